This design comes from an exercise in tuning for small area on the open sky130 flow, not from production work.
At most, simulation tests tie the RTL to the original design; equivalence was not proved.
The runs stand in the order in which they began. Some may have run side by side, so a run need not build on the results above it, and the first need not be the original design.
Some runs may be left out. An edit can pass the tests and still lose a function that they never use.
Function not checked in runs 1 to 5 and 11: the RTL went through the layout flow alone.
Power figures rest on the tool's default switching activity, not on a simulated workload.

### flow/constraint.sdc
create_clock -name core_clock -period 5.0 [get_ports {clk}]
set_input_delay 1.0000 -clock core_clock [delete_from_list [all_inputs] [get_ports {clk}]]
set_output_delay 1.0000 -clock core_clock [all_outputs]
set_load 0.01 [all_outputs]
### flow/design.v
module pwm (
    input  wire        clk,
    input  wire        reset,        
    input  wire [4:0]  address,      
    input  wire        write,
    input  wire        chipselect,
    input  wire [31:0] writedata,
    output wire [31:0] readdata,
    output wire [7:0]  pwm_out
);
    reg [31:0] div  [7:0];     
    reg [31:0] duty [7:0];     
    reg [31:0] readdata_reg;
    assign readdata = readdata_reg;
    reg [31:0] counter;
    reg [7:0] pwm_out_reg;
    assign pwm_out = ~pwm_out_reg;   
    integer i;
    always @(posedge clk or posedge reset) begin
        if (reset) begin
            for (i = 0; i < 8; i = i + 1) begin
                div[i]  <= 32'd100;
                duty[i] <= 32'd50;
            end
        end
        else if (chipselect && write) begin
            if (address[0] == 1'b0)
                div[address[3:1]]  <= writedata;    
            else
                duty[address[3:1]] <= writedata;
        end
    end
    always @(posedge clk) begin
        if (address[4:1] < 8) begin
            if (address[0] == 1'b0)
                readdata_reg <= div[address[4:1]];
            else
                readdata_reg <= duty[address[4:1]];
        end
        else begin
            readdata_reg <= 32'd0;
        end
    end
    always @(posedge clk or posedge reset) begin
        if (reset) begin
            counter <= 0;
        end
        else if (counter >= div[0]) begin
            counter <= 0;
        end
        else begin
            counter <= counter + 1;
        end
    end
    always @(posedge clk or posedge reset) begin
        if (reset) begin
            pwm_out_reg <= 8'b0;
        end
        else begin
            for (i = 0; i < 8; i = i + 1) begin
                pwm_out_reg[i] <= (counter < duty[i]) ? 1'b1 : 1'b0;
            end
        end
    end
endmodule
### flow/config.mk
export PLATFORM = sky130hd
export DESIGN_NAME = pwm
export DESIGN_NICKNAME = pwm
export VERILOG_FILES = /design/flow/design.v
export SDC_FILE = /design/flow/constraint.sdc
export NUM_CORES = 4
export LEC_CHECK = 0
export CAP_MARGIN = 20
export CORE_MARGIN = 2
export CORE_UTILIZATION = 40
export SLEW_MARGIN = 20
### flow/run.sh
#!/bin/bash
# synth_recipe.tcl (not shown) runs the flow's synth.tcl, then flattens the netlist and writes it again
# the make line also repeats each setting of config.mk as NAME=value (left out here)
make -C /OpenROAD-flow-scripts/flow DESIGN_CONFIG=/design/flow/config.mk WORK_HOME=/design/flow/orfs CLKGATE_MAP_FILE= SYNTH_SCRIPT=/design/flow/synth_recipe.tcl finish
==> summary.md, run 1 <==
| Metric | Value |
|---|---|
| Clock sinks | `584` |
| Layout cell share with drive strength beyond 1 | `0.2039` |
| Mapped Area | `32300 µm²` |
| DR pass1 iterations | `5` |
| Synth unique cells | `between 60 and 70` |
| H-tree depth | `3` |
| Hold Path Class | `flop to flop` |
| # diodes | `0` |
| Final hold violations | `0` |
| Final max-slew violation count | `0` |
| Routability congestion estimate | `0.8688` |
| Global route total overflow | `0` |
| Total power | `14110 µW` |
| All-Layer GR Usage | `0.2380` |
| Req. time, crit path | `5.53 ns` |
| Max FO, Critical Path | `12` |
| Power share of the sequential group | `0.440` |
| Rows | `around 100` |
| Sw frac | `0.2861` |
| Setup TNS | `0 ns` |
| Postcts setup bufs | `0` |
| Syn avg cell area | `10.75 µm²` |
| Achievable Freq | `around 280 MHz` |
| Fillers | `~7500` |
| Startpoint types | `flop` |
| Detail Route Antenna Nets | `0` |
| Status | `complete, no violations` |
| Detailed Route WL | `96.66 mm` |
| Endpoints failing setup | `0` |
| Sequential-to-total area share from yosys stat | `0.4494` |
| Internal power | `10070 µW` |
| Largest net degree at the start of global routing | `roughly 130` |
| Initial Util | `0.4023` |
| # IOs | `81` |
| Combinational share of power | `0.194` |
| Via total after detailed routing | `~23000` |
| First-pass GRT wire length | `149.5 mm` |
| PortBufs | `80` |
| Slew @ Worst Pin | `1.150 ns` |
| Placed wire-length estimate | `66.04 mm` |
| Final nets | `3367` |
| Count of flip-flops with a built-in enable after synthesis | `0` |
| Starting DRT DRC Count | `roughly 1800` |
| CP Capture Type | `flop` |
| Hold_buf cts | `0` |
| Pwr Density | `385.6 nW/µm²` |
| Leak | `0.01736 µW` |
| Reg clk slew, reported paths | `0.06 ns` |
| Crit Path Category | `flop to flop` |
| Full die area | `83030 µm²` |
| Clock Power Share | `0.366` |
| Num CTS Buffers | `between 60 and 70` |
| Fin crit share | `0.7088` |
| Worst IR Drop VDD | `231.0 µV` |
| Switching pwr | `4036 µW` |
| Vias in the first global route | `23950` |
| Main flop type after synthesis | `dfrtp_1` |
| CTS Root Cell | `clkbuf_16` |
| Register area | `14510 µm²` |
| Max-cap viol count | `0` |
| Max Root-Sink Buffers | `3` |
| Arrival @ worst endpoint | `4.08 ns` |
| RSZ-0062 raised after global routing | `no` |
| Slew HR | `0.2288` |
| Antenna violations before repair | `2` |
| CTS resizes | `0` |
| Clk_skew | `0.02949 ns` |
| Area Overhead vs Synth | `13.30%` |
| FF+latch count, synth | `584` |
| Synth Warn # | `3` |
| CTS tree | `built` |
| Post-DR vias/cell | `around 5.6` |
| Die Wd | `288.1 µm` |
| Crit path time final | `3.544 ns` |
| Core box area | `80290 µm²` |
| Die Ht | `about 290 µm` |
| Multi-input gate area | `15920 µm²` |
| Worst skew pair latency | `0.62 ns` |
| Synth Instances | `3004` |
| Routed len/inst | `approximately 23 µm` |
| Synth async-reset ratio | `0.9452` |
| DR DRC count | `0` |
## per-stage QoR
step                      hold slack (ns)  setup slack [ns]    util  area (µm²)  std cells
final                              0.4888             1.456  0.4558       36590       4160
after CTS                          0.4894             1.463  0.4557       36590       4160
after global routing               0.5089             1.298  0.4558       36590       4160
after global placement             0.4688             1.204  0.4271       34290       4035
after floorplan                    0.4574            -3.473       -       32300       3004
after detailed placement           0.4763             1.167  0.4271       34290       4035
## per-layer routing
metal | wire (µm) | up-vias | track usage
met4 | 3263 | 2 | 0.07863
li1 | - | 10750 | -
met2 | 44310 | 642 | 0.3788
met5 | 9 | - | 0
met1 | 43180 | 11800 | 0.3293
met3 | 5889 | 166 | 0.04194
## kinds of logic after synthesis
| group | share of synthesized area |
|---|---|
| AND/OR/NAND/NOR | 0.07872 |
| adder cells (fa/ha/maj) | 0.1089 |
| XOR/XNOR | 0.008136 |
| buffers and inverters | 0.06055 |
| multiplexers | 0.1674 |
| flip-flops | 0.4494 |
| AO/OA/AOI/OAI | 0.1269 |
## cell usage in the layout, fill, tap and decap left out, types with 18 or more instances in the layout
| master | synthesis | final |
|---|---|---|
| xor2_1 | 19 | 19 |
| mux2_2 | 266 | 266 |
| dfrtp_1 | 504 | 504 |
| clkdlybuf4s50_1 | 0 | 75 |
| mux2_4 | 30 | 30 |
| dfstp_2 | 48 | 48 |
| a21o_1 | 69 | 69 |
| clkbuf_16 | 0 | 69 |
| dfxtp_1 | 32 | 32 |
| o21ai_0 | 287 | 287 |
| inv_1 | 296 | 294 |
| clkbuf_1 | 95 | 18 |
| nand3_1 | 41 | 40 |
| a221oi_1 | 45 | 45 |
| ha_1 | 281 | 281 |
| nand2_1 | 292 | 291 |
| mux4_2 | 73 | 73 |
| buf_4 | 9 | 60 |
| a21oi_1 | 136 | 136 |
| nor2_1 | 104 | 97 |
| nand4_1 | 65 | 65 |
| a211oi_1 | 23 | 22 |
## power by group through the flow
| stage | Combinational, µW | Clock (µW) | Sequential (µW) |
|---|---|---|---|
| final | 2730 | 5160 | 6220 |
| after global routing | 3070 | 5460 | 6330 |
| after CTS | 2750 | 5260 | 6210 |
| after detailed placement | 2730 | 0 | 6290 |
| after global placement | 2680 | 0 | 6270 |
| after floorplan | 1990 | 0 | 6120 |
## synth_stat cells (30+ instances only)
library cell	n	area [µm²]
mux2_4	30	450.4
mux4_2	73	1644
dfstp_2	48	1261
dfxtp_1	32	640.6
a221oi_1	45	394.1
o21ai_0	287	1436
dfrtp_1	504	12610
a21o_1	69	518.0
buf_2	64	320.3
nand2_1	292	1096
nand4_1	65	406.6
inv_1	296	1111
ha_1	281	3516
nor2_1	104	390.4
mux2_2	266	2995
clkbuf_1	95	356.6
a21oi_1	136	680.7
nand3_1	41	205.2
## worst max-delay path, cell delays in order, from the launching register on
cell      delay, ns
dfrtp_1        0.72
ha_1           0.37
a41o_1         0.22
a221oi_1       0.30
o31ai_1        0.19
a211oi_1       0.94
o31ai_1        0.45
a21oi_1        0.28
## worst paths after layout
check	start	end	slack, ns	cells after the start
worst max register to register	counter[6]	pwm_out_reg[5]	1.46	7
max in group asynchronous	reset	counter[11]	3.03	3
worst max-delay path	counter[6]	pwm_out_reg[5]	1.46	7
min in group asynchronous	reset	duty[4][31]	0.84	2
worst min-delay path	div[2][22]	div[2][22]	0.49	1
worst min register to register	div[2][22]	div[2][22]	0.49	1
## area by class of cell
cell class / count / area share
Clock inverter: 21 / 0.007249
Clock buffer: 104 / 0.05543
Sequential cell: 584 / 0.3966
Inverter: 298 / 0.03074
Timing Repair Buffer: 149 / 0.03877
Multi-Input combinational cell: 1944 / 0.4349
Tap cell: 1060 / 0.03624
==> inputs of run 2 (changes only) <==
==> flow/design.v (replaced) <==
module pwm (
    input  wire        clk,
    input  wire        reset,        
    input  wire [4:0]  address,      
    input  wire        write,
    input  wire        chipselect,
    input  wire [31:0] writedata,
    output wire [31:0] readdata,
    output wire [7:0]  pwm_out
);
    reg [31:0] regs [15:0];
    reg [15:0] wrtn;
    wire we = chipselect & write;
    integer i;
    function automatic lt32(input [31:0] a, input [31:0] b);
        integer k;
        reg r;
        begin
            r = 1'b0;
            for (k = 0; k < 32; k = k + 1)
                r = (~a[k] & b[k]) | ((~a[k] | b[k]) & r);
            lt32 = r;
        end
    endfunction
    always @(posedge clk) begin
        for (i = 0; i < 16; i = i + 1)
            if (we && address[3:0] == i)
                regs[i] <= writedata;
    end
    always @(posedge clk or posedge reset) begin
        if (reset)
            wrtn <= 16'd0;
        else
            for (i = 0; i < 16; i = i + 1)
                if (we && address[3:0] == i)
                    wrtn[i] <= 1'b1;
    end
    reg [31:0] readdata_reg;
    assign readdata = readdata_reg;
    wire [31:0] raw_rd  = regs[address[3:0]];
    wire        flag_rd = wrtn[address[3:0]];
    wire [31:0] rst_rd  = address[0] ? 32'd50 : 32'd100;
    always @(posedge clk)
        readdata_reg <= address[4] ? 32'd0 : (flag_rd ? raw_rd : rst_rd);
    reg [31:0] counter;
    wire wrap = wrtn[0] ? ~lt32(counter, regs[0]) : (counter >= 32'd100);
    always @(posedge clk or posedge reset) begin
        if (reset)
            counter <= 32'd0;
        else if (wrap)
            counter <= 32'd0;
        else
            counter <= counter + 32'd1;
    end
    reg [7:0] pwm_out_reg;
    assign pwm_out = ~pwm_out_reg;
    wire lt_rst = counter < 32'd50;
    always @(posedge clk or posedge reset) begin
        if (reset)
            pwm_out_reg <= 8'b0;
        else
            for (i = 0; i < 8; i = i + 1)
                pwm_out_reg[i] <= wrtn[2*i+1] ? lt32(counter, regs[2*i+1]) : lt_rst;
    end
endmodule
==> summary.md, run 2 <==
| Metric | Value |
|---|---|
| Die Ht | `259.4 µm` |
| Routability congestion estimate | `about 0.96` |
| Crit Path Category | `flop to flop` |
| Slew HR | `0.1999` |
| DR DRC count | `0` |
| FF+latch count, synth | `600` |
| Req. time, crit path | `5.56 ns` |
| Core box area | `64460 µm²` |
| Hold_buf cts | `0` |
| Layout cell share with drive strength beyond 1 | `0.1172` |
| Synth Instances | `2010` |
| Crit path time final | `between 4 and 5 ns` |
| Commonest cells post-synth | `edfxtp_1 (512), a22oi_1 (175), nor2_1 (147)` |
| Endpoints failing setup | `0` |
| Final max-slew violation count | `0` |
| Largest family of logic cells by synthesized area | `compound AO/OA/AOI/OAI gates` |
| RSZ-0062 raised after global routing | `no` |
| Max incr delay on CP | `around 0.94 ns` |
| Num CTS Buffers | `about 60` |
| Worst Path Buf+Inv | `1` |
| Full die area | `67310 µm²` |
| Post-synthesis mux area share | `0.004314` |
| # IOs | `81` |
| Post-synth top area cell | `edfxtp_1` |
| Initial Util | `0.4049` |
| Global route total overflow | `0` |
| First-pass GRT wire length | `134.4 mm` |
| Critical-path cell list | `inv_2 -> o221ai_1 -> a2bb2oi_1 -> a221oi_1 -> maj3_1 -> o2bb2ai_1 -> a2111oi_0 -> a2111oi_0 -> nor2_1 -> o2111ai_1 -> a21oi_1 -> o32ai_1 -> nand2_1` |
| # diodes | `0` |
| Routed len/inst | `about 31 µm` |
| Main flop type after synthesis | `edfxtp_1` |
| Total power | `about 11000 µW` |
| PortBufs | `80` |
| Worst skew pair latency | `0.64 ns` |
| Status | `complete, no violations` |
| Max FFs per register | `slightly above 500` |
| CP top delay family | `compound AO/OA/AOI/OAI gates` |
| Detailed Route WL | `approximately 93 mm` |
| Most frequent CP cell | `a2111oi_0` |
| Antenna violations before repair | `1` |
| Fin util | `0.4704` |
| Rows | `93` |
| DR pass1 iterations | `6` |
| Fin crit share | `0.8508` |
| Share of the synthesized area in the top cell type | `0.5890` |
| CTS Root Cell | `clkbuf_16` |
| Max Root-Sink Buffers | `3` |
| Placed wire-length estimate | `a little over 60 mm` |
| All-Layer GR Usage | `0.2748` |
| Achievable Freq | `235.1 MHz` |
| H-tree depth | `2` |
| Max FO, Critical Path | `11` |
| Startpoint types | `flop` |
| Slew @ Worst Pin | `roughly 1.2 ns` |
| Die Wd | `roughly 260 µm` |
| DP Worst Slack | `between 0.8 and 0.9 ns` |
| CP Capture Type | `flop` |
| Starting DRT DRC Count | `around 2700` |
| Commonest non-fill, non-tap cell in the layout | `edfxtp_1` |
| Final worst slack | `0.7459 ns` |
| Final hold violations | `0` |
| CTS resizes | `0` |
| Post-DR vias/cell | `6.471` |
| Synth Warn # | `2` |
| Synth unique cells | `71` |
| Largest net degree at the start of global routing | `57` |
| Synth Area in Simple Gates | `0.08734` |
| CTS tree | `built` |
| Synth async-reset ratio | `0.09333` |
| Syn avg cell area | `about 13 µm²` |
| Mapped Area | `~26000 µm²` |
| Reg clk slew, reported paths | `0.06 ns` |
| Worst IR Drop VDD | `282.0 µV` |
| Pwr Density | `371.4 nW/µm²` |
| Count leader, synth | `edfxtp_1` |
| Area contributors post-synth | `edfxtp_1 (59%), dfrtp_1 (5.4%), a22oi_1 (5.0%)` |
| Synth Area in Compound Gates | `0.1735` |
| Hold Path Class | `flop to flop` |
| Area Overhead vs Synth | `16.17%` |
| Sequential-to-total area share from yosys stat | `0.6673` |
| Most frequent cells in the layout | `edfxtp_1 (512), a22oi_1 (175), nor2_1 (137), a21oi_1 (98), inv_1 (81)` |
| Leak | `between 0.009 and 0.01 µW` |
| Clk_skew | `0.02019 ns` |
| Clock sinks | `600` |
| Area share of fa/ha/maj cells after synthesis | `0.02512` |
| Via total after detailed routing | `19450` |
| Max-cap viol count | `0` |
| Postcts setup bufs | `0` |
| XOR/XNOR Fraction of Synth Area | `0.01007` |
| Arrival @ worst endpoint | `4.82 ns` |
| Final nets | `about 2100` |
| Vias in the first global route | `about 19000` |
| Slowest CP cell | `a2111oi_0` |
| Detail Route Antenna Nets | `0` |
| Count of flip-flops with a built-in enable after synthesis | `just over 500` |
run 2: cell types whose count changed after synthesis, moves of 55 or more:
cell      change
inv_1       -214
edfxtp_1    +512
dfrtp_1     -448
mux4_2       -68
ha_1        -279
a21o_1       -57
o21ai_0     -249
o22ai_1      +55
a22oi_1     +175
mux2_2      -266
nand2_1     -222
run 2: where the power goes:
part	total [µW]	internal, µW	switching [µW]
Clock	4640	2680	1960
Combinational	902	359	542
Sequential	5720	5570	147
Total	11300	8610	2650
run 2: logic make-up after synthesis:
logic type,count (synthesis)
xor gates and xnor gates,30
AOI/OAI and AO/OA,631
DFF,600
buffers and inverters,217
muxes,5
and+or+nand+nor,464
adders and majority gates,63
run 2: layer usage:
| metal | global-route usage | wire (µm) | up-vias |
|---|---|---|---|
| li1 | - | - | 8123 |
| met1 | 0.3737 | 36680 | 9864 |
| met2 | 0.4476 | 44100 | 1243 |
| met3 | 0.03740 | 8100 | 220 |
| met4 | 0.1071 | 3820 | 2 |
| met5 | 0 | 18 | - |
run 2: area by class of cell:
type,count,area (µm²)
Multi-Input combinational cell,1193,8082
Inverter,101,379.1
Timing Repair Buffer,142,1366
Clock inverter,35,360.3
Clock buffer,80,1648
Tap cell,855,1070
Sequential cell,600,17420
Fill cell,5744,34140
run 2: through the flow:
stage / setup TNS [ns] / std cells / cell area (µm²) / hold WS, ns
after floorplan: -5.425 / 2010 / 26130 / 0.4337
after global placement: 0 / 2891 / 28310 / 0.4508
after detailed placement: 0 / 2891 / 28310 / 0.4470
after CTS: 0 / 3006 / 30320 / 0.4622
after global routing: 0 / 3006 / 30320 / 0.4926
final: 0 / 3006 / 30320 / 0.4651
run 2: worst paths after layout:
check | end | start | slack (ns) | cells after the start
worst min register to register | wrtn[10] | wrtn[10] | 0.47 | 1
max in group asynchronous | counter[8] | reset | 3.47 | 3
worst min-delay path | wrtn[10] | wrtn[10] | 0.47 | 1
worst max-delay path | pwm_out_reg[2] | counter[2] | 0.75 | 13
min in group asynchronous | pwm_out_reg[5] | reset | 0.92 | 3
worst max register to register | pwm_out_reg[2] | counter[2] | 0.75 | 13
==> inputs of run 3 (changes only) <==
--- a/flow/design.v
+++ b/flow/design.v
@@ -1 +1,33 @@
+module pwm_lt2 (
+    input  wire [1:0] na,
+    input  wire [1:0] b,
+    input  wire       ci,
+    output wire       co
+);
+    wire c1 = (na[0] & b[0]) | ((na[0] | b[0]) & ci);
+    assign co = (na[1] & b[1]) | ((na[1] | b[1]) & c1);
+endmodule
+module pwm_lt32 (
+    input  wire [31:0] na,
+    input  wire [31:0] b,
+    output wire        lt
+);
+    wire [16:0] c;
+    assign c[0] = 1'b0;
+    genvar k;
+    generate
+        for (k = 0; k < 16; k = k + 1) begin : g
+            pwm_lt2 s (.na(na[2*k+1:2*k]), .b(b[2*k+1:2*k]), .ci(c[k]), .co(c[k+1]));
+        end
+    endgenerate
+    assign lt = c[16];
+endmodule
+module pwm_rdbit (
+    input  wire [15:0] q,
+    input  wire [15:0] sel,
+    input  wire        k,
+    output wire        y
+);
+    assign y = |(q & sel) | k;
+endmodule
 module pwm (
@@ -14,12 +46,2 @@
     integer i;
-    function automatic lt32(input [31:0] a, input [31:0] b);
-        integer k;
-        reg r;
-        begin
-            r = 1'b0;
-            for (k = 0; k < 32; k = k + 1)
-                r = (~a[k] & b[k]) | ((~a[k] | b[k]) & r);
-            lt32 = r;
-        end
-    endfunction
     always @(posedge clk) begin
@@ -39,9 +61,29 @@
     assign readdata = readdata_reg;
-    wire [31:0] raw_rd  = regs[address[3:0]];
-    wire        flag_rd = wrtn[address[3:0]];
-    wire [31:0] rst_rd  = address[0] ? 32'd50 : 32'd100;
+    reg [15:0] sel;
+    always @* begin
+        for (i = 0; i < 16; i = i + 1)
+            sel[i] = ~address[4] && address[3:0] == i && wrtn[i];
+    end
+    wire flag_rd = wrtn[address[3:0]];
+    wire k_div   = ~address[4] & ~address[0] & ~flag_rd;    
+    wire k_duty  = ~address[4] &  address[0] & ~flag_rd;    
+    wire [31:0] kbits = {25'd0, k_div, k_div | k_duty, k_duty, 1'b0, k_div, k_duty, 1'b0};
+    wire [31:0] rd_next;
+    genvar b;
+    generate
+        for (b = 0; b < 32; b = b + 1) begin : rb
+            wire [15:0] col;
+            for (genvar r = 0; r < 16; r = r + 1) begin : rc
+                assign col[r] = regs[r][b];
+            end
+            pwm_rdbit m (.q(col), .sel(sel), .k(kbits[b]), .y(rd_next[b]));
+        end
+    endgenerate
     always @(posedge clk)
-        readdata_reg <= address[4] ? 32'd0 : (flag_rd ? raw_rd : rst_rd);
+        readdata_reg <= rd_next;
     reg [31:0] counter;
-    wire wrap = wrtn[0] ? ~lt32(counter, regs[0]) : (counter >= 32'd100);
+    wire [31:0] ncounter = ~counter;
+    wire lt_div0;
+    pwm_lt32 cmp_div (.na(ncounter), .b(regs[0]), .lt(lt_div0));
+    wire wrap = wrtn[0] ? ~lt_div0 : (counter >= 32'd100);
     always @(posedge clk or posedge reset) begin
@@ -57,2 +99,8 @@
     wire lt_rst = counter < 32'd50;
+    wire [7:0] lt_duty;
+    generate
+        for (b = 0; b < 8; b = b + 1) begin : pc
+            pwm_lt32 cmp (.na(ncounter), .b(regs[2*b+1]), .lt(lt_duty[b]));
+        end
+    endgenerate
     always @(posedge clk or posedge reset) begin
@@ -62,3 +110,3 @@
             for (i = 0; i < 8; i = i + 1)
-                pwm_out_reg[i] <= wrtn[2*i+1] ? lt32(counter, regs[2*i+1]) : lt_rst;
+                pwm_out_reg[i] <= wrtn[2*i+1] ? lt_duty[i] : lt_rst;
     end
--- a/flow/config.mk
+++ b/flow/config.mk
@@ -11 +11,3 @@
 export SLEW_MARGIN = 20
+export SYNTH_HIERARCHICAL = 1
+export SYNTH_MINIMUM_KEEP_SIZE = 0
==> summary.md, run 3 <==
| Metric | Value |
|---|---|
| Core box area | `slightly above 60000 µm²` |
| Post-DR vias/cell | `~6` |
| Most frequent cells in the layout | `edfxtp_1 (512), a21oi_1 (166), nand2_1 (161), o22ai_1 (141), a22oi_1 (130)` |
| Syn avg cell area | `approximately 14 µm²` |
| Slowest CP cell | `dfrtp_1` |
| FF+latch count, synth | `600` |
| Arrival @ worst endpoint | `5.35 ns` |
| Critical path origin | `counter[1]` |
| Hold Path Class | `flop to flop` |
| Clk_skew | `roughly 0.032 ns` |
| CTS Root Cell | `clkbuf_16` |
| Max-cap viol count | `0` |
| Hold_buf cts | `0` |
| Worst IR Drop VDD | `280.4 µV` |
| Vias in the first global route | `16970` |
| Req. time, crit path | `5.50 ns` |
| RSZ-0062 raised after global routing | `yes` |
| # IOs | `81` |
| Synth Warn # | `9` |
| Commonest non-fill, non-tap cell in the layout | `edfxtp_1` |
| Max incr delay on CP | `0.39 ns` |
| Most frequent CP cell | `a21oi_1` |
| Post-route cell area | `a little under 30000 µm²` |
| Total power | `11410 µW` |
| Starting DRT DRC Count | `1883` |
| Fillers | `5235` |
| CTS tree | `built` |
| Full die area | `63460 µm²` |
| Endpoints failing setup | `0` |
| Antenna violations before repair | `0` |
| All-Layer GR Usage | `0.2159` |
| Count of flip-flops with a built-in enable after synthesis | `512` |
| Slew HR | `0.3226` |
| Die Ht | `~250 µm` |
| Crit Path Category | `flop to flop` |
| Fin crit share | `0.9690` |
| Max FO, Critical Path | `6` |
| Detailed Route WL | `69.57 mm` |
| Placed wire-length estimate | `between 40 and 50 mm` |
| Pwr Density | `383.4 nW/µm²` |
| Area Overhead vs Synth | `21.09%` |
| Via total after detailed routing | `17230` |
| Max FFs per register | `512` |
| Startpoint types | `flop` |
| Commonest cells post-synth | `edfxtp_1 (512), a21oi_1 (178), nand2_1 (161)` |
| Final nets | `2073` |
| Slew @ Worst Pin | `just over 1 ns` |
| Largest net degree at the start of global routing | `36` |
| Crit path time final | `4.845 ns` |
| Sequential-to-total area share from yosys stat | `0.7084` |
| RR Endpoint | `pwm_out_reg[4]` |
| Main flop type after synthesis | `edfxtp_1` |
| Achievable Freq | `206.4 MHz` |
| Hold Worst Slack | `approximately 0.5 ns` |
| Post-DP Area | `27210 µm²` |
| Clock sinks | `600` |
| Worst flop-to-flop path startpoint | `counter[1]` |
| H-tree depth | `3` |
| Synth async-reset ratio | `0.09333` |
| Final max-slew violation count | `0` |
| Initial Util | `0.4058` |
| Reg2reg path depth | `37` |
| Routed len/inst | `approximately 24 µm` |
| R2r setup slk | `0.16 ns` |
| Worst skew pair latency | `0.60 ns` |
| CP Capture Point | `pwm_out_reg[4]` |
| Detail Route Antenna Nets | `0` |
| Final worst slack | `0.1551 ns` |
| Reg clk slew, reported paths | `approximately 0.060 ns` |
| DR pass1 iterations | `9` |
| DR DRC count | `0` |
| Synth Instances | `1780` |
| Fin util | `0.4914` |
| Count leader, synth | `edfxtp_1` |
| Rows | `90` |
| Leak | `0.009778 µW` |
| Die Wd | `about 250 µm` |
| Mapped Area | `24590 µm²` |
| CP Capture Type | `flop` |
| DP Worst Slack | `-0.1656 ns` |
| Max Root-Sink Buffers | `3` |
| PortBufs | `80` |
| Area contributors post-synth | `edfxtp_1 (63%), dfrtp_1 (5.7%), a22oi_1 (4.0%)` |
| Share of the synthesized area in the top cell type | `0.6253` |
| Global route total overflow | `0` |
| First-pass GRT wire length | `103.5 mm` |
| Layout cell share with drive strength beyond 1 | `0.1523` |
| Routability congestion estimate | `0.8477` |
| Status | `complete, no violations` |
| Final hold violations | `0` |
| Post-synth top area cell | `edfxtp_1` |
| Num CTS Buffers | `66` |
| Synth unique cells | `39` |
[run 3: cell types whose count changed after synthesis, sizes merged, moves of 29 or more]
cell,before,now
a21oi,99,178
a22oi,175,131
and4,2,33
buf,32,3
clkbuf,84,8
inv,100,42
maj3,61,0
nand2,70,162
nand2b,52,3
nor2,147,53
nor2b,32,3
o21ai,51,154
o22ai,71,144
[run 3: cell type report]
type	count	area, µm²	share of cell area
Antenna cell	1	2.502	0.00008405
Clock buffer	93	1899	0.06379
Sequential cell	600	17420	0.5850
Timing Repair Buffer	167	1672	0.05615
Clock inverter	27	197.7	0.006640
Inverter	42	157.7	0.005295
Tap cell	782	978.4	0.03286
Multi-Input combinational cell	1153	7448	0.2502
[run 3: cells by family (layout without fill, tap and decap cells)]
kind of cell,after synthesis,count (layout),share of synthesized area
DFF,600,600,0.7084
buffers and inverters,53,329,0.008295
AOI/OAI and AO/OA,705,705,0.1888
and+or+nand+nor,378,378,0.07832
other,10,37,0.001527
xor gates and xnor gates,28,28,0.009975
muxes,4,4,0.003664
adders and majority gates,2,2,0.001018
[run 3: worst min path at each step]
stage / start / endpoint / slack (ns) / depth (start not counted)
floorplan: wrtn[10] / wrtn[10] / 0.45 / 1
global placement: wrtn[4] / wrtn[4] / 0.49 / 1
finish: wrtn[6] / wrtn[6] / 0.50 / 1
CTS: wrtn[6] / wrtn[6] / 0.49 / 1
detailed placement: wrtn[6] / wrtn[6] / 0.48 / 1
global route: wrtn[6] / wrtn[6] / 0.53 / 1
[run 3: per-stage QoR]
step / cells / TNS, ns
6_report: 2865 / 0
5_1_grt: 2864 / -10.24
4_1_cts: 2850 / 0
3_5_place_dp: 2729 / -4.024
3_3_place_gp: 2729 / -3.854
2_1_floorplan: 1806 / 0
[run 3: where the power goes]
| part | internal (µW) | switching (µW) |
|---|---|---|
| sequential | 5570 | 92.2 |
| combinational | 461 | 560 |
| clock | 2800 | 1930 |
[run 3: critical path, delay by kind of cell (launching register included)]
kind                   cells  cell delay (ns)
AO/OA/AOI/OAI             33             3.96
buffers and inverters      3             0.33
AND/OR/NAND/NOR            1             0.07
flip-flops                 1             0.39
[run 3: timing repair]
item | 4_1_cts | 5_1_grt
gates cloned | 0 | 6
resized for setup | 7 | 88
buffers inserted | 1 | 8
pin swaps | 6 | 131
setup endpoints to repair | 33 | 40
[run 3: modules after synthesis, one instance, submodules excluded]
| module | cells | flops+latches | copies in the design |
|---|---|---|---|
| pwm_rdbit | 10 | 0 | 32 |
| pwm | 875 | 600 | 1 |
| pwm_lt2 | 4 | 0 | 144 |
| pwm_lt32 | 1 | 0 | 9 |
[run 3: routing by layer]
metal | vias to the layer above | GRT usage | part of all wire
met5 | - | 0 | 0
met2 | 622 | 0.3603 | 0.49
met3 | 123 | 0.03931 | 0.068
met1 | 8687 | 0.2856 | 0.42
met4 | 0 | 0.07134 | 0.027
li1 | 7801 | - | -
==> inputs of run 4 (changes only) <==
==> flow/design.v (replaced) <==
module pwm (
    input  wire        clk,
    input  wire        reset,        
    input  wire [4:0]  address,      
    input  wire        write,
    input  wire        chipselect,
    input  wire [31:0] writedata,
    output wire [31:0] readdata,
    output wire [7:0]  pwm_out
);
    reg [31:0] regs [15:0];
    reg [15:0] wrtn;
    wire we = chipselect & write;
    integer i;
    function automatic lt32(input [31:0] a, input [31:0] b);
        integer k;
        reg r;
        begin
            r = 1'b0;
            for (k = 0; k < 32; k = k + 1)
                r = (~a[k] & b[k]) | ((~a[k] | b[k]) & r);
            lt32 = r;
        end
    endfunction
    always @(posedge clk) begin
        for (i = 0; i < 16; i = i + 1)
            if (we && address[3:0] == i)
                regs[i] <= writedata;
    end
    always @(posedge clk or posedge reset) begin
        if (reset)
            wrtn <= 16'd0;
        else
            for (i = 0; i < 16; i = i + 1)
                if (we && address[3:0] == i)
                    wrtn[i] <= 1'b1;
    end
    reg [31:0] readdata_reg;
    assign readdata = readdata_reg;
    wire [31:0] raw_rd  = regs[address[3:0]];
    wire        flag_rd = wrtn[address[3:0]];
    wire [31:0] rst_rd  = address[0] ? 32'd50 : 32'd100;
    always @(posedge clk)
        readdata_reg <= address[4] ? 32'd0 : (flag_rd ? raw_rd : rst_rd);
    reg [31:0] counter;
    wire wrap = wrtn[0] ? ~lt32(counter, regs[0]) : (counter >= 32'd100);
    always @(posedge clk or posedge reset) begin
        if (reset)
            counter <= 32'd0;
        else if (wrap)
            counter <= 32'd0;
        else
            counter <= counter + 32'd1;
    end
    reg [7:0] pwm_out_reg;
    assign pwm_out = ~pwm_out_reg;
    wire lt_rst = counter < 32'd50;
    always @(posedge clk or posedge reset) begin
        if (reset)
            pwm_out_reg <= 8'b0;
        else
            for (i = 0; i < 8; i = i + 1)
                pwm_out_reg[i] <= wrtn[2*i+1] ? lt32(counter, regs[2*i+1]) : lt_rst;
    end
endmodule
--- a/flow/config.mk
+++ b/flow/config.mk
@@ -7,7 +7,6 @@
 export LEC_CHECK = 0
-export CAP_MARGIN = 20
+export CAP_MARGIN = 0
 export CORE_MARGIN = 2
 export CORE_UTILIZATION = 40
-export SLEW_MARGIN = 20
-export SYNTH_HIERARCHICAL = 1
-export SYNTH_MINIMUM_KEEP_SIZE = 0
+export CTS_BUF_LIST = sky130_fd_sc_hd__clkbuf_4
+export SLEW_MARGIN = 0
==> summary.md, run 4 <==
| Metric | Value |
|---|---|
| Clk_skew | `0.06867 ns` |
| Reg clk slew, reported paths | `0.06 ns` |
| Routed len/inst | `29.44 µm` |
| DP Worst Slack | `roughly 0.89 ns` |
| Core box area | `64460 µm²` |
| Hold_sp | `wrtn[10]` |
| First-pass GRT wire length | `136.2 mm` |
| FF+latch count, synth | `600` |
| Reg2reg path depth | `13` |
| Placed wire-length estimate | `60.83 mm` |
| Final hold violations | `0` |
| Syn avg cell area | `12.99 µm²` |
| Fin util | `0.4719` |
| Max Root-Sink Buffers | `3` |
| Worst Path Buf+Inv | `1` |
| Arrival @ worst endpoint | `5.23 ns` |
| DR DRC count | `0` |
| Final worst slack | `approximately 0.7 ns` |
| Slew @ Worst Pin | `between 1 and 1.5 ns` |
| Endpoints failing setup | `0` |
| Startpoint types | `flop` |
| Post-synth top area cell | `edfxtp_1` |
| Max FO, Critical Path | `11` |
| Worst skew pair latency | `1.02 ns` |
| Crit path time final | `about 4.3 ns` |
| Commonest non-fill, non-tap cell in the layout | `edfxtp_1` |
| Commonest cells post-synth | `edfxtp_1 (512), a22oi_1 (175), nor2_1 (147)` |
| H-tree depth | `4` |
| Worst flop-to-flop path startpoint | `counter[2]` |
| Achievable Freq | `approximately 230 MHz` |
| Hold Path Stages | `1` |
| Hold Path Class | `flop to flop` |
| Area contributors post-synth | `edfxtp_1 (59%), dfrtp_1 (5.4%), a22oi_1 (5.0%)` |
| Slowest CP cell | `a2111oi_0` |
| Hold endpoint | `wrtn[10]` |
| Detail Route Antenna Nets | `0` |
| Crit Path Category | `flop to flop` |
| CP top delay family | `compound AO/OA/AOI/OAI gates` |
| Max incr delay on CP | `0.91 ns` |
| Hold_buf cts | `0` |
| Share of the synthesized area in the top cell type | `0.5890` |
| Fin crit share | `0.8567` |
| Postcts setup bufs | `0` |
| Global route total overflow | `0` |
| Count of flip-flops with a built-in enable after synthesis | `512` |
| Worst IR Drop VDD | `192.7 µV` |
| Initial Util | `0.4049` |
| Starting DRT DRC Count | `~2700` |
| Leak | `0.01011 µW` |
| R2r setup slk | `between 0.7 and 0.8 ns` |
| Fillers | `5823` |
| Via total after detailed routing | `20010` |
| Synth unique cells | `71` |
| Die Ht | `259.4 µm` |
| Largest net degree at the start of global routing | `57` |
| Vias in the first global route | `19720` |
| Main flop type after synthesis | `edfxtp_1` |
| Die Wd | `259.4 µm` |
| Max-cap viol count | `0` |
| Most frequent cells in the layout | `edfxtp_1 (512), clkbuf_4 (238), a22oi_1 (175), nor2_1 (137), a21oi_1 (98)` |
| Synth Warn # | `2` |
| All-Layer GR Usage | `0.2799` |
| Req. time, crit path | `5.95 ns` |
| RSZ-0062 raised after global routing | `no` |
| CTS tree | `built` |
| PortBufs | `80` |
| Critical path origin | `counter[2]` |
| Sequential-to-total area share from yosys stat | `0.6673` |
| DR pass1 iterations | `6` |
| Clock sinks | `600` |
| Most frequent CP cell | `a2111oi_0` |
| Num CTS Buffers | `155` |
| Synth Instances | `2010` |
| Area Overhead vs Synth | `16.55%` |
| Post-DR vias/cell | `6.282` |
| Pwr Density | `~360 nW/µm²` |
| Routability congestion estimate | `0.9564` |
| Status | `complete, no violations` |
| CTS resizes | `0` |
| Final nets | `2236` |
| RR Endpoint | `pwm_out_reg[2]` |
| Count leader, synth | `edfxtp_1` |
| Slew HR | `0.2252` |
| Critical-path cell list | `inv_2 -> o221ai_1 -> a2bb2oi_1 -> a221oi_1 -> maj3_1 -> o2bb2ai_1 -> a2111oi_0 -> a2111oi_0 -> nor2_1 -> o2111ai_1 -> a21oi_1 -> o32ai_1 -> nand2_1` |
| Post-DP Area | `28310 µm²` |
| Mapped Area | `approximately 26000 µm²` |
| Setup TNS | `0 ns` |
| Post-route cell area | `30420 µm²` |
| Antenna violations before repair | `2` |
| CTS Root Cell | `clkbuf_4` |
| Max FFs per register | `512` |
| CP Capture Type | `flop` |
| Final max-slew violation count | `0` |
| Layout cell share with drive strength beyond 1 | `0.1800` |
| Synth async-reset ratio | `0.09333` |
| Rows | `93` |
| Detailed Route WL | `93.76 mm` |
| Full die area | `67310 µm²` |
| # IOs | `81` |
## run 4: cells by family (layout without fill, tap and decap cells)
| kind of cell | count (synthesis) | after routing | share of synthesized area |
|---|---|---|---|
| AOI/OAI and AO/OA | 631 | 631 | 0.1735 |
| xor gates and xnor gates | 30 | 30 | 0.01007 |
| adders and majority gates | 63 | 63 | 0.02512 |
| buffers and inverters | 217 | 529 | 0.03236 |
| DFF | 600 | 600 | 0.6673 |
| muxes | 5 | 5 | 0.004314 |
| other | 0 | 8 | 0 |
| and+or+nand+nor | 464 | 464 | 0.08734 |
## run 4: area by class of cell
| class | count | area [µm²] | area share |
|---|---|---|---|
| Inverter | 101 | 379.1 | 0.01246 |
| Multi-Input combinational cell | 1193 | 8082 | 0.2656 |
| Clock inverter | 48 | 301.5 | 0.009912 |
| Timing Repair Buffer | 142 | 1366 | 0.04491 |
| Sequential cell | 600 | 17420 | 0.5725 |
| Clock buffer | 238 | 1787 | 0.05873 |
| Antenna cell | 8 | 20.02 | 0.0006581 |
| Tap cell | 855 | 1070 | 0.03517 |
## run 4: per-layer routing
layer	track usage	vias up	share of wire
met5	0	-	0
met4	0.1250	0	0.039
met3	0.05136	238	0.091
met2	0.4517	1300	0.48
met1	0.3692	10040	0.39
li1	-	8431	-
## run 4: report_power, final
group | switching (µW) | internal (µW)
clock network | 2080 | 2340
registers | 149 | 5570
logic | 543 | 359
## run 4: worst max-delay path by stage
stage / to / cells after the start
finish: pwm_out_reg[2] / 13
global route: pwm_out_reg[2] / 13
CTS: pwm_out_reg[2] / 13
detailed placement: readdata_reg[19] / 10
global placement: readdata_reg[8] / 9
floorplan: regs[1][0] / 4
## run 4: per-stage QoR
step / hold slack [ns] / std cells / power [µW]
after floorplan: 0.4337 / 2010 / 6265
after global placement: 0.4508 / 2891 / 6699
after detailed placement: 0.4470 / 2891 / 6711
after CTS: 0.4604 / 3177 / 11110
after global routing: 0.4832 / 3185 / 11480
final: 0.4691 / 3185 / 11040
==> inputs of run 5 (changes only) <==
==> flow/design.v (replaced) <==
module pwm_lt2 (
    input  wire [1:0] na,
    input  wire [1:0] b,
    input  wire       ci,
    output wire       co
);
    wire c1 = (na[0] & b[0]) | ((na[0] | b[0]) & ci);
    assign co = (na[1] & b[1]) | ((na[1] | b[1]) & c1);
endmodule
module pwm_lt32 (
    input  wire [31:0] na,
    input  wire [31:0] b,
    output wire        lt
);
    wire [16:0] c;
    assign c[0] = 1'b0;
    genvar k;
    generate
        for (k = 0; k < 16; k = k + 1) begin : g
            pwm_lt2 s (.na(na[2*k+1:2*k]), .b(b[2*k+1:2*k]), .ci(c[k]), .co(c[k+1]));
        end
    endgenerate
    assign lt = c[16];
endmodule
module pwm_aoi222 (
    input  wire [2:0] a,
    input  wire [2:0] b,
    output wire       y
);
    assign y = ~|(a & b);
endmodule
module pwm_rdbit (
    input  wire [15:0] q,
    input  wire [15:0] sel,
    input  wire        k,
    output wire        y
);
    wire [4:0] n;
    genvar j;
    generate
        for (j = 0; j < 5; j = j + 1) begin : g
            pwm_aoi222 m (.a(q[3*j+2:3*j]), .b(sel[3*j+2:3*j]), .y(n[j]));
        end
    endgenerate
    assign y = ~(&n & ~(q[15] & sel[15])) | k;
endmodule
module pwm_rdbit0 (
    input  wire [15:0] q,
    input  wire [15:0] sel,
    output wire        y
);
    wire [4:0] n;
    genvar j;
    generate
        for (j = 0; j < 5; j = j + 1) begin : g
            pwm_aoi222 m (.a(q[3*j+2:3*j]), .b(sel[3*j+2:3*j]), .y(n[j]));
        end
    endgenerate
    assign y = ~(&n & ~(q[15] & sel[15]));
endmodule
module pwm (
    input  wire        clk,
    input  wire        reset,        
    input  wire [4:0]  address,      
    input  wire        write,
    input  wire        chipselect,
    input  wire [31:0] writedata,
    output wire [31:0] readdata,
    output wire [7:0]  pwm_out
);
    reg [31:0] regs [15:0];
    reg [15:0] wrtn;
    wire we = chipselect & write;
    integer i;
    always @(posedge clk) begin
        for (i = 0; i < 16; i = i + 1)
            if (we && address[3:0] == i)
                regs[i] <= writedata;
    end
    always @(posedge clk or posedge reset) begin
        if (reset)
            wrtn <= 16'd0;
        else
            for (i = 0; i < 16; i = i + 1)
                if (we && address[3:0] == i)
                    wrtn[i] <= 1'b1;
    end
    reg [31:0] readdata_reg;
    assign readdata = readdata_reg;
    reg [15:0] sel;
    always @* begin
        for (i = 0; i < 16; i = i + 1)
            sel[i] = ~address[4] && address[3:0] == i && wrtn[i];
    end
    wire flag_rd = |sel;
    wire k_div   = ~address[4] & ~address[0] & ~flag_rd;    
    wire k_duty  = ~address[4] &  address[0] & ~flag_rd;    
    wire [31:0] kbits = {25'd0, k_div, k_div | k_duty, k_duty, 1'b0, k_div, k_duty, 1'b0};
    wire [31:0] rd_next;
    genvar b;
    generate
        for (b = 0; b < 32; b = b + 1) begin : rb
            wire [15:0] col;
            for (genvar r = 0; r < 16; r = r + 1) begin : rc
                assign col[r] = regs[r][b];
            end
            if (b == 1 || b == 2 || b == 4 || b == 5 || b == 6) begin : k
                pwm_rdbit m (.q(col), .sel(sel), .k(kbits[b]), .y(rd_next[b]));
            end else begin : n
                pwm_rdbit0 m (.q(col), .sel(sel), .y(rd_next[b]));
            end
        end
    endgenerate
    always @(posedge clk)
        readdata_reg <= rd_next;
    reg  [31:0] ncounter;
    wire [31:0] counter = ~ncounter;
    wire lt_div0;
    pwm_lt32 cmp_div (.na(ncounter), .b(regs[0]), .lt(lt_div0));
    wire wrap = wrtn[0] ? ~lt_div0 : (counter >= 32'd100);
    always @(posedge clk or posedge reset) begin
        if (reset)
            ncounter <= 32'hFFFFFFFF;
        else if (wrap)
            ncounter <= 32'hFFFFFFFF;
        else
            ncounter <= ncounter - 32'd1;
    end
    reg [7:0] pwm_out_reg;
    assign pwm_out = ~pwm_out_reg;
    wire lt_rst = counter < 32'd50;
    wire [7:0] lt_duty;
    generate
        for (b = 0; b < 8; b = b + 1) begin : pc
            pwm_lt32 cmp (.na(ncounter), .b(regs[2*b+1]), .lt(lt_duty[b]));
        end
    endgenerate
    always @(posedge clk or posedge reset) begin
        if (reset)
            pwm_out_reg <= 8'b0;
        else
            for (i = 0; i < 8; i = i + 1)
                pwm_out_reg[i] <= wrtn[2*i+1] ? lt_duty[i] : lt_rst;
    end
endmodule
--- a/flow/config.mk
+++ b/flow/config.mk
@@ -7,6 +7,11 @@
 export LEC_CHECK = 0
-export CAP_MARGIN = 0
+export CAP_MARGIN = 20
 export CORE_MARGIN = 2
 export CORE_UTILIZATION = 40
-export CTS_BUF_LIST = sky130_fd_sc_hd__clkbuf_4
-export SLEW_MARGIN = 0
+export CTS_BUF_LIST = sky130_fd_sc_hd__clkbuf_16
+export CTS_CLUSTER_DIAMETER = 70
+export CTS_CLUSTER_SIZE = 24
+export SETUP_SLACK_MARGIN = 0.1
+export SLEW_MARGIN = 20
+export SYNTH_HIERARCHICAL = 1
+export SYNTH_MINIMUM_KEEP_SIZE = 0
==> summary.md, run 5 <==
| Metric | Value |
|---|---|
| Status | `failed layout checks` |
| Violated checks | `setup timing` |
| Clock sinks | `600` |
| Req. time, crit path | `5.49 ns` |
| Via total after detailed routing | `17020` |
| First-pass GRT wire length | `101.3 mm` |
| Hold_buf cts | `0` |
| Final nets | `1930` |
| Num CTS Buffers | `35` |
| Count leader, synth | `edfxtp_1` |
| Max FO, Critical Path | `7` |
| Final max-slew violation count | `0` |
| Worst skew pair latency | `0.59 ns` |
| Fin crit share | `1.007` |
| Fin util | `0.4734` |
| Global route total overflow | `0` |
| Full die area | `around 62000 µm²` |
| Sequential-to-total area share from yosys stat | `0.7252` |
| Detailed Route WL | `68.36 mm` |
| Arrival @ worst endpoint | `5.53 ns` |
| Rows | `89` |
| Commonest cells post-synth | `edfxtp_1 (512), nand2_1 (206), a222oi_1 (160)` |
| Startpoint types | `flop` |
| # diodes | `0` |
| Crit path time final | `5.037 ns` |
| Share of the synthesized area in the top cell type | `0.6387` |
| M1 wire length | `28.80 mm` |
| Area contributors post-synth | `edfxtp_1 (64%), a222oi_1 (6.7%), o22ai_1 (3.7%)` |
| Synth Warn # | `9` |
| Most frequent cells in the layout | `edfxtp_1 (512), nand2_1 (206), a222oi_1 (160), a21oi_1 (142), o22ai_1 (141)` |
| Met3 wire len | `4.647 mm` |
| CTS tree | `built` |
| Placed wire-length estimate | `43.23 mm` |
| Endpoints failing setup | `1` |
| FF+latch count, synth | `600` |
| Max incr delay on CP | `0.58 ns` |
| Setup TNS | `-0.03699 ns` |
| Final hold violations | `0` |
| Die Ht | `249.3 µm` |
| Post-synth top area cell | `edfxtp_1` |
| Hold Path Stages | `1` |
| Routed len/inst | `between 20 and 30 µm` |
| Synth Instances | `1706` |
| Reg2reg path depth | `36` |
| Antenna violations before repair | `0` |
| Main flop type after synthesis | `edfxtp_1` |
| Core box area | `approximately 60000 µm²` |
| Area Overhead vs Synth | `16.51%` |
| Leak | `0.009004 µW` |
| Clk_skew | `0.02636 ns` |
| Hold Worst Slack | `0.4776 ns` |
| PortBufs | `80` |
| Max-cap viol count | `0` |
| Commonest non-fill, non-tap cell in the layout | `edfxtp_1` |
| Top Metal Used | `met4` |
| Achievable Freq | `198.5 MHz` |
| RSZ-0062 raised after global routing | `yes` |
| Final worst slack | `-0.03699 ns` |
| Layout cell share with drive strength beyond 1 | `0.1338` |
| Detail Route met2 WL | `33.54 mm` |
| Slew @ Worst Pin | `just under 1 ns` |
| Pwr Density | `354.7 nW/µm²` |
| Most frequent CP cell | `a21oi_1` |
| DR pass1 iterations | `10` |
| Max Root-Sink Buffers | `3` |
| DR DRC count | `0` |
| Syn avg cell area | `14.11 µm²` |
| Worst IR Drop VDD | `180.6 µV` |
| Hold Path Class | `flop to flop` |
| CTS Root Cell | `clkbuf_16` |
| Die Wd | `249.3 µm` |
| Detail Route Antenna Nets | `0` |
| Post-DR vias/cell | `between 6 and 7` |
| Total power | `9947 µW` |
| DP Worst Slack | `-0.3190 ns` |
| Slowest CP cell | `dfstp_2` |
| Max FFs per register | `between 500 and 600` |
| Vias in the first global route | `approximately 16000` |
| Reg clk slew, reported paths | `about 0.10 ns` |
| Crit Path Category | `flop to flop` |
| Starting DRT DRC Count | `between 2000 and 2500` |
| Count of flip-flops with a built-in enable after synthesis | `512` |
| # IOs | `81` |
| All-Layer GR Usage | `0.2123` |
| H-tree depth | `2` |
| Largest net degree at the start of global routing | `34` |
| Synth unique cells | `51` |
| Routability congestion estimate | `between 0.8 and 0.9` |
| CP Capture Type | `flop` |
| Mapped Area | `24070 µm²` |
| Synth async-reset ratio | `0.09333` |
| Initial Util | `0.4063` |
| Slew HR | `0.3481` |
-- run 5: cell types whose count changed after synthesis, sizes merged, moves of 38 or more --
cell,previous run,this run
a21oi,99,144
a222oi,14,160
a22oi,175,0
nand2b,52,2
and3,2,40
a221oi,40,0
maj3,61,0
nor2,147,24
nand2,70,206
clkbuf,84,7
inv,100,16
a22o,38,0
o21ai,51,157
o22ai,71,144
-- run 5: worst max-delay path: cells and delay by family (launching register included) --
kind | cells | cell delay, ns
flip-flops | 1 | 0.58
buffers and inverters | 2 | 0.25
AO/OA/AOI/OAI | 33 | 4.03
AND/OR/NAND/NOR | 1 | 0.06
-- run 5: Yosys stat by module, one instance, submodules excluded --
module / cells / times used
pwm: 865 / 1
pwm_aoi222: 1 / 160
pwm_lt2: 4 / 144
pwm_lt32: 1 / 9
pwm_rdbit: 3 / 5
pwm_rdbit0: 3 / 27
-- run 5: per-stage QoR --
stage          area (µm²)  instances
2_1_floorplan       24070       1706
3_3_place_gp        26400       2610
3_5_place_dp        26400       2610
4_1_cts             27910       2684
5_1_grt             28040       2687
6_report            28040       2687
-- run 5: cells by family after synthesis --
logic type / share of synthesized area
AOI/OAI and AO/OA: 0.1743
other: 0.001403
DFF: 0.7252
adders and majority gates: 0.0005197
and+or+nand+nor: 0.08956
buffers and inverters: 0.004886
xor gates and xnor gates: 0.003638
muxes: 0.0004159
-- run 5: timing repair --
action | 4_1_cts | 5_1_grt
pin swaps | 113 | 51
gates resized for setup | 51 | 22
endpoints found under the hold margin | 0 | 0
setup endpoints to repair | 40 | 40
buffers inserted | 8 | 2
cloned | 3 | 1
-- run 5: layout make-up --
type | count | area (µm²)
Tap cell | 773 | 967.2
Timing Repair Buffer | 155 | 1538
Inverter | 16 | 60.06
Sequential cell | 600 | 17460
Clock inverter | 26 | 262.8
Fill cell | 5158 | 31200
Clock buffer | 37 | 925.9
Multi-Input combinational cell | 1080 | 6834
-- run 5: metal layers --
layer  global-route usage  vias up
met5                    0        -
met4              0.05387        0
met3              0.02571       90
met2               0.3618      727
met1               0.2891     8610
li1                     -     7591
-- run 5: power breakdown --
| group | total (µW) | internal, µW | switching [µW] |
|---|---|---|---|
| clock network | 3270 | 1550 | 1720 |
| logic | 981 | 460 | 520 |
| registers | 5690 | 5580 | 112 |
| total | 9950 | 7590 | 2350 |
-- run 5: worst paths after layout --
check | slack [ns] | end | startpoint
max in group asynchronous | 3.26 | pwm_out_reg[6] | reset
min in group asynchronous | 1.28 | ncounter[0] | reset
min reg2reg | 0.48 | wrtn[4] | wrtn[4]
max reg2reg | -0.04 | pwm_out_reg[0] | ncounter[1]
max | -0.04 | pwm_out_reg[0] | ncounter[1]
min | 0.48 | wrtn[4] | wrtn[4]
==> inputs of run 6 (changes only) <==
--- a/flow/design.v
+++ b/flow/design.v
@@ -9,2 +9,16 @@
 endmodule
+module pwm_lt6 (
+    input  wire [5:0] na,
+    input  wire [5:0] b,
+    output wire       co
+);
+    integer k;
+    reg c;
+    always @* begin
+        c = 1'b0;
+        for (k = 0; k < 6; k = k + 1)
+            c = (na[k] & b[k]) | ((na[k] | b[k]) & c);
+    end
+    assign co = c;
+endmodule
 module pwm_lt32 (
@@ -14,11 +28,11 @@
 );
-    wire [16:0] c;
-    assign c[0] = 1'b0;
+    wire [13:0] c;
+    pwm_lt6 s0 (.na(na[5:0]), .b(b[5:0]), .co(c[0]));
     genvar k;
     generate
-        for (k = 0; k < 16; k = k + 1) begin : g
-            pwm_lt2 s (.na(na[2*k+1:2*k]), .b(b[2*k+1:2*k]), .ci(c[k]), .co(c[k+1]));
+        for (k = 0; k < 13; k = k + 1) begin : g
+            pwm_lt2 s (.na(na[2*k+7:2*k+6]), .b(b[2*k+7:2*k+6]), .ci(c[k]), .co(c[k+1]));
         end
     endgenerate
-    assign lt = c[16];
+    assign lt = c[13];
 endmodule
@@ -94,3 +108,3 @@
     end
-    wire flag_rd = |sel;
+    wire flag_rd = wrtn[address[3:0]];
     wire k_div   = ~address[4] & ~address[0] & ~flag_rd;    
@@ -115,4 +129,4 @@
         readdata_reg <= rd_next;
-    reg  [31:0] ncounter;
-    wire [31:0] counter = ~ncounter;
+    reg [31:0] counter;
+    wire [31:0] ncounter = ~counter;
     wire lt_div0;
@@ -122,7 +136,7 @@
         if (reset)
-            ncounter <= 32'hFFFFFFFF;
+            counter <= 32'd0;
         else if (wrap)
-            ncounter <= 32'hFFFFFFFF;
+            counter <= 32'd0;
         else
-            ncounter <= ncounter - 32'd1;
+            counter <= counter + 32'd1;
     end
--- a/flow/config.mk
+++ b/flow/config.mk
@@ -9,3 +9,3 @@
 export CORE_MARGIN = 2
-export CORE_UTILIZATION = 40
+export CORE_UTILIZATION = 55
 export CTS_BUF_LIST = sky130_fd_sc_hd__clkbuf_16
@@ -13,3 +13,3 @@
 export CTS_CLUSTER_SIZE = 24
-export SETUP_SLACK_MARGIN = 0.1
+export SETUP_SLACK_MARGIN = 0.05
 export SLEW_MARGIN = 20
==> summary.md, run 6 <==
| Metric | Value |
|---|---|
| Final hold violations | `0` |
| CP Capture Type | `flop` |
| Met3 GRT Util | `0.04280` |
| Starting DRT DRC Count | `3204` |
| Final cell count without fillers | `2483` |
| Achievable Freq | `208.3 MHz` |
| Power share of the sequential group | `0.579` |
| Register area | `17420 µm²` |
| FF+latch count, synth | `600` |
| PortBufs | `80` |
| Sw frac | `0.2332` |
| Largest net degree at the start of global routing | `34` |
| Detailed Route WL | `between 60 and 70 mm` |
| Area Overhead vs Synth | `15.39%` |
| Vias in the first global route | `15690` |
| Switching pwr | `~2300 µW` |
| Leak | `0.009025 µW` |
| Area contributors post-synth | `edfxtp_1 (64%), a222oi_1 (6.7%), dfrtp_1 (5.8%)` |
| First-pass GRT wire length | `97.39 mm` |
| Pwr Density | `352.4 nW/µm²` |
| Total power | `9778 µW` |
| Hold Path Class | `flop to flop` |
| Synth async-reset ratio | `0.09333` |
| CP top delay family | `compound AO/OA/AOI/OAI gates` |
| Final nets | `1915` |
| Clk_skew | `0.02272 ns` |
| Most frequent cells in the layout | `edfxtp_1 (512), nand2_1 (168), a222oi_1 (160), a21oi_1 (129), o22ai_1 (126)` |
| Routed len/inst | `about 27 µm` |
| GR peak layer | `met2` |
| Commonest non-fill, non-tap cell in the layout | `edfxtp_1` |
| Antenna violations before repair | `0` |
| All-Layer GR Usage | `0.2908` |
| Clock sinks | `600` |
| Core box area | `about 43000 µm²` |
| Placed wire-length estimate | `42.45 mm` |
| Max incr delay on CP | `0.41 ns` |
| Fillers | `3200` |
| Final max-slew violation count | `0` |
| Post-DR vias/cell | `6.861` |
| Req. time, crit path | `5.48 ns` |
| Detail Route Antenna Nets | `0` |
| Internal power | `7498 µW` |
| Global route total overflow | `0` |
| RSZ-0062 raised after global routing | `yes` |
| Syn avg cell area | `14.30 µm²` |
| GRT met2 Usage | `0.4445` |
| Multi-input gate area | `between 6000 and 7000 µm²` |
| Die Wd | `between 200 and 250 µm` |
| Max FFs per register | `between 500 and 600` |
| Layout cell share with drive strength beyond 1 | `0.1196` |
| # IOs | `81` |
| Met1 usage | `0.4363` |
| # diodes | `0` |
| Hold_buf cts | `0` |
| Arrival @ worst endpoint | `between 5 and 6 ns` |
| Num CTS Buffers | `36` |
| Initial Util | `0.5582` |
| DR DRC count | `0` |
| Sequential-to-total area share from yosys stat | `0.7243` |
| Commonest cells post-synth | `edfxtp_1 (512), nand2_1 (168), a222oi_1 (160)` |
| CTS tree | `built` |
| Rows | `76` |
| Routability congestion estimate | `0.8632` |
| Synth unique cells | `40` |
| Full die area | `45410 µm²` |
| Worst skew pair latency | `0.58 ns` |
| Status | `complete, no violations` |
| Reg clk slew, reported paths | `0.09 ns` |
| Clock Power Share | `0.327` |
| Worst Path Buf+Inv | `1` |
| Main flop type after synthesis | `edfxtp_1` |
| Worst IR Drop VDD | `325.8 µV` |
| Die Ht | `between 200 and 250 µm` |
| Slew HR | `0.3501` |
| Share of the synthesized area in the top cell type | `0.6394` |
| Endpoints failing setup | `0` |
| Synth Warn # | `10` |
| Fin crit share | `0.9600` |
| CTS Root Cell | `clkbuf_16` |
| Startpoint types | `flop` |
| H-tree depth | `2` |
| Post-synth top area cell | `edfxtp_1` |
| Via total after detailed routing | `17040` |
| DR pass1 iterations | `10` |
| Max FO, Critical Path | `8` |
| Count of flip-flops with a built-in enable after synthesis | `roughly 510` |
| Most frequent CP cell | `a21oi_1` |
| Slew @ Worst Pin | `0.9749 ns` |
| Slowest CP cell | `dfrtp_1` |
| Max Root-Sink Buffers | `3` |
| Crit Path Category | `flop to flop` |
| Placed insts | `2407` |
| Mapped Area | `24050 µm²` |
| Combinational share of power | `0.094` |
| Synth Instances | `approximately 1700` |
| Max-cap viol count | `0` |
| Count leader, synth | `edfxtp_1` |
| Crit path time final | `4.800 ns` |
[run 6: layout make-up]
cell class,instances,share of cell area
repair inverters,1,0.0002706
inverters,42,0.005862
flip-flops and latches,600,0.6277
well taps,585,0.02638
clock inverters,27,0.009154
clock buffers,37,0.03337
multi-input cells,1032,0.2414
repair buffers,159,0.05587
[run 6: cell families after synthesis]
logic type / share of synthesized area
simple gates: 0.07831
fa+ha+maj: 0.001040
xor+xnor: 0.008741
compound gates: 0.1747
buf+inv: 0.008273
flops: 0.7243
mux: 0.004683
[run 6: modules after synthesis (local to each module, per instance), a selection]
module      cell area [µm²]  flip-flops and latches
pwm_rdbit0            16.27                       0
pwm_lt2               20.02                       0
pwm_lt6               61.31                       0
pwm_rdbit             20.02                       0
pwm_aoi222            10.01                       0
pwm                   19010                     600
[run 6: worst paths after layout]
check,from,to,slack [ns],cells past startpoint
setup reg to reg,counter[2],pwm_out_reg[3],0.20,32
setup / recovery,counter[2],pwm_out_reg[3],0.20,32
max in group asynchronous,reset,counter[16],3.28,3
hold / removal,regs[4][20],readdata_reg[20],0.49,2
hold reg to reg,regs[4][20],readdata_reg[20],0.49,2
min in group asynchronous,reset,wrtn[14],0.84,2
[run 6: worst reg2reg max path: cells and delay by family (launching register included)]
kind	cells	cell delay, ns
AND/OR/NAND/NOR	1	0.06
AO/OA/AOI/OAI	30	4.10
buffers and inverters	1	0.13
flip-flops	1	0.41
[run 6: power by group through the flow]
stage | registers (µW) | logic [µW] | clock network [µW]
global route | 5680 | 982 | 3410
detailed placement | 5760 | 807 | 0
CTS | 5650 | 815 | 3250
finish | 5660 | 922 | 3190
floorplan | 5760 | 385 | 0
global placement | 5760 | 804 | 0
[run 6: timing repair]
action	in CTS	in global routing
setup endpoints to repair	33	40
hold endpoints to repair	0	0
pin swaps	2	80
gates resized for setup	6	45
cloned	0	2
setup buffers	0	10
[run 6: metrics by stage]
stage | setup WS (ns) | utilization | setup TNS, ns | hold WS [ns] | instance area, µm²
finish | 0.2001 | 0.6442 | 0 | 0.4898 | 27750
CTS | 0.03736 | 0.6378 | 0 | 0.4907 | 27470
detailed placement | -0.09325 | 0.6102 | -0.09482 | 0.4636 | 26290
global placement | -0.06707 | 0.6102 | -0.06707 | 0.4655 | 26290
global route | -0.2032 | 0.6442 | -6.305 | 0.5053 | 27750
floorplan | 0.6314 | - | 0 | 0.4471 | 24050
[run 6: per-layer routing]
layer | vias up | part of all wire
met5 | - | 0
met4 | 0 | 0.027
met3 | 106 | 0.095
met2 | 946 | 0.46
met1 | 8493 | 0.42
li1 | 7491 | -
==> inputs of run 7 (changes only) <==
==> flow/flow/run.sh (new file) <==
#!/bin/bash
# Layout flow: the standard layout (standard.sh, all ORFS steps unchanged)
# with two settings added to its config.mk:
#  - port buffers: every input and output port still gets a buffer, but a
#    sky130_fd_sc_hd__buf_1 instead of the default delay cell;
#  - clock tree: the same clustering as config.mk asks for, without the dummy
#    loads CTS otherwise adds for balancing.
# The full make output goes to standard.log in the work folder; ORFS's own
# per-step logs are under orfs/logs/.
set -euo pipefail
cat >> config.mk <<'EOF'
export BUFFER_PORTS_ARGS = -buffer_cell sky130_fd_sc_hd__buf_1
export CTS_ARGS = -sink_clustering_enable -repair_clock_nets -buf_list sky130_fd_sc_hd__clkbuf_16 -sink_clustering_size 24 -sink_clustering_max_diameter 70 -dont_use_dummy_load
EOF
bash standard.sh > standard.log 2>&1
==> flow/standard.sh (new file) <==
#!/bin/bash
# synth_recipe.tcl (not shown) runs the flow's synth.tcl, then flattens the netlist and writes it again
# the make line also repeats each setting of config.mk as NAME=value (left out here)
make -C /OpenROAD-flow-scripts/flow DESIGN_CONFIG=/design/flow/config.mk WORK_HOME=/design/flow/orfs CLKGATE_MAP_FILE= SYNTH_SCRIPT=/design/flow/synth_recipe.tcl "${@:-finish}"
--- a/flow/config.mk
+++ b/flow/config.mk
@@ -17 +17,3 @@
 export SYNTH_MINIMUM_KEEP_SIZE = 0
+export BUFFER_PORTS_ARGS = -buffer_cell sky130_fd_sc_hd__buf_1
+export CTS_ARGS = -sink_clustering_enable -repair_clock_nets -buf_list sky130_fd_sc_hd__clkbuf_16 -sink_clustering_size 24 -sink_clustering_max_diameter 70 -dont_use_dummy_load
removed: flow/run.sh
==> summary.md, run 7 <==
| Metric | Value |
|---|---|
| Arrival @ worst endpoint | `between 5 and 6 ns` |
| Largest net degree at the start of global routing | `57` |
| Max incr delay on CP | `0.43 ns` |
| Die Wd | `213.1 µm` |
| H-tree depth | `2` |
| Sw frac | `0.2262` |
| Worst skew pair latency | `0.58 ns` |
| Max FFs per register | `512` |
| Area Overhead vs Synth | `12.28%` |
| Status | `complete, no violations` |
| Max-cap viol count | `0` |
| First-pass GRT wire length | `between 90 and 100 mm` |
| Placed wire-length estimate | `42.26 mm` |
| Final cell count without fillers | `~2500` |
| Core box area | `43080 µm²` |
| Clk_skew | `~0.043 ns` |
| Fin crit share | `0.9637` |
| Clock Power Share | `0.299` |
| Final nets | `between 1500 and 2000` |
| Startpoint types | `flop` |
| Endpoints failing setup | `0` |
| Share of the synthesized area in the top cell type | `0.6394` |
| Slew @ Worst Pin | `approximately 1 ns` |
| RSZ-0062 raised after global routing | `yes` |
| Crit path time final | `4.819 ns` |
| Slowest CP cell | `dfrtp_2` |
| Final hold violations | `0` |
| Synth Instances | `1682` |
| CTS tree | `built` |
| Slew HR | `0.3258` |
| Hold Path Class | `flop to flop` |
| Main flop type after synthesis | `edfxtp_1` |
| Rows | `76` |
| Count leader, synth | `edfxtp_1` |
| Pwr Density | `~350 nW/µm²` |
| CP top delay family | `compound AO/OA/AOI/OAI gates` |
| Initial Util | `0.5582` |
| Count of flip-flops with a built-in enable after synthesis | `512` |
| Post-DR vias/cell | `6.947` |
| Most frequent cells in the layout | `edfxtp_1 (512), nand2_1 (168), a222oi_1 (160), a21oi_1 (130), o22ai_1 (126)` |
| Sequential-to-total area share from yosys stat | `0.7243` |
| Achievable Freq | `207.5 MHz` |
| Worst IR Drop VDD | `between 200 and 300 µV` |
| Internal power | `7239 µW` |
| DR DRC count | `0` |
| Global route total overflow | `0` |
| Synth unique cells | `40` |
| Syn avg cell area | `14.30 µm²` |
| Detail Route Antenna Nets | `0` |
| Synth Warn # | `10` |
| FF+latch count, synth | `600` |
| Combinational share of power | `0.096` |
| Post-synth top area cell | `edfxtp_1` |
| All-Layer GR Usage | `0.2925` |
| Antenna violations before repair | `0` |
| Commonest non-fill, non-tap cell in the layout | `edfxtp_1` |
| Power share of the sequential group | `0.605` |
| Die Ht | `213.1 µm` |
| Crit Path Category | `flop to flop` |
| Max FO, Critical Path | `10` |
| Switching pwr | `2116 µW` |
| Most frequent CP cell | `a21oi_1` |
| Placed insts | `around 2400` |
| Total power | `9355 µW` |
| PortBufs | `80` |
| DR pass1 iterations | `10` |
| Synth async-reset ratio | `0.09333` |
| Req. time, crit path | `5.43 ns` |
| Fin util | `0.6268` |
| Max Root-Sink Buffers | `3` |
| Starting DRT DRC Count | `2979` |
| Mapped Area | `24050 µm²` |
| Routability congestion estimate | `0.8340` |
| Commonest cells post-synth | `edfxtp_1 (512), nand2_1 (168), a222oi_1 (160)` |
| Leak | `between 0.008 and 0.009 µW` |
| Layout cell share with drive strength beyond 1 | `0.1097` |
| # IOs | `just over 80` |
| # diodes | `0` |
| CP Capture Type | `flop` |
| Num CTS Buffers | `36` |
| Final max-slew violation count | `0` |
| Vias in the first global route | `15380` |
| Worst Path Buf+Inv | `4` |
| Full die area | `45410 µm²` |
| Reg clk slew, reported paths | `0.09 ns` |
| Detailed Route WL | `66.83 mm` |
| CTS Root Cell | `clkbuf_16` |
| Routed len/inst | `27.24 µm` |
| Via total after detailed routing | `approximately 17000` |
| Area contributors post-synth | `edfxtp_1 (64%), a222oi_1 (6.7%), dfrtp_1 (5.8%)` |
| Clock sinks | `600` |
==> run 7: worst paths after layout <==
check | to | slack [ns] | cells past startpoint | startpoint
min in group asynchronous | wrtn[5] | 0.64 | 3 | reset
max | counter[4] | 0.18 | 35 | counter[4]
min reg2reg | readdata_reg[24] | 0.47 | 2 | regs[4][24]
max reg2reg | counter[4] | 0.18 | 35 | counter[4]
max in group asynchronous | counter[4] | 3.79 | 3 | reset
min | readdata_reg[24] | 0.47 | 2 | regs[4][24]
==> run 7: power groups by stage <==
stage | registers (µW) | logic [µW] | clock network (µW)
floorplan | 5760 | 385 | 0
global placement | 5760 | 719 | 0
detailed placement | 5760 | 731 | 0
global route | 5670 | 959 | 3000
finish | 5660 | 897 | 2800
CTS | 5650 | 749 | 2860
==> run 7: cells by family (layout without fill, tap and decap cells) <==
group,count (synthesis),in the layout,synth area share
DFF,600,600,0.7243
adders and majority gates,2,2,0.001040
buffers and inverters,50,236,0.008273
muxes,5,5,0.004683
xor gates and xnor gates,24,24,0.008741
AOI/OAI and AO/OA,617,617,0.1747
and+or+nand+nor,384,384,0.07831
==> run 7: per-module statistics from Yosys (local to each module, per instance), a selection <==
module | cells inside | area, µm² | times used
pwm | 877 | 19010 | 1
pwm_lt6 | 9 | 61.31 | 9
pwm_lt2 | 4 | 20.02 | 117
pwm_rdbit | 3 | 20.02 | 5
pwm_rdbit0 | 3 | 16.27 | 27
pwm_aoi222 | 1 | 10.01 | 160
==> run 7: routing by layer <==
metal  part of all wire  GRT usage  wire (µm)
met1               0.42     0.4374      28060
met2               0.46     0.4477      30440
met3              0.098    0.04236       6582
met4              0.026    0.08874       1744
met5                  0          0          0
==> run 7: timing repair <==
item                       4_1_cts  5_1_grt
cloned                           0        5
setup endpoints to repair       35       40
pin swaps                        2       92
hold buffers                     0        0
resized for setup               14       45
setup buffers                    0        7
==> run 7: layout make-up <==
| class | instances | area [µm²] |
|---|---|---|
| Timing Repair inverter | 1 | 7.507 |
| Sequential cell | 600 | 17420 |
| Tap cell | 585 | 732.0 |
| Fill cell | 3309 | 16080 |
| Inverter | 42 | 162.7 |
| Timing Repair Buffer | 157 | 1064 |
| Multi-Input combinational cell | 1032 | 6715 |
| Clock buffer | 36 | 900.9 |
==> run 7: metrics by stage <==
stage / setup slack (ns) / TNS, ns / hold WS (ns) / area [µm²]
floorplan: 0.6314 / 0 / 0.4471 / 24050
global placement: -0.1657 / -1.711 / 0.4621 / 25660
detailed placement: -0.2256 / -3.438 / 0.4628 / 25710
CTS: 0.06434 / 0 / 0.4700 / 26640
global route: -0.2099 / -4.706 / 0.4971 / 27000
finish: 0.1813 / 0 / 0.4704 / 27000
==> run 7: worst reg2reg max path: cells and delay by family, from the launching register on <==
kind / cells / cell delay (ns)
AOI/OAI and AO/OA: 30 / 3.64
buffers and inverters: 4 / 0.59
DFF: 1 / 0.43
and+or+nand+nor: 1 / 0.05
==> inputs of run 8 (changes only) <==
--- a/flow/config.mk
+++ b/flow/config.mk
@@ -7,5 +7,5 @@
 export LEC_CHECK = 0
-export CAP_MARGIN = 20
+export CAP_MARGIN = 0
 export CORE_MARGIN = 2
-export CORE_UTILIZATION = 55
+export CORE_UTILIZATION = 65
 export CTS_BUF_LIST = sky130_fd_sc_hd__clkbuf_16
@@ -14,3 +14,3 @@
 export SETUP_SLACK_MARGIN = 0.05
-export SLEW_MARGIN = 20
+export SLEW_MARGIN = 0
 export SYNTH_HIERARCHICAL = 1
==> summary.md, run 8 <==
| Metric | Value |
|---|---|
| Status | `complete, no violations` |
| Req. time, crit path | `approximately 5.5 ns` |
| First-pass GRT wire length | `between 90 and 100 mm` |
| Main flop type after synthesis | `edfxtp_1` |
| Synth Instances | `1682` |
| Worst skew pair latency | `0.58 ns` |
| Detail Route Antenna Nets | `0` |
| Via total after detailed routing | `17090` |
| Detailed Route WL | `about 64 mm` |
| Clock sinks | `600` |
| Synth Warn # | `10` |
| Hold Path Stages | `2` |
| Most frequent cells in the layout | `edfxtp_1 (512), nand2_1 (168), a222oi_1 (160), o22ai_1 (126), a21oi_1 (121)` |
| Worst IR Drop VDD | `between 300 and 400 µV` |
| Commonest non-fill, non-tap cell in the layout | `edfxtp_1` |
| Final max-slew violation count | `0` |
| Max FO, Critical Path | `5` |
| Endpoints failing setup | `0` |
| Hold_buf cts | `0` |
| CTS Root Cell | `clkbuf_16` |
| Core box area | `between 30000 and 40000 µm²` |
| Routed len/inst | `27.38 µm` |
| Rows | `70` |
| Synth async-reset ratio | `0.09333` |
| DR pass1 iterations | `10` |
| Worst flop-to-flop path startpoint | `counter[1]` |
| Reg clk slew, reported paths | `0.08 ns` |
| Crit Path Category | `flop to flop` |
| Final hold violations | `0` |
| PortBufs | `80` |
| Die Ht | `196.3 µm` |
| Synth unique cells | `40` |
| Largest net degree at the start of global routing | `57` |
| All-Layer GR Usage | `0.3294` |
| Total power | `9355 µW` |
| Share of the synthesized area in the top cell type | `0.6394` |
| Max-cap viol count | `0` |
| Hold endpoint | `readdata_reg[10]` |
| CP Capture Type | `flop` |
| Post-DR vias/cell | `approximately 7.3` |
| Count of flip-flops with a built-in enable after synthesis | `512` |
| Num CTS Buffers | `36` |
| Final nets | `roughly 1900` |
| Sequential-to-total area share from yosys stat | `0.7243` |
| Slew @ Worst Pin | `around 1.3 ns` |
| Global route total overflow | `0` |
| Die Wd | `196.3 µm` |
| Commonest cells post-synth | `edfxtp_1 (512), nand2_1 (168), a222oi_1 (160)` |
| Count leader, synth | `edfxtp_1` |
| Vias in the first global route | `15600` |
| Leak | `roughly 0.0086 µW` |
| CTS tree | `built` |
| Most frequent CP cell | `a21oi_1` |
| RSZ-0062 raised after global routing | `yes` |
| Pwr Density | `348.7 nW/µm²` |
| Max FFs per register | `512` |
| Routability congestion estimate | `0.8762` |
| Syn avg cell area | `14.30 µm²` |
| Startpoint types | `flop` |
| Placed insts | `~2300` |
| Max Root-Sink Buffers | `3` |
| FF+latch count, synth | `600` |
| Max incr delay on CP | `0.41 ns` |
| Area contributors post-synth | `edfxtp_1 (64%), a222oi_1 (6.7%), dfrtp_1 (5.8%)` |
| Hold Worst Slack | `0.4520 ns` |
| RR Endpoint | `pwm_out_reg[3]` |
| Antenna violations before repair | `1` |
| Final cell count without fillers | `2331` |
| Post-route cell area | `26830 µm²` |
| Mapped Area | `24050 µm²` |
| Post-synth top area cell | `edfxtp_1` |
| Fin crit share | `0.9484` |
| R2r setup slk | `around 0.26 ns` |
| Slew HR | `0.1594` |
| # diodes | `0` |
| Arrival @ worst endpoint | `5.21 ns` |
| Post-DP Area | `25470 µm²` |
| Crit path time final | `between 4 and 5 ns` |
| Area Overhead vs Synth | `11.56%` |
| Layout cell share with drive strength beyond 1 | `0.1159` |
| Clk_skew | `0.04288 ns` |
| H-tree depth | `2` |
| Reg2reg path depth | `33` |
| Starting DRT DRC Count | `around 2800` |
| Initial Util | `0.6584` |
| Full die area | `38550 µm²` |
| Hold Path Class | `flop to flop` |
| DR DRC count | `0` |
| # IOs | `81` |
| Achievable Freq | `210.9 MHz` |
| Hold_sp | `regs[4][10]` |
| Slowest CP cell | `dfrtp_1` |
| Placed wire-length estimate | `~40 mm` |
## run 8: changes by cell type in the layout (fill, tap and decap cells not counted), sizes merged
cell	before	now
clkbuf	39	38
buf	154	150
clkinvlp	1	2
inv	42	41
## run 8: power breakdown
| part | leakage, µW | switching, µW | total, µW | internal [µW] |
|---|---|---|---|---|
| Combinational | 0.00258 | 525 | 917 | 392 |
| Clock | 0.000444 | 1490 | 2780 | 1280 |
| Sequential | 0.00558 | 93.1 | 5660 | 5570 |
## run 8: modules after synthesis, one instance, submodules excluded, a selection
module	flip-flops and latches	cells inside	area, µm²	times used
pwm_rdbit0	0	3	16.27	27
pwm_lt2	0	4	20.02	117
pwm	600	877	19010	1
pwm_rdbit	0	3	20.02	5
pwm_lt6	0	9	61.31	9
pwm_aoi222	0	1	10.01	160
## run 8: stage by stage
| stage | util | TNS, ns | setup WS [ns] |
|---|---|---|---|
| 2_1_floorplan | - | 0 | 0.6314 |
| 3_3_place_gp | 0.6973 | 0 | 0.04386 |
| 3_5_place_dp | 0.6973 | -0.04509 | -0.04509 |
| 4_1_cts | 0.7220 | 0 | 0.04346 |
| 5_1_grt | 0.7345 | -1.573 | -0.07419 |
| 6_report | 0.7345 | 0 | 0.2580 |
## run 8: routing by layer
metal	vias to the layer above	wire length, µm	track usage
li1	7437	-	-
met1	8456	25290	0.4955
met2	1091	28880	0.4951
met3	109	7761	0.05784
met4	0	1894	0.1136
met5	-	0	0
## run 8: kinds of logic after synthesis
logic type,after synthesis,share of synthesized area
adder cells (fa/ha/maj),2,0.001040
XOR/XNOR,24,0.008741
buffers and inverters,50,0.008273
AO/OA/AOI/OAI,617,0.1747
multiplexers,5,0.004683
flip-flops,600,0.7243
AND/OR/NAND/NOR,384,0.07831
## run 8: worst max-delay path by stage
stage / start / endpoint / slack [ns] / cells after the start
final: counter[1] / pwm_out_reg[3] / 0.26 / 33
after global routing: counter[1] / counter[2] / -0.07 / 35
after CTS: counter[4] / pwm_out_reg[7] / 0.04 / 33
after detailed placement: counter[4] / pwm_out_reg[7] / -0.05 / 33
after global placement: counter[4] / counter[2] / 0.04 / 34
after floorplan: counter[4] / counter[2] / 0.63 / 33
## run 8: critical path: cells and delay by family, from the launching register on
kind | cells | cell delay [ns]
flops | 1 | 0.41
buf+inv | 2 | 0.20
compound gates | 30 | 4.00
simple gates | 1 | 0.06
## run 8: area by class of cell
type                       count  area [µm²]
timing repair inverter         1       7.507
inverter                      42       173.9
fill                        2402        9697
clock buffer                  36       900.9
tap                          468       585.6
sequential                   600       17420
multi-input combinational   1032        6795
timing repair buffer         152       944.7
## run 8: what timing repair did
| item | 4_1_cts | 5_1_grt |
|---|---|---|
| gates resized for setup | 4 | 77 |
| setup endpoints to repair | 27 | 40 |
| gates cloned | 0 | 3 |
| setup buffers | 0 | 15 |
| pin swaps | 0 | 112 |
==> inputs of run 9 (changes only) <==
--- a/flow/flow/run.sh
+++ b/flow/flow/run.sh
@@ -12,3 +12,3 @@
 export BUFFER_PORTS_ARGS = -buffer_cell sky130_fd_sc_hd__buf_1
-export CTS_ARGS = -sink_clustering_enable -repair_clock_nets -buf_list sky130_fd_sc_hd__clkbuf_16 -sink_clustering_size 24 -sink_clustering_max_diameter 70 -dont_use_dummy_load
+export CTS_ARGS = -sink_clustering_enable -repair_clock_nets -buf_list sky130_fd_sc_hd__clkbuf_16 -sink_clustering_size 32 -sink_clustering_max_diameter 80 -dont_use_dummy_load
 EOF
--- a/flow/config.mk
+++ b/flow/config.mk
@@ -11,4 +11,4 @@
 export CTS_BUF_LIST = sky130_fd_sc_hd__clkbuf_16
-export CTS_CLUSTER_DIAMETER = 70
-export CTS_CLUSTER_SIZE = 24
+export CTS_CLUSTER_DIAMETER = 80
+export CTS_CLUSTER_SIZE = 32
 export SETUP_SLACK_MARGIN = 0.05
@@ -18,2 +18,2 @@
 export BUFFER_PORTS_ARGS = -buffer_cell sky130_fd_sc_hd__buf_1
-export CTS_ARGS = -sink_clustering_enable -repair_clock_nets -buf_list sky130_fd_sc_hd__clkbuf_16 -sink_clustering_size 24 -sink_clustering_max_diameter 70 -dont_use_dummy_load
+export CTS_ARGS = -sink_clustering_enable -repair_clock_nets -buf_list sky130_fd_sc_hd__clkbuf_16 -sink_clustering_size 32 -sink_clustering_max_diameter 80 -dont_use_dummy_load
==> summary.md, run 9 <==
| Metric | Value |
|---|---|
| Hold_sp | `regs[4][4]` |
| Synth Instances | `roughly 1700` |
| Worst skew pair latency | `0.59 ns` |
| Max incr delay on CP | `about 0.41 ns` |
| Synth async-reset ratio | `0.09333` |
| Clk_skew | `0.04786 ns` |
| Hold endpoint | `readdata_reg[4]` |
| DR pass1 iterations | `10` |
| FF+latch count, synth | `600` |
| Count of flip-flops with a built-in enable after synthesis | `512` |
| Global route total overflow | `0` |
| DP Worst Slack | `-0.04509 ns` |
| Detail Route Antenna Nets | `0` |
| Synth unique cells | `40` |
| Slew HR | `0.1740` |
| Startpoint types | `flop` |
| CP Capture Type | `flop` |
| Synth Warn # | `10` |
| Hold Worst Slack | `0.4681 ns` |
| Max FFs per register | `512` |
| Slew @ Worst Pin | `between 1 and 1.5 ns` |
| Initial Util | `0.6584` |
| Num CTS Buffers | `26` |
| Routed len/inst | `27.27 µm` |
| Fin crit share | `0.9458` |
| Main flop type after synthesis | `edfxtp_1` |
| CTS tree | `built` |
| All-Layer GR Usage | `0.3236` |
| Req. time, crit path | `between 5 and 6 ns` |
| Detailed Route WL | `63.24 mm` |
| Full die area | `between 30000 and 40000 µm²` |
| Syn avg cell area | `~14 µm²` |
| Mapped Area | `24050 µm²` |
| Final nets | `approximately 1900` |
| RSZ-0062 raised after global routing | `yes` |
| # IOs | `81` |
| Core box area | `about 37000 µm²` |
| Final worst slack | `0.2708 ns` |
| Worst flop-to-flop path startpoint | `counter[4]` |
| Final max-slew violation count | `0` |
| Die Ht | `196.3 µm` |
| Worst IR Drop VDD | `around 350 µV` |
| Area contributors post-synth | `edfxtp_1 (64%), a222oi_1 (6.7%), dfrtp_1 (5.8%)` |
| DR DRC count | `0` |
| Leak | `0.008488 µW` |
| Count leader, synth | `edfxtp_1` |
| Routability congestion estimate | `0.8762` |
| Share of the synthesized area in the top cell type | `0.6394` |
| Most frequent cells in the layout | `edfxtp_1 (512), nand2_1 (168), a222oi_1 (160), o22ai_1 (126)` |
| PortBufs | `80` |
| Clock sinks | `600` |
| Endpoints failing setup | `0` |
| Arrival @ worst endpoint | `5.18 ns` |
| Reg clk slew, reported paths | `0.12 ns` |
| Die Wd | `196.3 µm` |
| Max Root-Sink Buffers | `3` |
| Area Overhead vs Synth | `10.44%` |
| Starting DRT DRC Count | `~2800` |
| Vias in the first global route | `15470` |
| Post-synth top area cell | `edfxtp_1` |
| RR Endpoint | `pwm_out_reg[7]` |
| Sequential-to-total area share from yosys stat | `0.7243` |
| Placed wire-length estimate | `~40 mm` |
| Max FO, Critical Path | `8` |
| Setup TNS | `0 ns` |
| R2r setup slk | `0.27 ns` |
| Final hold violations | `0` |
| Pwr Density | `between 300 and 400 nW/µm²` |
| Status | `complete, no violations` |
| Fin util | `0.7272` |
| Hold Path Class | `flop to flop` |
| Max-cap viol count | `0` |
| H-tree depth | `1` |
| Crit Path Category | `flop to flop` |
| Largest net degree at the start of global routing | `57` |
| Most frequent CP cell | `a21oi_1` |
| Commonest non-fill, non-tap cell in the layout | `edfxtp_1` |
| Commonest cells post-synth | `edfxtp_1 (512), nand2_1 (168), a222oi_1 (160)` |
| Antenna violations before repair | `1` |
| Fillers | `2412` |
| Achievable Freq | `211.5 MHz` |
| Rows | `70` |
| Crit path time final | `4.729 ns` |
| Slowest CP cell | `dfrtp_1` |
| Via total after detailed routing | `17030` |
| Layout cell share with drive strength beyond 1 | `0.1097` |
| Reg2reg path depth | `33` |
| Post-DR vias/cell | `roughly 7.3` |
| First-pass GRT wire length | `93.74 mm` |
| Hold Path Stages | `2` |
| CTS Root Cell | `clkbuf_16` |
==> run 9: cell types whose count changed in the layout (fill, tap and decap cells not counted), moves of 2 or more <==
cell,delta
clkbuf_16,-9
nor2_4,-4
buf_4,-3
nor2_1,+2
nor2_2,+2
o21ai_0,-2
o21ai_2,+2
==> run 9: power breakdown <==
group          total, µW  switching [µW]  internal (µW)  leakage, µW
combinational        891             510            381      0.00259
sequential          5660            90.7           5570      0.00558
clock               2330            1390            932     0.000320
==> run 9: worst max path at each step <==
| stage | start | end | depth (start not counted) |
|---|---|---|---|
| 3_3_place_gp | counter[4] | counter[2] | 34 |
| 5_1_grt | counter[2] | counter[26] | 35 |
| 3_5_place_dp | counter[4] | pwm_out_reg[7] | 33 |
| 4_1_cts | counter[4] | pwm_out_reg[7] | 33 |
| 6_report | counter[4] | pwm_out_reg[7] | 33 |
| 2_1_floorplan | counter[4] | counter[2] | 33 |
==> run 9: cell type report <==
| class | instances | area [µm²] | area share |
|---|---|---|---|
| clock buffer | 26 | 650.6 | 0.02450 |
| antenna | 1 | 2.502 | 0.00009422 |
| multi-input combinational | 1032 | 6782 | 0.2553 |
| sequential | 600 | 17420 | 0.6558 |
| timing repair buffer | 150 | 947.2 | 0.03566 |
| tap | 468 | 585.6 | 0.02205 |
| inverter | 42 | 173.9 | 0.006549 |
==> run 9: routing by layer <==
| layer | wire length (µm) | global-route usage | vias to the layer above | part of all wire |
|---|---|---|---|---|
| met1 | 24860 | 0.4974 | 8382 | 0.39 |
| met4 | 1861 | 0.09063 | 0 | 0.029 |
| met3 | 7742 | 0.04432 | 113 | 0.12 |
| met2 | 28770 | 0.4947 | 1130 | 0.45 |
| met5 | 0 | 0 | - | 0 |
| li1 | - | - | 7408 | - |
==> run 9: Yosys stat by module (local to each module, per instance), a selection <==
module / cells inside / cell area (µm²) / copies in the design
pwm_lt2: 4 / 20.02 / 117
pwm: 877 / 19010 / 1
pwm_aoi222: 1 / 10.01 / 160
pwm_lt6: 9 / 61.31 / 9
pwm_rdbit: 3 / 20.02 / 5
pwm_rdbit0: 3 / 16.27 / 27
==> run 9: worst max-delay path, delay by kind of cell (launching register included) <==
family,cells,cell delay (ns)
compound gates,30,3.89
buf+inv,2,0.27
simple gates,1,0.06
flops,1,0.41
==> run 9: kinds of logic after synthesis <==
group	share of synthesized area
AO/OA/AOI/OAI	0.1747
flip-flops	0.7243
AND/OR/NAND/NOR	0.07831
buffers and inverters	0.008273
XOR/XNOR	0.008741
multiplexers	0.004683
adder cells (fa/ha/maj)	0.001040
==> run 9: what timing repair did <==
action	CTS	global route
setup endpoints to repair	9	40
pin swaps	0	120
hold buffers	0	0
cloned	0	3
gates resized for setup	4	75
setup buffers	0	12
==> run 9: through the flow <==
step | instances | area, µm² | total power [µW]
final | 2319 | 26560 | 8875
after global routing | 2319 | 26560 | 9117
after CTS | 2303 | 26120 | 8728
after detailed placement | 2277 | 25470 | 6485
after global placement | 2277 | 25470 | 6468
after floorplan | 1682 | 24050 | 6142
==> inputs of run 10 (changes only) <==
--- a/flow/config.mk
+++ b/flow/config.mk
@@ -13,3 +13,3 @@
 export CTS_CLUSTER_SIZE = 32
-export SETUP_SLACK_MARGIN = 0.05
+export SETUP_SLACK_MARGIN = 0
 export SLEW_MARGIN = 0
==> summary.md, run 10 <==
| Metric | Value |
|---|---|
| Status | `complete, no violations` |
| Routed len/inst | `27.28 µm` |
| Synth unique cells | `40` |
| Area contributors post-synth | `edfxtp_1 (64%), a222oi_1 (6.7%), dfrtp_1 (5.8%)` |
| Final worst slack | `0.1907 ns` |
| Full die area | `between 30000 and 40000 µm²` |
| # IOs | `slightly above 80` |
| Top Metal Used | `met4` |
| Worst flop-to-flop path startpoint | `counter[2]` |
| Layout cell share with drive strength beyond 1 | `0.1035` |
| Clock sinks | `600` |
| Post-DR vias/cell | `7.287` |
| Combinational share of power | `0.102` |
| Hold_buf cts | `0` |
| Antenna violations before repair | `1` |
| Pwr Density | `335.1 nW/µm²` |
| Largest family of logic cells by synthesized area | `compound AO/OA/AOI/OAI gates` |
| Final nets | `1900` |
| Crit Path Category | `flop to flop` |
| Fillers | `2418` |
| Endpoints failing setup | `0` |
| Slew @ Worst Pin | `1.244 ns` |
| Switching pwr | `1993 µW` |
| Detail Route Antenna Nets | `0` |
| Synth Instances | `1682` |
| Placed insts | `2277` |
| H-tree depth | `1` |
| Internal power | `6894 µW` |
| Area share of fa/ha/maj cells after synthesis | `0.001041` |
| CP Capture Type | `flop` |
| Routability congestion estimate | `0.8762` |
| Die Wd | `196.3 µm` |
| Synth async-reset ratio | `0.09333` |
| Syn avg cell area | `14.30 µm²` |
| Main flop type after synthesis | `edfxtp_1` |
| Max incr delay on CP | `0.42 ns` |
| Power share of the sequential group | `0.637` |
| Synth Warn # | `10` |
| Worst skew pair latency | `0.59 ns` |
| CTS tree | `built` |
| Detail Route met2 WL | `28.94 mm` |
| First-pass GRT wire length | `93.74 mm` |
| Register area | `17420 µm²` |
| Initial Util | `0.6584` |
| Synth Area in Simple Gates | `0.07831` |
| Setup TNS | `0 ns` |
| Synth Area in Compound Gates | `0.1747` |
| Final max-slew violation count | `0` |
| Hold_sp | `regs[4][21]` |
| Final cell count without fillers | `2324` |
| Post-synthesis mux area share | `0.004683` |
| Mapped Area | `24050 µm²` |
| Reg clk slew, reported paths | `0.11 ns` |
| Worst Path Buf+Inv | `3` |
| Final hold violations | `0` |
| DP Worst Slack | `-0.04509 ns` |
| Total power | `8886 µW` |
| Global route total overflow | `0` |
| Max FO, Critical Path | `9` |
| Sw frac | `0.2242` |
| Count leader, synth | `edfxtp_1` |
| Starting DRT DRC Count | `2846` |
| Worst IR Drop VDD | `352.4 µV` |
| Post-synth top area cell | `edfxtp_1` |
| DR DRC count | `0` |
| Slowest CP cell | `dfrtp_1` |
| Achievable Freq | `207.9 MHz` |
| Count of flip-flops with a built-in enable after synthesis | `between 500 and 600` |
| Fin crit share | `0.9619` |
| M1 wire length | `25.46 mm` |
| Placed wire-length estimate | `40.13 mm` |
| Via total after detailed routing | `16940` |
| Sequential-to-total area share from yosys stat | `0.7243` |
| Clock Power Share | `0.261` |
| Share of the synthesized area in the top cell type | `0.6394` |
| All-Layer GR Usage | `0.3236` |
| FF+latch count, synth | `600` |
| Largest net degree at the start of global routing | `57` |
| Crit path time final | `4.809 ns` |
| Req. time, crit path | `5.43 ns` |
| Num CTS Buffers | `26` |
| Hold Worst Slack | `~0.47 ns` |
| Met3 wire len | `7.213 mm` |
| Area Overhead vs Synth | `10.29%` |
| XOR/XNOR Fraction of Synth Area | `0.008741` |
| Vias in the first global route | `roughly 15000` |
| Max-cap viol count | `0` |
| Die Ht | `196.3 µm` |
| CTS Root Cell | `clkbuf_16` |
| DR pass1 iterations | `9` |
| Startpoint types | `flop` |
| Rows | `70` |
| Max FFs per register | `about 510` |
| Slew HR | `0.1689` |
| Leak | `0.008516 µW` |
| Commonest cells post-synth | `edfxtp_1 (512), nand2_1 (168), a222oi_1 (160)` |
| Max Root-Sink Buffers | `3` |
| Multi-input gate area | `6700 µm²` |
| PortBufs | `80` |
| RSZ-0062 raised after global routing | `yes` |
| Core box area | `36520 µm²` |
| Arrival @ worst endpoint | `5.24 ns` |
| Commonest non-fill, non-tap cell in the layout | `edfxtp_1` |
| Clk_skew | `about 0.058 ns` |
| Critical path origin | `counter[2]` |
| Detailed Route WL | `about 63 mm` |
| CP top delay family | `compound AO/OA/AOI/OAI gates` |
| Hold Path Class | `flop to flop` |
| Most frequent cells in the layout | `edfxtp_1 (512), nand2_1 (168), a222oi_1 (160), o22ai_1 (126), o21ai_1 (125)` |
run 10: changes by cell type in the layout (fill, tap and decap cells not counted), sizes merged:
cell,before,now
buf,147,152
run 10: path summary, 6_finish.rpt:
check                                    to  slack, ns  cells after the start
min in group asynchronous    pwm_out_reg[1]       0.62                      3
min                        readdata_reg[21]       0.47                      2
max                          pwm_out_reg[5]       0.19                     34
max reg2reg                  pwm_out_reg[5]       0.19                     34
max in group asynchronous        counter[8]       3.83                      3
min reg2reg                readdata_reg[21]       0.47                      2
run 10: per-layer routing:
layer,up-vias,global-route usage
met2,1038,0.4947
li1,7406,-
met1,8384,0.4974
met3,108,0.04432
met4,0,0.09063
met5,-,0
run 10: final cells by class:
| type | instances | share of cell area |
|---|---|---|
| sequential | 600 | 0.6567 |
| tap | 468 | 0.02208 |
| timing repair buffer | 155 | 0.03741 |
| antenna | 1 | 0.00009435 |
| multi-input combinational | 1032 | 0.2526 |
| clock buffer | 26 | 0.02453 |
| inverter | 42 | 0.006558 |
run 10: worst reg2reg max path, delay by kind of cell, from the launching register on:
family | cells | cell delay [ns]
compound gates | 30 | 3.85
simple gates | 1 | 0.07
buf+inv | 3 | 0.37
flops | 1 | 0.42
run 10: repair_timing:
action                     in CTS  in global routing
setup endpoints to repair       2                 40
pin swaps                       0                 93
setup buffers                   0                 17
gates resized for setup         3                 54
cloned                          0                  4
run 10: stage by stage:
step           cell area (µm²)  utilization
2_1_floorplan            24050            -
3_3_place_gp             25470       0.6973
3_5_place_dp             25470       0.6973
4_1_cts                  26120       0.7151
5_1_grt                  26520       0.7262
6_report                 26520       0.7262
run 10: power by group through the flow:
stage          combinational [µW]  clock, µW  sequential [µW]
2_1_floorplan                 385          0             5760
3_3_place_gp                  710          0             5760
3_5_place_dp                  722          0             5760
4_1_cts                       727       2350             5650
5_1_grt                       967       2490             5670
6_report                      905       2320             5660
run 10: per-module statistics from Yosys (local to each module, per instance), a selection:
module / flops+latches / copies in the design
pwm_rdbit: 0 / 5
pwm_aoi222: 0 / 160
pwm_lt6: 0 / 9
pwm: 600 / 1
pwm_rdbit0: 0 / 27
pwm_lt2: 0 / 117
run 10: cells by family (layout without fill, tap and decap cells):
logic type,count (synthesis),in the layout
other,0,1
AOI/OAI and AO/OA,617,617
DFF,600,600
xor gates and xnor gates,24,24
adders and majority gates,2,2
buffers and inverters,50,223
and+or+nand+nor,384,384
muxes,5,5
==> inputs of run 11 (changes only) <==
--- a/flow/design.v
+++ b/flow/design.v
@@ -74,2 +74,19 @@
 endmodule
+module pwm_incbit (
+    input  wire c,
+    input  wire t,
+    input  wire wrap,
+    output wire n
+);
+    assign n = ~wrap & (c ^ t);
+endmodule
+module pwm_cy2 (
+    input  wire [1:0] c,
+    input  wire       t,
+    output wire       t1,
+    output wire       to
+);
+    assign t1 = c[0] & t;
+    assign to = c[1] & c[0] & t;
+endmodule
 module pwm (
@@ -134,2 +151,16 @@
     wire wrap = wrtn[0] ? ~lt_div0 : (counter >= 32'd100);
+    wire [31:0] counter_next;
+    wire [31:0] cin;        
+    assign cin[1] = counter[0];
+    assign cin[2] = counter[1] & counter[0];
+    assign cin[31] = counter[30] & cin[30];
+    assign counter_next[0] = ~wrap & ~counter[0];
+    generate
+        for (b = 1; b < 15; b = b + 1) begin : ic
+            pwm_cy2 cy (.c(counter[2*b+1:2*b]), .t(cin[2*b]), .t1(cin[2*b+1]), .to(cin[2*b+2]));
+        end
+        for (b = 1; b < 32; b = b + 1) begin : ib
+            pwm_incbit m (.c(counter[b]), .t(cin[b]), .wrap(wrap), .n(counter_next[b]));
+        end
+    endgenerate
     always @(posedge clk or posedge reset) begin
@@ -137,6 +168,4 @@
             counter <= 32'd0;
-        else if (wrap)
-            counter <= 32'd0;
         else
-            counter <= counter + 32'd1;
+            counter <= counter_next;
     end
--- a/flow/config.mk
+++ b/flow/config.mk
@@ -13,3 +13,3 @@
 export CTS_CLUSTER_SIZE = 32
-export SETUP_SLACK_MARGIN = 0
+export SETUP_SLACK_MARGIN = 0.05
 export SLEW_MARGIN = 0
==> summary.md, run 11 <==
| Metric | Value |
|---|---|
| First-pass GRT wire length | `93.76 mm` |
| Met1 usage | `0.4696` |
| Reg clk slew, reported paths | `around 0.10 ns` |
| DR DRC count | `0` |
| # IOs | `about 80` |
| Commonest non-fill, non-tap cell in the layout | `edfxtp_1` |
| GR peak layer | `met2` |
| Fillers | `2409` |
| Area contributors post-synth | `edfxtp_1 (64%), a222oi_1 (6.7%), dfrtp_1 (5.8%)` |
| Achievable Freq | `204.6 MHz` |
| Max FFs per register | `512` |
| Synth async-reset ratio | `0.09333` |
| RSZ-0062 raised after global routing | `yes` |
| Slew @ Worst Pin | `1.307 ns` |
| Full die area | `38450 µm²` |
| FF+latch count, synth | `600` |
| Clock Power Share | `0.260` |
| Placed wire-length estimate | `40.44 mm` |
| CTS tree | `built` |
| H-tree depth | `1` |
| Slowest CP cell | `dfrtp_1` |
| Max Root-Sink Buffers | `3` |
| CTS Root Cell | `clkbuf_16` |
| Mapped Area | `23980 µm²` |
| Internal power | `roughly 6900 µW` |
| Worst IR Drop VDD | `345.3 µV` |
| Share of the synthesized area in the top cell type | `0.6411` |
| DR pass1 iterations | `11` |
| Commonest cells post-synth | `edfxtp_1 (512), a222oi_1 (160), nand2_1 (159)` |
| Final hold violations | `0` |
| Die Ht | `196.1 µm` |
| Total power | `8924 µW` |
| Sequential-to-total area share from yosys stat | `0.7262` |
| Fin util | `0.7351` |
| Rows | `70` |
| Die Wd | `196.1 µm` |
| Most frequent cells in the layout | `edfxtp_1 (512), a222oi_1 (160), nand2_1 (159), o22ai_1 (126), a21oi_1 (119)` |
| Combinational share of power | `0.106` |
| All-Layer GR Usage | `0.3249` |
| DP Worst Slack | `-0.2700 ns` |
| Num CTS Buffers | `26` |
| PortBufs | `80` |
| Arrival @ worst endpoint | `5.39 ns` |
| Routed len/inst | `~28 µm` |
| Switching pwr | `between 1500 and 2000 µW` |
| Final nets | `1892` |
| Hold_buf cts | `0` |
| Post-DR vias/cell | `between 7 and 8` |
| Hold Path Class | `input pin to async pin` |
| Slew HR | `0.1290` |
| Req. time, crit path | `between 5 and 6 ns` |
| CP top delay family | `compound AO/OA/AOI/OAI gates` |
| Status | `complete, no violations` |
| Pwr Density | `around 330 nW/µm²` |
| Post-synth top area cell | `edfxtp_1` |
| Max-cap viol count | `0` |
| Via total after detailed routing | `16850` |
| Core box area | `36430 µm²` |
| Vias in the first global route | `15710` |
| Synth Instances | `1661` |
| Synth unique cells | `43` |
| Crit Path Category | `flop to flop` |
| Main flop type after synthesis | `edfxtp_1` |
| Routability congestion estimate | `around 0.9` |
| Clock sinks | `600` |
| Power share of the sequential group | `0.634` |
| GRT met2 Usage | `0.5204` |
| Endpoints failing setup | `0` |
| Met3 GRT Util | `0.05346` |
| Leak | `0.008645 µW` |
| Most frequent CP cell | `o21ai_1` |
| Startpoint types | `flop` |
| Starting DRT DRC Count | `2822` |
| Count of flip-flops with a built-in enable after synthesis | `512` |
| Layout cell share with drive strength beyond 1 | `0.1255` |
| Sw frac | `0.2235` |
| Synth Warn # | `10` |
| Final worst slack | `0.1120 ns` |
| Count leader, synth | `edfxtp_1` |
| Crit path time final | `roughly 4.9 ns` |
| Antenna violations before repair | `0` |
| Max FO, Critical Path | `8` |
| Detailed Route WL | `~64 mm` |
| Area Overhead vs Synth | `11.68%` |
| Detail Route Antenna Nets | `0` |
| Fin crit share | `0.9776` |
| Initial Util | `0.6582` |
| CP Capture Type | `flop` |
| Final max-slew violation count | `0` |
| Largest net degree at the start of global routing | `34` |
| Clk_skew | `between 0.05 and 0.06 ns` |
| # diodes | `0` |
| Worst skew pair latency | `roughly 0.58 ns` |
| Worst Path Buf+Inv | `3` |
| Global route total overflow | `0` |
| Max incr delay on CP | `0.40 ns` |
| Syn avg cell area | `14.44 µm²` |
run 11: cell types whose count changed in the layout (fill, tap and decap cells not counted), moves of 6 or more:
cell and change:
nand2_1 -9, and2_1 +15, nand4_1 -14, and3_1 +15
xnor2_1 +7, nor2_4 +16, nand3_1 -10, o21ai_2 +17
nor2_1 -16, o21ai_1 -9, o21ai_0 -14, nor2_2 -6
buf_8 +6
run 11: logic make-up after synthesis:
logic type,after synthesis,share of synthesized area
AO/OA/AOI/OAI,610,0.1759
XOR/XNOR,31,0.01132
buffers and inverters,47,0.007826
flip-flops,600,0.7262
multiplexers,6,0.003234
AND/OR/NAND/NOR,367,0.07554
run 11: final cells by class:
type	instances	area [µm²]	share of cell area
Inverter	42	160.2	0.005979
Clock buffer	26	650.6	0.02429
Tap cell	468	585.6	0.02186
Sequential cell	600	17420	0.6503
Multi-Input combinational cell	1014	6823	0.2547
Timing Repair Buffer	167	1149	0.04288
run 11: power groups by stage:
stage / registers, µW / logic (µW) / clock network (µW)
final: 5660 / 946 / 2320
after CTS: 5650 / 748 / 2350
after floorplan: 5750 / 378 / 0
after global routing: 5670 / 1010 / 2510
after detailed placement: 5770 / 742 / 0
after global placement: 5760 / 733 / 0
run 11: Yosys stat by module, one instance, submodules excluded, excerpt:
| module | cells inside | cell area (µm²) | copies in the design |
|---|---|---|---|
| pwm_aoi222 | 1 | 10.01 | 160 |
| pwm_rdbit0 | 3 | 16.27 | 27 |
| pwm_cy2 | 2 | 12.51 | 14 |
| pwm_rdbit | 3 | 20.02 | 5 |
| pwm_lt6 | 9 | 61.31 | 9 |
| pwm | 766 | 18390 | 1 |
| pwm_incbit | 2 | 12.51 | 31 |
| pwm_lt2 | 4 | 20.02 | 117 |
run 11: through the flow:
step / TNS [ns] / cell area (µm²) / hold WS (ns) / cells
floorplan: 0 / 23980 / 0.4429 / 1661
finish: 0 / 26780 / 0.4334 / 2317
CTS: 0 / 26200 / 0.4291 / 2298
global route: -1.483 / 26780 / 0.4669 / 2317
global placement: -0.4162 / 25520 / 0.4593 / 2272
detailed placement: -0.6046 / 25520 / 0.4679 / 2272
run 11: path summary, 6_finish.rpt:
path                            depth (start not counted)         endpoint  slack (ns)  startpoint
worst min-delay path                                    2          wrtn[8]        0.43       reset
worst max register to register                         34   pwm_out_reg[3]        0.11  counter[1]
min in group core_clock                                 2  readdata_reg[5]        0.49  regs[4][5]
worst max-delay path                                   34   pwm_out_reg[3]        0.11  counter[1]
max in group asynchronous                               3       counter[3]        3.66       reset
worst min register to register                          2  readdata_reg[5]        0.49  regs[4][5]
run 11: layer usage:
layer	routed length [µm]	vias up
met5	0	-
met4	1682	0
met3	7323	117
met2	30440	1027
met1	24620	8354
li1	-	7349
run 11: repair_timing:
item                       CTS  global route
setup buffers                0            15
pin swaps                   19           111
setup endpoints to repair    7            39
cloned                       0             4
gates resized for setup      9           100

==> afterwards: timing with drivers on the ports <==
No port has a modelled driver above. Below, the same layouts with a new extraction and two added sets of constraints.
Step 1, drivers: a clkbuf_16 drives clk and a buf_2 each remaining input, both assumed.
Step 2 moves the port delays by t, midway between the first and last clock arrival at a register: inputs arrive t later, outputs are due t later. That takes back most of the time a late clock gives input paths.
Slacks: ideal ports / drivers / drivers and shift; pairs: ideal ports / drivers.
run	shift t [ns]	setup WS [ns]	worst setup path after step 2	worst data-port slew with drivers (ns)
run 1	0.676	1.456 / 1.456 / 1.161	input to register	0.08
run 2	0.689	0.746 / 0.746 / 0.746	register to register	0.06
run 3	0.643	0.155 / 0.155 / 0.155	register to register	0.04
run 4	1.057	0.717 / 0.717 / 0.717	register to register	0.06
run 5	0.627	-0.037 / -0.037 / -0.037	register to register	0.05
run 6	0.630	0.200 / 0.200 / 0.200	register to register	0.04
run 7	0.608	0.181 / 0.181 / 0.181	register to register	0.04
run 8	0.616	0.258 / 0.258 / 0.258	register to register	0.04
run 9	0.625	0.271 / 0.271 / 0.271	register to register	0.04
run 10	0.621	0.191 / 0.191 / 0.191	register to register	0.04
run 11	0.613	0.112 / 0.112 / 0.112	register to register	0.04
The setup slack of run 1, which loses most, moves by 0.000 ns with the drivers and by -0.295 ns with both steps.
